This design comes from an exercise in tuning for small area, a short achievable clock period and few clock cycles per item on the open sky130 flow, not from production work.
Where RTL was checked, it was by simulation tests only, not by an equivalence proof against the original.
Order is by start time. A run may have started before the one above it ended, and the first run may already hold edits.
Not every run is shown, and edits may drop behaviour that the tests do not exercise.
No functional check of the RTL was part of runs 2 to 4.
Power is estimated from default activity; no workload was simulated.

## design/flow/run.sh

```bash
#!/bin/bash
# synth_recipe.tcl (not shown) runs the flow's synth.tcl, then flattens the netlist and writes it again
# the make line also repeats each setting of config.mk as NAME=value (left out here)
make -C /OpenROAD-flow-scripts/flow DESIGN_CONFIG=/design/flow/config.mk WORK_HOME=/design/flow/orfs CLKGATE_MAP_FILE= SYNTH_SCRIPT=/design/flow/synth_recipe.tcl finish
```

## design/flow/config.mk

```make
export PLATFORM = sky130hd
export DESIGN_NAME = sort_paralell
export DESIGN_NICKNAME = sort_paralell
export VERILOG_FILES = /design/flow/design.v
export SDC_FILE = /design/flow/constraint.sdc
export NUM_CORES = 4
export LEC_CHECK = 0
export CAP_MARGIN = 20
export CORE_MARGIN = 2
export CORE_UTILIZATION = 40
export SLEW_MARGIN = 20
```

## design/flow/constraint.sdc

```tcl
create_clock -name core_clock -period 5.0 [get_ports {clk}]
set_input_delay 1.0000 -clock core_clock [delete_from_list [all_inputs] [get_ports {clk}]]
set_output_delay 1.0000 -clock core_clock [all_outputs]
set_load 0.01 [all_outputs]
```

## design/flow/design.v

```verilog
module sort_paralell(
				input 					clk,
				input 					rst_n,
				input						en,
				input 		[15:0] 	in0, in1, in2, in3, in4, in5, in6, in7,
				output reg				complete,
				output reg 	[15:0] 	out0, out1, out2, out3, out4, out5, out6,out7
						);
reg [15:0] out_temp[7:0];				 
reg  [6:0] a;
reg  [6:0] b;
reg  [6:0] c;
reg  [6:0] d;
reg  [6:0] e;
reg  [6:0] f;
reg  [6:0] g;
reg  [6:0] h;
reg add_start;      
reg assignm_start;  
reg out_start;      
reg [3:0] mid0, mid1, mid2, mid3, mid4, mid5, mid6, mid7;  
reg [15:0] d1_0, d1_1, d1_2, d1_3, d1_4, d1_5, d1_6, d1_7;
reg [15:0] d2_0, d2_1, d2_2, d2_3, d2_4, d2_5, d2_6, d2_7;
always@(posedge clk or negedge rst_n)
begin
	if(!rst_n)
		begin
			a <= 7'b000_0000;
			b <= 7'b000_0000;
			c <= 7'b000_0000;
			d <= 7'b000_0000;
			e <= 7'b000_0000;
			f <= 7'b000_0000;
			g <= 7'b000_0000;
			h <= 7'b000_0000;
			d1_0 <= 16'd0; d1_1 <= 16'd0; d1_2 <= 16'd0; d1_3 <= 16'd0;
			d1_4 <= 16'd0; d1_5 <= 16'd0; d1_6 <= 16'd0; d1_7 <= 16'd0;
			add_start <= 0;
		end
		else
			begin
			add_start <= en;
			if(en)
			begin
				if(in0 >= in1) a[0] <= 1'b1;
				else a[0] <= 1'b0;
				if(in0 >= in2) a[1] <= 1'b1;
				else a[1] <= 1'b0;
				if(in0 >= in3) a[2] <= 1'b1;
				else a[2] <= 1'b0;
				if(in0 >= in4) a[3] <= 1'b1;
				else a[3] <= 1'b0;
				if(in0 >= in5) a[4] <= 1'b1;
				else a[4] <= 1'b0;
				if(in0 >= in6) a[5] <= 1'b1;
				else a[5] <= 1'b0;
				if(in0 >= in7) a[6] <= 1'b1;
				else a[6] <= 1'b0;
				if(in1 > in0) b[0] <= 1'b1;
				else b[0] <= 1'b0;
				if(in1 >= in2) b[1] <= 1'b1;
				else b[1] <= 1'b0;
				if(in1 >= in3) b[2] <= 1'b1;
				else b[2] <= 1'b0;
				if(in1 >= in4) b[3] <= 1'b1;
				else b[3] <= 1'b0;
				if(in1 >= in5) b[4] <= 1'b1;
				else b[4] <= 1'b0;
				if(in1 >= in6) b[5] <= 1'b1;
				else b[5] <= 1'b0;
				if(in1 >= in7) b[6] <= 1'b1;
				else b[6] <= 1'b0;
				if(in2 > in0) c[0] <= 1'b1;
				else c[0] <= 1'b0;
				if(in2 > in1) c[1] <= 1'b1;
				else c[1] <= 1'b0;
				if(in2 >= in3) c[2] <= 1'b1;
				else c[2] <= 1'b0;
				if(in2 >= in4) c[3] <= 1'b1;
				else c[3] <= 1'b0;
				if(in2 >= in5) c[4] <= 1'b1;
				else c[4] <= 1'b0;
				if(in2 >= in6) c[5] <= 1'b1;
				else c[5] <= 1'b0;
				if(in2 >= in7) c[6] <= 1'b1;
				else c[6] <= 1'b0;
				if(in3 > in0) d[0] <= 1'b1;
				else d[0] <= 1'b0;
				if(in3 > in1) d[1] <= 1'b1;
				else d[1] <= 1'b0;
				if(in3 > in2) d[2] <= 1'b1;
				else d[2] <= 1'b0;
				if(in3 >= in4) d[3] <= 1'b1;
				else d[3] <= 1'b0;
				if(in3 >= in5) d[4] <= 1'b1;
				else d[4] <= 1'b0;
				if(in3 >= in6) d[5] <= 1'b1;
				else d[5] <= 1'b0;
				if(in3 >= in7) d[6] <= 1'b1;
				else d[6] <= 1'b0;
				if(in4 > in0) e[0] <= 1'b1;
				else e[0] <= 1'b0;
				if(in4 > in1) e[1] <= 1'b1;
				else e[1] <= 1'b0;
				if(in4 > in2) e[2] <= 1'b1;
				else e[2] <= 1'b0;
				if(in4 > in3) e[3] <= 1'b1;
				else e[3] <= 1'b0;
				if(in4 >= in5) e[4] <= 1'b1;
				else e[4] <= 1'b0;
				if(in4 >= in6) e[5] <= 1'b1;
				else e[5] <= 1'b0;
				if(in4 >= in7) e[6] <= 1'b1;
				else e[6] <= 1'b0;
				if(in5 > in0) f[0] <= 1'b1;
				else f[0] <= 1'b0;
				if(in5 > in1) f[1] <= 1'b1;
				else f[1] <= 1'b0;
				if(in5 > in2) f[2] <= 1'b1;
				else f[2] <= 1'b0;
				if(in5 > in3) f[3] <= 1'b1;
				else f[3] <= 1'b0;
				if(in5 > in4) f[4] <= 1'b1;
				else f[4] <= 1'b0;
				if(in5 >= in6) f[5] <= 1'b1;
				else f[5] <= 1'b0;
				if(in5 >= in7) f[6] <= 1'b1;
				else f[6] <= 1'b0;
				if(in6 > in0) g[0] <= 1'b1;
				else g[0] <= 1'b0;
				if(in6 > in1) g[1] <= 1'b1;
				else g[1] <= 1'b0;
				if(in6 > in2) g[2] <= 1'b1;
				else g[2] <= 1'b0;
				if(in6 > in3) g[3] <= 1'b1;
				else g[3] <= 1'b0;
				if(in6 > in4) g[4] <= 1'b1;
				else g[4] <= 1'b0;
				if(in6 > in5) g[5] <= 1'b1;
				else g[5] <= 1'b0;
				if(in6 >= in7) g[6] <= 1'b1;
				else g[6] <= 1'b0;
				if(in7 > in0) h[0] <= 1'b1;
				else h[0] <= 1'b0;
				if(in7 > in1) h[1] <= 1'b1;
				else h[1] <= 1'b0;
				if(in7 > in2) h[2] <= 1'b1;
				else h[2] <= 1'b0;
				if(in7 > in3) h[3] <= 1'b1;
				else h[3] <= 1'b0;
				if(in7 > in4) h[4] <= 1'b1;
				else h[4] <= 1'b0;
				if(in7 > in5) h[5] <= 1'b1;
				else h[5] <= 1'b0;
				if(in7 > in6) h[6] <= 1'b1;
				else h[6] <= 1'b0;
				d1_0 <= in0; d1_1 <= in1; d1_2 <= in2; d1_3 <= in3;
				d1_4 <= in4; d1_5 <= in5; d1_6 <= in6; d1_7 <= in7;
			end
			end
end
always@(posedge clk or negedge rst_n)
begin
	if(!rst_n)
		begin
			mid0 <= 4'b0000;
			mid1 <= 4'b0000;
			mid2 <= 4'b0000;
			mid3 <= 4'b0000;
			mid4 <= 4'b0000;
			mid5 <= 4'b0000;
			mid6 <= 4'b0000;
			mid7 <= 4'b0000;
			d2_0 <= 16'd0; d2_1 <= 16'd0; d2_2 <= 16'd0; d2_3 <= 16'd0;
			d2_4 <= 16'd0; d2_5 <= 16'd0; d2_6 <= 16'd0; d2_7 <= 16'd0;
			assignm_start <= 0;
		end
	else
		begin
		assignm_start <= add_start;
		if(add_start == 1)
		begin
			mid0 <= a[0] + a[1] + a[2] + a[3] + a[4] + a[5] + a[6];
			mid1 <= b[0] + b[1] + b[2] + b[3] + b[4] + b[5] + b[6];
			mid2 <= c[0] + c[1] + c[2] + c[3] + c[4] + c[5] + c[6];
			mid3 <= d[0] + d[1] + d[2] + d[3] + d[4] + d[5] + d[6];
			mid4 <= e[0] + e[1] + e[2] + e[3] + e[4] + e[5] + e[6];
			mid5 <= f[0] + f[1] + f[2] + f[3] + f[4] + f[5] + f[6];
			mid6 <= g[0] + g[1] + g[2] + g[3] + g[4] + g[5] + g[6];
			mid7 <= h[0] + h[1] + h[2] + h[3] + h[4] + h[5] + h[6];
			d2_0 <= d1_0; d2_1 <= d1_1; d2_2 <= d1_2; d2_3 <= d1_3;
			d2_4 <= d1_4; d2_5 <= d1_5; d2_6 <= d1_6; d2_7 <= d1_7;
		end
		end
end
always@(posedge clk or negedge rst_n)
begin
	if(!rst_n)
		begin
			out_temp[0]  <= 16'b00000000_00000000;
			out_temp[1]  <= 16'b00000000_00000000;
			out_temp[2]  <= 16'b00000000_00000000;
			out_temp[3]  <= 16'b00000000_00000000;
			out_temp[4]  <= 16'b00000000_00000000;
			out_temp[5]  <= 16'b00000000_00000000;
			out_temp[6]  <= 16'b00000000_00000000;
			out_temp[7]  <= 16'b00000000_00000000;
			out_start <= 0;
		end
	else
		begin
		out_start <= assignm_start;
		if(assignm_start == 1)
		begin
			out_temp[mid0[2:0]] <= d2_0;
			out_temp[mid1[2:0]] <= d2_1;
			out_temp[mid2[2:0]] <= d2_2;
			out_temp[mid3[2:0]] <= d2_3;
			out_temp[mid4[2:0]] <= d2_4;
			out_temp[mid5[2:0]] <= d2_5;
			out_temp[mid6[2:0]] <= d2_6;
			out_temp[mid7[2:0]] <= d2_7;
		end
		end
end
always@(posedge clk or negedge rst_n)
begin
	if(!rst_n)
		begin
			out0 <= 16'b00000000_00000000;
			out1 <= 16'b00000000_00000000;
			out2 <= 16'b00000000_00000000;
			out3 <= 16'b00000000_00000000;
			out4 <= 16'b00000000_00000000;
			out5 <= 16'b00000000_00000000;
			out6 <= 16'b00000000_00000000;
			out7 <= 16'b00000000_00000000;
			complete <= 0;
		end
	else
		begin
		complete <= out_start;
		if(out_start == 1)
		begin
			out0 <= out_temp[0];
			out1 <= out_temp[1];
			out2 <= out_temp[2];
			out3 <= out_temp[3];
			out4 <= out_temp[4];
			out5 <= out_temp[5];
			out6 <= out_temp[6];
			out7 <= out_temp[7];
		end
		end
end
endmodule
```

==> flow_summary.ini, run 1 <==
[cts]
clock-sinks = 596
cts_buffers = 69
insertion_delay_ps = 670
cts_htree_levels = 3
clock_tree.buffer_depth = 3
path_clk_slew_ps = 70
hold_buffers = 0
cts.repair.resized = 0
cts-root-buf = clkbuf_16
cts_tree = built
cts_setup_buffers = 0

[timing]
finalHoldViolations = 0
setup_violations = 0
fmax_ghz = 0.289
final_max_slew_viol_count = 0
period_minus_slack_ps = 3450
rsz0062_at_grt = no
fin_tns_setup_ps = 0
max_slew_margin = 0.175
finClkSkew_ps = 37.3
finalCritPeriodShare = 0.691
setup_ws_ps = 1550
worst_pin_slew_ps = 1240

[min_path]
hold_path.class = primary input to async pin

[detailed_routing]
vias = 40400
top_layer_used = met5
met3_length_um = 23900
dr.pass1.iters = 7
viasPerCell = 6.76
drt-met1-wl_um = 86400
ant_nets = 0
drtIter0Drc = 5763
wl_um = 219000
wl_met2_um = 91400
drc = 0
routedWlPerCell_um = 36.7

[yosys]
ys_ff_latch = 596
yosysTopAreaCell = dfrtp_1
avgSynthCellArea_um2 = 9.49
synthArstFlopShare = 1.00
yosysMostFrequentCell = dfrtp_1
synth_edf_count = 0
ys_seq_area_frac = 0.352
ys_top_cells_by_count = dfrtp_1 (596), ha_1 (448), mux2_2 (360), clkbuf_1 (282), nand2_1 (276)
yosysUniqueCellTypes = 65
yosysWarnings = 2
yosysTopAreaCellShare = 0.352
netlist_instances = 4467
synthesis.nets = 5078
synthTopCellsByArea = dfrtp_1 (35%), ha_1 (13%), mux2_2 (9.6%), o21ai_0 (3.2%), o211ai_1 (2.9%)
ys.flop_type = dfrtp_1
syn_area_um2 = 42400

[cells_and_area]
final_cells = 5969
utilization = 0.462
area_growth_pct = 14.5
nets = 5122
top_register = out_temp
drive_gt1_frac = 0.140
largest_register_ffs = 128

[pwr]
p_leak_nw = 20.1
irDropWorstVdd_mv = 0.431
pwr_density_cell_nw_per_um2 = 589

[floorplanning]
start_util = 0.403
fp.coreArea_um2 = 105000
die_area_um2 = 109000
rows = 119
die_h_um = 329
io_pins = 260
die_w_um = 329

[placement]
post-place-ws_ps = 1240
placed_cells = 5831
routabilityCongestion = 1.11
port_buffers = 259
hpwl_um = 157000

[global_route]
antenna_found_initial = 22
grt_pass1_wl_um = 300000
grt_overflow = 0
grt_pass1_vias = 37500
grt_max_degree = 146
gr-usage-all-layers = 0.396

[critical_path]
cp-start-kind = register
worstSetupEndpointType = register
required_ps = 5500
ff2ff_setup_slack_ps = 1550
crit_type = register to register
path_max_fanout = 33
cp.arrival_ps = 3960

[run_status]
status = timing/DRC/antenna clean

[run]
cap_viol_max_count = 0
## critical path: stages (launching register included)
cell and delay [ps]:
dfrtp_1 650, buf_4 290, or3_1 780, o21a_1 760, o211ai_1 440, o2111ai_1 230, a31oi_1 110
## worst paths after layout
check	to	cells after the start	start
worst min register to register	d2_6[2]	2	d1_6[2]
worst max register to register	out_temp[0][14]	6	mid6[1]
min in group core_clock	d2_6[2]	2	d1_6[2]
max in group asynchronous	d1_4[3]	2	rst_n
worst max-delay path	out_temp[0][14]	6	mid6[1]
worst min-delay path	out0[2]	1	rst_n
## cell usage in the layout (no fill, tap or decap), types with 33 or more instances in the layout
master and count:
nor3_1 61, inv_1 249, a31oi_1 114, a22oi_1 105, nor2_1 158, o22ai_1 61, nand3_1 96, nor2b_1 61
ha_1 448, o21a_1 35, o2111ai_1 46, a21oi_1 241, nand2b_1 33, o31ai_1 47, o21ai_0 271, nand4_1 95
o211ai_1 161, a211oi_1 56, dfrtp_1 592, nand2_1 276, buf_4 92, o32ai_1 34, nor4_1 60, mux2_2 360
clkdlybuf4s50_1 257, clkbuf_16 70, a221oi_1 116
## per-stage QoR
stage / power (mW) / cell area [um^2] / hold WS (ps)
finish: 28.6 / 48500 / 447
global placement: 22.2 / 46000 / 466
detailed placement: 22.3 / 46000 / 469
floorplan: 15.9 / 42400 / 370
CTS: 27.8 / 48500 / 467
global route: 29.6 / 48500 / 503
## power breakdown
part | leakage (nW) | total [mW] | internal (mW) | switching [mW]
Clock | 1.18 | 5.45 | 3.23 | 2.22
Combinational | 12.0 | 14.5 | 5.33 | 9.22
Sequential | 6.89 | 8.61 | 6.31 | 2.30
Total | 20.1 | 28.6 | 14.9 | 13.7
## kinds of logic (layout without fill, tap and decap cells)
| logic type | Yosys count | in the layout | synth area share |
|---|---|---|---|
| AO/OA/AOI/OAI | 1381 | 1381 | 0.219 |
| AND/OR/NAND/NOR | 986 | 986 | 0.120 |
| buffers and inverters | 634 | 732 | 0.0588 |
| flip-flops | 596 | 596 | 0.352 |
| adder cells (fa/ha/maj) | 480 | 480 | 0.147 |
| multiplexers | 390 | 390 | 0.103 |
| other | 0 | 13 | 0 |
## metal layers
metal / up-vias / track usage
met3: 777 / 0.131
li1: 17000 / -
met4: 16 / 0.254
met1: 19900 / 0.505
met2: 2671 / 0.574
met5: - / 0
## layout make-up
cell class	count	area (um^2)
Tap cell	1391	1740
Clock inverter	31	520
Timing Repair Buffer	358	3430
Inverter	249	935
Multi-Input combinational cell	3237	25000
Sequential cell	596	14900
Fill cell	10100	56600
Clock buffer	94	1930
Antenna cell	13	32.5
Testbench counts, summed over its fixed seeds: cycles 2,072, items 2,048.
==> inputs of run 2 (changes only) <==
==> design/flow/design.v (replaced) <==
module sort_paralell(
				input 					clk,
				input 					rst_n,
				input						en,
				input 		[15:0] 	in0, in1, in2, in3, in4, in5, in6, in7,
				output reg				complete,
				output reg 	[15:0] 	out0, out1, out2, out3, out4, out5, out6,out7
						);
wire [15:0] in_w [0:7];
assign in_w[0] = in0; assign in_w[1] = in1; assign in_w[2] = in2; assign in_w[3] = in3;
assign in_w[4] = in4; assign in_w[5] = in5; assign in_w[6] = in6; assign in_w[7] = in7;
reg        v1;               
reg [15:0] d1 [0:7];         
reg        ge [0:7][0:7];    
integer i, j, p;
always @(posedge clk or negedge rst_n)
	if (!rst_n) v1 <= 1'b0;
	else        v1 <= en;
always @(posedge clk) begin
	for (i = 0; i < 8; i = i + 1) begin
		d1[i] <= in_w[i];
		for (j = i + 1; j < 8; j = j + 1)
			ge[i][j] <= (in_w[i] >= in_w[j]);
	end
end
reg [2:0] rank [0:7];
always @* begin
	for (i = 0; i < 8; i = i + 1) begin
		rank[i] = 3'd0;
		for (j = 0; j < 8; j = j + 1)
			if (j < i)      rank[i] = rank[i] + {2'b00, ~ge[j][i]};
			else if (j > i) rank[i] = rank[i] + {2'b00,  ge[i][j]};
	end
end
reg [15:0] placed [0:7];
always @* begin
	for (p = 0; p < 8; p = p + 1) begin
		placed[p] = 16'd0;
		for (i = 0; i < 8; i = i + 1)
			placed[p] = placed[p] | ({16{rank[i] == p}} & d1[i]);
	end
end
always @(posedge clk or negedge rst_n)
	if (!rst_n) complete <= 1'b0;
	else        complete <= v1;
always @(posedge clk) begin
	out0 <= placed[0]; out1 <= placed[1]; out2 <= placed[2]; out3 <= placed[3];
	out4 <= placed[4]; out5 <= placed[5]; out6 <= placed[6]; out7 <= placed[7];
end
endmodule
==> run 2 against run 1 <==
  * Via count is 42% lower
  * Total power decreased by 44%
  * Worst setup slack lost 620 ps
  * Worst hold slack worse by 94 ps
  * Highest routed layer is now met4
==> flow_summary.ini, run 2 <==
[yosys]
syn_area_um2 = 22500
yosysUniqueCellTypes = 51
yosysWarnings = 5
yosysTopAreaCellShare = 0.252
ys.flop_type = dfxtp_1
synthTopCellsByArea = dfxtp_1 (25%), ha_1 (25%), a22oi_1 (7.3%), a221oi_1 (4.6%), nand3_1 (3.2%)
synth_edf_count = 0
netlist_instances = 2549
synthesis.nets = 3160
avgSynthCellArea_um2 = 8.84
synthArstFlopShare = 0.00699
ys_seq_area_frac = 0.254
ys_ff_latch = 286
ys_top_cells_by_count = ha_1 (448), dfxtp_1 (284), a22oi_1 (220), inv_1 (178), nand2_1 (174)
yosysTopAreaCell = dfxtp_1
yosysMostFrequentCell = ha_1

[critical_path]
r2r_end = out3[15]
path_cells = inv_1 -> fa_1 -> inv_1 -> fa_1 -> fa_1 -> inv_1 -> fa_1 -> nand2b_1 -> nor2_2 -> a221oi_1 -> nand3_1
path_max_fanout = 14
max_stage_delay_ps = 920
ff2ff_path_depth = 11
crit_type = register to register
r2r_start = ge[55]
required_ps = 5550
worstSetupEndpointType = register
cp_top_family = adder cells
cp-start-kind = register
critical_path_buf_inv_count = 3
ff2ff_setup_slack_ps = 920
cp_slowest_cell = nor2_2
cp.arrival_ps = 4620
timing.critical_path.mode_cell = fa_1

[cts]
cts.repair.resized = 0
path_clk_slew_ps = 70
hold_buffers = 0
cts_tree = built
cts_buffers = 31
clock-sinks = 286
cts_htree_levels = 1
clock_tree.buffer_depth = 3
insertion_delay_ps = 610
cts-root-buf = clkbuf_16
cts_setup_buffers = 0

[timing]
max_slew_margin = 0.108
finClkSkew_ps = 15.1
finalHoldViolations = 0
period_minus_slack_ps = 4080
rsz0062_at_grt = no
fmax_ghz = 0.245
finalCritPeriodShare = 0.816
setup_violations = 0
final_max_slew_viol_count = 0
worst_pin_slew_ps = 1340
fin_tns_setup_ps = 0

[min_path]
hold_depth = 0
min_to = complete
hold_path.class = register to register
min_from = v1

[detailed_routing]
wl_um = 111000
dr.pass1.iters = 11
viasPerCell = 6.76
vias = 23400
drtIter0Drc = 3592
routedWlPerCell_um = 32.1
ant_nets = 0
drc = 0

[cells_and_area]
multi_input_area_um2 = 15300
largest_register_ffs = 128
final_cells = 3468
nets = 3296
drive_gt1_frac = 0.0535
top_regs = d1 (128), ge (28)
fillers = 5288
final-seq-area_um2 = 5740
fin_area_um2 = 26800
top_register = d1
area_growth_pct = 18.8
layout_commonest_cell = ha_1
final_cell_mix = ha_1 (448), dfxtp_1 (284), clkdlybuf4s50_1 (259)

[global_route]
grt_overflow = 0
antenna_found_initial = 2
grt_pass1_wl_um = 158000
gr-usage-all-layers = 0.373
grt_max_degree = 28
grt_pass1_vias = 22800

[run]
cap_viol_max_count = 0

[placement]
place_area_um2 = 25700
port_buffers = 259
placed_cells = 3408
routabilityCongestion = 1.04
hpwl_um = 82900

[floorplanning]
die_h_um = 241
die_w_um = 241
io_pins = 260
start_util = 0.402
die_area_um2 = 58300
fp.coreArea_um2 = 56100
rows = 87

[pwr]
p_leak_nw = 12.0
finalPower_mw = 16.2
irDropWorstVdd_mv = 0.466
pwr_density_cell_nw_per_um2 = 604

[run_status]
status = timing/DRC/antenna clean
## run 2: cells by family (layout without fill, tap and decap cells)
family,count (synthesis),after routing,synth area share
adders and majority gates,480,480,0.277
buffers and inverters,385,546,0.0705
other,0,2,0
AOI/OAI and AO/OA,839,839,0.268
DFF,286,286,0.254
and+or+nand+nor,559,559,0.130
## run 2: power by group
group	total, mW	switching [mW]	leakage [nW]	internal, mW
Combinational	10.1	6.30	9.00	3.81
Clock	2.56	1.14	0.540	1.42
Sequential	3.50	0.481	2.42	3.02
Total	16.2	7.92	12.0	8.24
## run 2: metal layers
layer / global-route usage / part of all wire / wire [um]
met4: 0.221 / 0.070 / 7750
met5: 0 / 0 / 0
met2: 0.571 / 0.43 / 47700
met3: 0.0830 / 0.097 / 10900
met1: 0.480 / 0.40 / 45000
## run 2: worst register-to-register path: stages (launching register included)
cell and delay, ps:
dfxtp_1 310, inv_1 80, fa_1 510, inv_1 50, fa_1 450, fa_1 380
inv_1 80, fa_1 580, nand2b_1 310, nor2_2 920, a221oi_1 210, nand3_1 150
## run 2: worst max path at each step
stage           start       end  slack [ps]  cells past startpoint
6_report       ge[55]  out3[15]         920                     11
3_3_place_gp   ge[55]  out0[15]        1120                     11
2_1_floorplan  ge[15]  out0[12]        1670                     13
3_5_place_dp   ge[55]   out3[0]        1110                     11
5_1_grt        ge[55]   out3[0]         760                     11
4_1_cts        ge[55]   out3[0]        1080                     11
## run 2: area by class of cell
type	count	share of cell area
inverters	179	0.0251
flip-flops and latches	286	0.214
clock buffers	34	0.0305
repair buffers	309	0.111
well taps	756	0.0353
multi-input cells	1878	0.573
diodes	2	0.000187
clock inverters	24	0.0109
## run 2: stage by stage
step	hold slack, ps	worst slack [ps]	util
floorplan	331	1670	-
global placement	338	1120	0.458
detailed placement	340	1110	0.458
CTS	355	1080	0.478
global route	368	759	0.478
finish	353	922	0.478
==> inputs of run 3 (changes only) <==
==> design/flow/design.v (replaced) <==
module sort_paralell(
				input 					clk,
				input 					rst_n,
				input						en,
				input 		[15:0] 	in0, in1, in2, in3, in4, in5, in6, in7,
				output reg				complete,
				output reg 	[15:0] 	out0, out1, out2, out3, out4, out5, out6,out7
						);
function automatic ge16(input [15:0] a, input [15:0] b);
	reg [15:0] g, l;
	reg [7:0]  g1, l1;
	reg [3:0]  g2, l2;
	reg [1:0]  g3, l3;
	integer k;
	begin
		g = a & ~b;
		l = ~a & b;
		for (k = 0; k < 8; k = k + 1) begin
			g1[k] = g[2*k+1] | (~l[2*k+1] & g[2*k]);
			l1[k] = l[2*k+1] | (~g[2*k+1] & l[2*k]);
		end
		for (k = 0; k < 4; k = k + 1) begin
			g2[k] = g1[2*k+1] | (~l1[2*k+1] & g1[2*k]);
			l2[k] = l1[2*k+1] | (~g1[2*k+1] & l1[2*k]);
		end
		for (k = 0; k < 2; k = k + 1) begin
			g3[k] = g2[2*k+1] | (~l2[2*k+1] & g2[2*k]);
			l3[k] = l2[2*k+1] | (~g2[2*k+1] & l2[2*k]);
		end
		ge16 = g3[1] | (~l3[1] & ~l3[0]);
	end
endfunction
function automatic [7:0] onehot7(input [6:0] c);
	reg [3:0] x;
	reg [4:0] y;
	integer m, n;
	begin
		x[0] = ~c[0] & ~c[1] & ~c[2];
		x[1] = (c[0] & ~c[1] & ~c[2]) | (~c[0] & c[1] & ~c[2]) | (~c[0] & ~c[1] & c[2]);
		x[2] = (c[0] & c[1] & ~c[2]) | (c[0] & ~c[1] & c[2]) | (~c[0] & c[1] & c[2]);
		x[3] = c[0] & c[1] & c[2];
		y[0] = ~c[3] & ~c[4] & ~c[5] & ~c[6];
		y[1] = (c[3] & ~c[4] & ~c[5] & ~c[6]) | (~c[3] & c[4] & ~c[5] & ~c[6]) |
		       (~c[3] & ~c[4] & c[5] & ~c[6]) | (~c[3] & ~c[4] & ~c[5] & c[6]);
		y[2] = (c[3] & c[4] & ~c[5] & ~c[6]) | (c[3] & ~c[4] & c[5] & ~c[6]) |
		       (c[3] & ~c[4] & ~c[5] & c[6]) | (~c[3] & c[4] & c[5] & ~c[6]) |
		       (~c[3] & c[4] & ~c[5] & c[6]) | (~c[3] & ~c[4] & c[5] & c[6]);
		y[3] = (~c[3] & c[4] & c[5] & c[6]) | (c[3] & ~c[4] & c[5] & c[6]) |
		       (c[3] & c[4] & ~c[5] & c[6]) | (c[3] & c[4] & c[5] & ~c[6]);
		y[4] = c[3] & c[4] & c[5] & c[6];
		onehot7 = 8'd0;
		for (m = 0; m < 4; m = m + 1)
			for (n = 0; n < 5; n = n + 1)
				onehot7[m+n] = onehot7[m+n] | (x[m] & y[n]);
	end
endfunction
wire [15:0] in_w [0:7];
assign in_w[0] = in0; assign in_w[1] = in1; assign in_w[2] = in2; assign in_w[3] = in3;
assign in_w[4] = in4; assign in_w[5] = in5; assign in_w[6] = in6; assign in_w[7] = in7;
integer i, j, p;
reg ge [0:7][0:7];
always @* begin
	for (i = 0; i < 8; i = i + 1)
		for (j = 0; j < 8; j = j + 1)
			ge[i][j] = (j > i) ? ge16(in_w[i], in_w[j]) : 1'b0;
end
reg [6:0] above [0:7];
reg [7:0] sel [0:7];         
always @* begin
	for (i = 0; i < 8; i = i + 1) begin
		p = 0;
		for (j = 0; j < 8; j = j + 1)
			if (j != i) begin
				above[i][p] = (j < i) ? ~ge[j][i] : ge[i][j];
				p = p + 1;
			end
		sel[i] = onehot7(above[i]);
	end
end
reg [15:0] placed [0:7];
always @* begin
	for (p = 0; p < 8; p = p + 1) begin
		placed[p] = 16'd0;
		for (i = 0; i < 8; i = i + 1)
			placed[p] = placed[p] | ({16{sel[i][p]}} & in_w[i]);
	end
end
always @(posedge clk or negedge rst_n)
	if (!rst_n) complete <= 1'b0;
	else        complete <= en;
always @(posedge clk) begin
	out0 <= placed[0]; out1 <= placed[1]; out2 <= placed[2]; out3 <= placed[3];
	out4 <= placed[4]; out5 <= placed[5]; out6 <= placed[6]; out7 <= placed[7];
end
endmodule
--- a/design/flow/config.mk
+++ b/design/flow/config.mk
@@ -8,4 +8,5 @@
 export CAP_MARGIN = 20
 export CORE_MARGIN = 2
 export CORE_UTILIZATION = 40
+export SETUP_SLACK_MARGIN = 2.8
 export SLEW_MARGIN = 20
==> run 3 against run 2 <==
  * The run now fails in 5_1_grt
  * Synthesized area fell by 3.5%
  * Synthesized cell count rose by 26%
==> flow_summary.ini, run 3 <==
[cts]
hold_buffers = 0
cts-root-buf = clkbuf_16
clock-sinks = 129
cts_buffers = 17
cts_htree_levels = 4
clock_tree.buffer_depth = 2

[yosys]
ys.flop_type = dfxtp_1
yosysTopAreaCellShare = 0.118
ys_top_cells_by_count = nand2_1 (282), a21oi_1 (239), o21ai_0 (236), nor2_1 (193), clkbuf_1 (192)
ys_ff_latch = 129
synthTopCellsByArea = dfxtp_1 (12%), a21oi_1 (5.5%), o21ai_0 (5.4%), nand2_1 (4.9%), maj3_1 (4.5%)
yosysWarnings = 5
netlist_instances = 3210
avgSynthCellArea_um2 = 6.78
ys_seq_area_frac = 0.119
yosysMostFrequentCell = nand2_1
synthesis.nets = 3341
synthArstFlopShare = 0.00775
syn_area_um2 = 21800
yosysUniqueCellTypes = 105
synth_edf_count = 0
yosysTopAreaCell = dfxtp_1

[run_status]
stop_error = [ERROR GRT-0232] Routing congestion too high. Check the congestion heatmap in the GUI.
status = did not finish
lastStage = 5_1_grt

[floorplanning]
rows = 85
start_util = 0.404
die_h_um = 237
io_pins = 260
die_w_um = 237

[placement]
place_area_um2 = 34700
placed_cells = 4996
routabilityCongestion = 1.34
port_buffers = 259
hpwl_um = 137000

[timing]
grt-worst-endpoint = out2[10]$_DFF_P_/D
worst-ep-kind = register data pin

[global_route]
grt_max_degree = 23
grt_overflow = 8
gr-usage-all-layers = 0.780
run 3: cell count changes after synthesis, sizes merged, moves of 76 or more:
cell / delta
a21oi: +101
inv: -77
nor3: +76
dfxtp: -156
nor2: +113
a22oi: -119
maj3: +105
o21ai: +119
clkbuf: +86
buf: +92
nand2: +109
ha: -448
run 3: metal layers:
metal,GRT overflow,global-route usage
met1,0,0.793
met2,6,0.899
met3,0,0.676
met4,2,0.746
met5,0,0.409
run 3: metrics by stage:
stage	setup WS, ps	total power, mW
CTS	467	11.2
detailed placement	-924	9.01
global placement	-1030	8.90
floorplan	614	4.77
run 3: worst max-delay path by stage:
stage	from	endpoint	slack (ps)	cells after the start
after CTS	in6[3]	out2[1]	470	18
after detailed placement	in4[5]	out3[15]	-920	16
after global placement	in7[2]	out7[6]	-1030	15
after floorplan	in0[0]	out4[4]	610	14
run 3: repair_timing:
action                     4_1_cts
gates resized for setup        660
cloned                          14
pin swaps                      169
buffers inserted               156
setup endpoints to repair      257
run 3: logic make-up after synthesis:
kind of cell | share of synthesized area
AOI/OAI and AO/OA | 0.487
and+or+nand+nor | 0.229
buffers and inverters | 0.102
DFF | 0.119
adders and majority gates | 0.0487
xor gates and xnor gates | 0.0101
muxes | 0.00529
run 3: power by group through the flow:
stage                     logic (mW)  registers [mW]  clock network [mW]
after floorplan                 3.05            1.72                   0
after global placement          7.24            1.66                   0
after detailed placement        7.36            1.66                   0
after CTS                       8.17            1.64                1.36
==> inputs of run 4 (changes only) <==
--- a/design/flow/design.v
+++ b/design/flow/design.v
@@ -57,12 +57,19 @@
 wire [15:0] in_w [0:7];
 assign in_w[0] = in0; assign in_w[1] = in1; assign in_w[2] = in2; assign in_w[3] = in3;
 assign in_w[4] = in4; assign in_w[5] = in5; assign in_w[6] = in6; assign in_w[7] = in7;
+reg        v1;               
+reg [15:0] d1 [0:7];         
+reg        ge [0:7][0:7];    
 integer i, j, p;
-reg ge [0:7][0:7];
-always @* begin
-	for (i = 0; i < 8; i = i + 1)
-		for (j = 0; j < 8; j = j + 1)
-			ge[i][j] = (j > i) ? ge16(in_w[i], in_w[j]) : 1'b0;
+always @(posedge clk or negedge rst_n)
+	if (!rst_n) v1 <= 1'b0;
+	else        v1 <= en;
+always @(posedge clk) begin
+	for (i = 0; i < 8; i = i + 1) begin
+		d1[i] <= in_w[i];
+		for (j = i + 1; j < 8; j = j + 1)
+			ge[i][j] <= ge16(in_w[i], in_w[j]);
+	end
 end
 reg [6:0] above [0:7];
 reg [7:0] sel [0:7];         
@@ -82,12 +89,12 @@
 	for (p = 0; p < 8; p = p + 1) begin
 		placed[p] = 16'd0;
 		for (i = 0; i < 8; i = i + 1)
-			placed[p] = placed[p] | ({16{sel[i][p]}} & in_w[i]);
+			placed[p] = placed[p] | ({16{sel[i][p]}} & d1[i]);
 	end
 end
 always @(posedge clk or negedge rst_n)
 	if (!rst_n) complete <= 1'b0;
-	else        complete <= en;
+	else        complete <= v1;
 always @(posedge clk) begin
 	out0 <= placed[0]; out1 <= placed[1]; out2 <= placed[2]; out3 <= placed[3];
 	out4 <= placed[4]; out5 <= placed[5]; out6 <= placed[6]; out7 <= placed[7];
==> run 4 against run 3 <==
  * Now clean on timing, DRC and antenna
  * Synthesized area grew 7.7%
  * Synthesized cell count shrank 1.2%
==> flow_summary.ini, run 4 <==
[run_status]
status = timing/DRC/antenna clean

[detailed_routing]
vias = 33400
wl_um = 160000
dr.pass1.iters = 20
ant_nets = 0
drtIter0Drc = 6224
routedWlPerCell_um = 36.2
drc = 0
viasPerCell = 7.57

[min_path]
min_to = complete
hold_depth = 0
min_from = v1
hold_path.class = register to register

[timing]
finalHoldViolations = 0
setup_violations = 0
final_max_slew_viol_count = 0
finalCritPeriodShare = 0.597
finClkSkew_ps = 21.6
max_slew_margin = 0.406
rsz0062_at_grt = yes
period_minus_slack_ps = 2980
fin_tns_setup_ps = 0
worst_pin_slew_ps = 889
hold_slack_ps = 349
fmax_ghz = 0.335

[floorplanning]
rows = 88
die_w_um = 246
fp.coreArea_um2 = 57800
die_h_um = 246
start_util = 0.405
die_area_um2 = 60500
io_pins = 260

[critical_path]
r2r_end = out3[13]
required_ps = 5300
path_max_fanout = 9
cp-start-kind = register
r2r_start = ge[19]
worstSetupEndpointType = register
ff2ff_setup_slack_ps = 2020
ff2ff_path_depth = 9
cp.arrival_ps = 3280
crit_type = register to register

[cts]
clock-sinks = 286
cts-root-buf = clkbuf_16
insertion_delay_ps = 600
clock_tree.buffer_depth = 3
cts_htree_levels = 2
cts_buffers = 34
cts_tree = built
path_clk_slew_ps = 60
hold_buffers = 0

[global_route]
grt_overflow = 0
grt_pass1_vias = 31100
gr-usage-all-layers = 0.497
grt_pass1_wl_um = 220000
grt_max_degree = 30
antenna_found_initial = 12

[pwr]
pwr_density_cell_nw_per_um2 = 366
irDropWorstVdd_mv = 0.315
p_leak_nw = 14.3

[yosys]
yosysUniqueCellTypes = 84
ys.flop_type = dfxtp_1
synthesis.nets = 3303
ys_seq_area_frac = 0.245
netlist_instances = 3172
synth_edf_count = 0
syn_area_um2 = 23400
avgSynthCellArea_um2 = 7.39
yosysMostFrequentCell = clkbuf_1
yosysTopAreaCellShare = 0.243
synthArstFlopShare = 0.00699
ys_ff_latch = 286
synthTopCellsByArea = dfxtp_1 (24%), a22oi_1 (5.8%), maj3_1 (5.2%), a221oi_1 (4.7%), clkbuf_1 (4.7%)
yosysWarnings = 6
ys_top_cells_by_count = clkbuf_1 (291), dfxtp_1 (284), nand2_1 (252), o21ai_0 (201), a22oi_1 (182)
yosysTopAreaCell = dfxtp_1

[cells_and_area]
area_growth_pct = 56.8
largest_register_ffs = 128
top_register = d1
layout_commonest_cell = buf_4
nets = 3747
fillers = 4916
drive_gt1_frac = 0.407
top_regs = d1 (128), ge (28)
final_cell_mix = buf_4 (322), dfxtp_1 (251), nand2_1 (230)
final_cells = 4417

[placement]
routabilityCongestion = 1.07
hpwl_um = 97300
port_buffers = 259
placed_cells = 3902

[run]
cap_viol_max_count = 0
[run 4: worst max-delay path: stages, from the launching register on]
cell	delay, ps
dfxtp_4	410
xnor2_1	210
a221o_1	360
a222oi_1	410
buf_4	200
a22oi_2	90
buf_12	170
a22o_1	190
a2111oi_2	220
nand4_1	420
[run 4: worst max-delay path by stage]
stage,from,end,cells after the start
CTS,ge[30],out3[13],9
global placement,in4[0],ge[38],7
floorplan,in6[0],ge[46],8
finish,ge[19],out3[13],9
global route,ge[19],out3[13],9
detailed placement,in2[0],ge[22],7
[run 4: routing by layer]
layer | vias up | GRT usage | share of wire
li1 | 13200 | - | -
met1 | 15800 | 0.579 | 0.34
met2 | 3283 | 0.719 | 0.40
met3 | 1180 | 0.196 | 0.15
met4 | 8 | 0.396 | 0.11
met5 | - | 0.0131 | 0.00064
[run 4: kinds of logic (layout without fill, tap and decap cells)]
| group | Yosys count | in the layout | synth area share |
|---|---|---|---|
| adders and majority gates | 121 | 121 | 0.0517 |
| and+or+nand+nor | 895 | 896 | 0.192 |
| buffers and inverters | 561 | 1025 | 0.0942 |
| other | 0 | 11 | 0 |
| xor gates and xnor gates | 44 | 44 | 0.0171 |
| AOI/OAI and AO/OA | 1253 | 1256 | 0.395 |
| DFF | 286 | 286 | 0.245 |
| muxes | 12 | 13 | 0.00523 |
[run 4: final cells by class]
cell class                      count  area, um^2  area share
Antenna cell                       11        27.5    0.000749
Clock buffer                       40         913      0.0249
Clock inverter                     21         303     0.00824
Inverter                          157         771      0.0210
Multi-Input combinational cell   2330       19500       0.531
Sequential cell                   286        5850       0.159
Tap cell                          765         957      0.0261
Timing Repair Buffer              805        8410       0.229
Timing Repair inverter              2        12.5    0.000341
[run 4: per-stage QoR]
| step | setup WS [ps] | cell area (um^2) | power, mW | utilization |
|---|---|---|---|---|
| after floorplan | 2330 | 24700 | 5.95 | - |
| after global placement | 877 | 27100 | 8.18 | 0.468 |
| after detailed placement | 889 | 27100 | 8.23 | 0.468 |
| after CTS | 2340 | 34500 | 12.3 | 0.597 |
| after global routing | 2050 | 36700 | 13.7 | 0.635 |
| final | 2020 | 36700 | 13.5 | 0.635 |
[run 4: what timing repair did]
| item | CTS | global route |
|---|---|---|
| gates resized for setup | 1349 | 356 |
| buffers inserted | 311 | 99 |
| gates cloned | 23 | 9 |
| pin swaps | 233 | 188 |
| endpoints found under the setup margin | 285 | 194 |
[run 4: where the power goes]
part / switching (mW) / total (mW) / internal [mW]
Combinational: 4.27 / 7.52 / 3.26
Clock: 1.16 / 2.72 / 1.56
Sequential: 0.493 / 3.21 / 2.72
==> inputs of run 5 (changes only) <==
--- a/design/flow/design.v
+++ b/design/flow/design.v
@@ -7,27 +7,27 @@
 				output reg 	[15:0] 	out0, out1, out2, out3, out4, out5, out6,out7
 						);
 function automatic ge16(input [15:0] a, input [15:0] b);
-	reg [15:0] g, l;
-	reg [7:0]  g1, l1;
-	reg [3:0]  g2, l2;
-	reg [1:0]  g3, l3;
+	reg [15:0] g, q;
+	reg [7:0]  g1, q1;
+	reg [3:0]  g2, q2;
+	reg [1:0]  g3, q3;
 	integer k;
 	begin
 		g = a & ~b;
-		l = ~a & b;
+		q = a | ~b;
 		for (k = 0; k < 8; k = k + 1) begin
-			g1[k] = g[2*k+1] | (~l[2*k+1] & g[2*k]);
-			l1[k] = l[2*k+1] | (~g[2*k+1] & l[2*k]);
+			g1[k] = g[2*k+1] | (q[2*k+1] & g[2*k]);
+			q1[k] = g[2*k+1] | (q[2*k+1] & q[2*k]);
 		end
 		for (k = 0; k < 4; k = k + 1) begin
-			g2[k] = g1[2*k+1] | (~l1[2*k+1] & g1[2*k]);
-			l2[k] = l1[2*k+1] | (~g1[2*k+1] & l1[2*k]);
+			g2[k] = g1[2*k+1] | (q1[2*k+1] & g1[2*k]);
+			q2[k] = g1[2*k+1] | (q1[2*k+1] & q1[2*k]);
 		end
 		for (k = 0; k < 2; k = k + 1) begin
-			g3[k] = g2[2*k+1] | (~l2[2*k+1] & g2[2*k]);
-			l3[k] = l2[2*k+1] | (~g2[2*k+1] & l2[2*k]);
+			g3[k] = g2[2*k+1] | (q2[2*k+1] & g2[2*k]);
+			q3[k] = g2[2*k+1] | (q2[2*k+1] & q2[2*k]);
 		end
-		ge16 = g3[1] | (~l3[1] & ~l3[0]);
+		ge16 = g3[1] | (q3[1] & q3[0]);
 	end
 endfunction
 function automatic [7:0] onehot7(input [6:0] c);
@@ -57,18 +57,18 @@
 wire [15:0] in_w [0:7];
 assign in_w[0] = in0; assign in_w[1] = in1; assign in_w[2] = in2; assign in_w[3] = in3;
 assign in_w[4] = in4; assign in_w[5] = in5; assign in_w[6] = in6; assign in_w[7] = in7;
+integer i, j, p;
 reg        v1;               
-reg [15:0] d1 [0:7];         
+reg [15:0] d [0:7];          
 reg        ge [0:7][0:7];    
-integer i, j, p;
 always @(posedge clk or negedge rst_n)
 	if (!rst_n) v1 <= 1'b0;
 	else        v1 <= en;
 always @(posedge clk) begin
 	for (i = 0; i < 8; i = i + 1) begin
-		d1[i] <= in_w[i];
-		for (j = i + 1; j < 8; j = j + 1)
-			ge[i][j] <= ge16(in_w[i], in_w[j]);
+		d[i] <= in_w[i];
+		for (j = 0; j < 8; j = j + 1)
+			ge[i][j] <= (j > i) ? ge16(in_w[i], in_w[j]) : 1'b0;
 	end
 end
 reg [6:0] above [0:7];
@@ -89,7 +89,7 @@
 	for (p = 0; p < 8; p = p + 1) begin
 		placed[p] = 16'd0;
 		for (i = 0; i < 8; i = i + 1)
-			placed[p] = placed[p] | ({16{sel[i][p]}} & d1[i]);
+			placed[p] = placed[p] | ({16{sel[i][p]}} & d[i]);
 	end
 end
 always @(posedge clk or negedge rst_n)
--- a/design/flow/config.mk
+++ b/design/flow/config.mk
@@ -8,5 +8,5 @@
 export CAP_MARGIN = 20
 export CORE_MARGIN = 2
 export CORE_UTILIZATION = 40
-export SETUP_SLACK_MARGIN = 2.8
+export SETUP_SLACK_MARGIN = 2.5
 export SLEW_MARGIN = 20
==> run 5 against run 4 <==
  * Clock-buffer cell count down 1
  * Flip-flop and latch count did not move
  * Combinational power shrank 17%
  * Worst setup slack gained 230 ps
  * Maximum frequency increased by 8.2%
  * Clock skew grew 6.0 ps
  * First-iteration DRC count decreased by 2.8%
  * Critical endpoint is now out3[14]
  * Largest cell class unchanged
==> flow_summary.ini, run 5 <==
[cells_and_area]
top_register = d
fillers = 5047
top_regs = d (128), ge (28)
layout_commonest_cell = a22oi_1
area_growth_pct = 34.7
nets = 3312
largest_register_ffs = 128
utilization = 0.547
final_cell_mix = a22oi_1 (268), dfxtp_1 (258), o21ai_0 (233)
drive_gt1_frac = 0.226

[floorplanning]
start_util = 0.406
fp.coreArea_um2 = 55200
die_w_um = 241
rows = 86
die_area_um2 = 57900
die_h_um = 241
io_pins = 260

[timing]
fin_tns_setup_ps = 0
setup_violations = 0
setup_ws_ps = 2240
finalHoldViolations = 0
finClkSkew_ps = 27.5
max_slew_margin = 0.204
final_max_slew_viol_count = 0
rsz0062_at_grt = yes
fmax_ghz = 0.363
period_minus_slack_ps = 2760
worst_pin_slew_ps = 1190
finalCritPeriodShare = 0.551

[critical_path]
worstSetupEndpointType = register
critical_path_buf_inv_count = 4
cp.arrival_ps = 3160
path_max_fanout = 8
max_stage_delay_ps = 410
cp_slowest_cell = dfxtp_4
cp-start-kind = register
path_cells = buf_8 -> xor2_4 -> a222oi_1 -> buf_4 -> nor2_2 -> a211o_4 -> buf_12 -> mux2_4 -> buf_4 -> a22oi_2 -> nand4_1
crit_type = register to register
required_ps = 5410
cp_top_family = compound AO/OA/AOI/OAI gates
timing.critical_path.mode_cell = buf_4

[pwr]
irDropWorstVdd_mv = 0.240
sequentialPowerShare = 0.271
finalPower_mw = 11.7
power_switching_share = 0.429
p_leak_nw = 11.3
p_switching_mw = 5.04
pwr_density_cell_nw_per_um2 = 389
pwr-share-clk = 0.197
combPwrFrac = 0.532
p_int_mw = 6.71

[global_route]
grt_max_degree = 36
grt_overflow = 0
grt_use_met2 = 0.619
gr-usage-all-layers = 0.424
grt_pass1_wl_um = 183000
globalRouteMet1Util = 0.560
antenna_found_initial = 3
grt_busiest_layer = met2
grt_pass1_vias = 26500
met3_usage = 0.109

[yosys]
synth_adder_area_share = 0.0307
synth_top_family_by_area = compound AO/OA/AOI/OAI gates
ys.flop_type = dfxtp_1
yosysWarnings = 6
synthArstFlopShare = 0.00699
ys_ff_latch = 286
ys_seq_area_frac = 0.256
yosysTopAreaCellShare = 0.254
syn_area_um2 = 22400
yosysTopAreaCell = dfxtp_1
synth_xor_area_frac = 0.0143
yosysUniqueCellTypes = 93
synthesis.nets = 3109
yosys.area_share.simple = 0.161
yosysMostFrequentCell = dfxtp_1
synth_compound_area_frac = 0.434
avgSynthCellArea_um2 = 7.52
synth_edf_count = 0
ys_top_cells_by_count = dfxtp_1 (284), a22oi_1 (277), o21ai_0 (259), clkbuf_1 (229), nand2_1 (212)
netlist_instances = 2978
synthTopCellsByArea = dfxtp_1 (25%), a22oi_1 (9.3%), o21ai_0 (5.8%), a222oi_1 (5.5%), clkbuf_1 (3.8%)
synthMuxAreaShare = 0.00832

[placement]
post-place-ws_ps = 702
port_buffers = 259
hpwl_um = 90300
routabilityCongestion = 1.07

[detailed_routing]
ant_nets = 0
drc = 0
routedWlPerCell_um = 34.0
viasPerCell = 7.50
vias = 29700
wl_um = 135000
dr.pass1.iters = 13
drtIter0Drc = 6049

[cts]
cts-root-buf = clkbuf_16
cts_buffers = 30
clock_tree.buffer_depth = 3
cts_htree_levels = 1
path_clk_slew_ps = 70
cts_tree = built
insertion_delay_ps = 600
clock-sinks = 286

[run]
cap_viol_max_count = 0

[run_status]
status = timing/DRC/antenna clean

[min_path]
hold_path.class = register to register
[run 5: worst paths after layout]
path                        start        to  slack [ps]  cells after the start
max                        ge[23]  out3[14]        2240                     11
min                            v1  complete         350                      0
max reg2reg                ge[23]  out3[14]        2240                     11
min reg2reg                    v1  complete         350                      0
max in group asynchronous   rst_n        v1        4310                      1
min in group asynchronous   rst_n  complete         580                      1
[run 5: cell type report]
cell class	instances	area [um^2]	area share
Sequential cell	286	5830	0.193
Clock buffer	39	866	0.0287
Clock inverter	16	151	0.00502
Inverter	116	536	0.0177
Antenna cell	3	7.51	0.000249
Multi-Input combinational cell	2181	16100	0.532
Timing Repair Buffer	563	5770	0.191
Tap cell	748	936	0.0310
Timing Repair inverter	3	20.0	0.000663
[run 5: repair_timing]
item	in CTS	in global routing
gates cloned	9	15
pin swaps	89	123
hold buffers	0	0
setup endpoints to repair	168	150
resized for setup	461	260
setup buffers	121	100
[run 5: logic make-up (layout without fill, tap and decap cells)]
kind of cell,Yosys count,count (layout)
AO/OA/AOI/OAI,1338,1341
XOR/XNOR,34,34
adder cells (fa/ha/maj),68,68
buffers and inverters,518,737
flip-flops,286,286
multiplexers,17,20
other,0,3
AND/OR/NAND/NOR,717,718
[run 5: routing by layer]
metal / part of all wire / routed length [um] / vias to the layer above
met5: 0 / 0 / -
met4: 0.085 / 11500 / 0
met3: 0.14 / 18900 / 664
met2: 0.40 / 53800 / 2835
met1: 0.37 / 50400 / 14100
li1: - / - / 12100
[run 5: power groups by stage]
| stage | Combinational (mW) | Sequential [mW] | Clock [mW] |
|---|---|---|---|
| after floorplan | 2.57 | 3.05 | 0 |
| after global routing | 6.37 | 3.21 | 2.41 |
| after global placement | 4.49 | 3.20 | 0 |
| after CTS | 5.17 | 3.16 | 2.33 |
| final | 6.25 | 3.19 | 2.31 |
| after detailed placement | 4.51 | 3.22 | 0 |
[run 5: metrics by stage]
stage               hold WS, ps  cell area [um^2]  std cells
finish                      351             30200       3955
global route                366             30200       3952
CTS                         353             28100       3837
detailed placement          342             24900       3652
global placement            344             24900       3652
floorplan                   331             22400       2978
Testbench counts for the RTL of run 5, summed over its fixed seeds: cycles 2,056, items 2,048.
==> inputs of run 6 (changes only) <==
==> design/flow/flow/run.sh (new file) <==
#!/bin/bash
# Layout flow: the standard ORFS flow (standard.sh), with
#  - port buffers of type buf_2 instead of the delay cell buffer_ports picks by default,
#  - timing repair aiming at a setup slack margin of 2.5 ns through CTS and 2.5 ns after global routing.
# Each make run's full output goes to a log of its own in the work folder.
set -euo pipefail
cd "$(dirname "$0")/.."
export BUFFER_PORTS_ARGS="-buffer_cell sky130_fd_sc_hd__buf_2"
SETUP_SLACK_MARGIN=2.5 bash standard.sh cts > make_to_cts.log 2>&1
SETUP_SLACK_MARGIN=2.5 bash standard.sh finish > make_finish.log 2>&1
test -f out/final.def
==> design/flow/standard.sh (new file) <==
#!/bin/bash
# synth_recipe.tcl (not shown) runs the flow's synth.tcl, then flattens the netlist and writes it again
# the make line also repeats each setting of config.mk as NAME=value (left out here)
make -C /OpenROAD-flow-scripts/flow DESIGN_CONFIG=/design/flow/config.mk WORK_HOME=/design/flow/orfs CLKGATE_MAP_FILE= SYNTH_SCRIPT=/design/flow/synth_recipe.tcl "${@:-finish}"
--- a/design/flow/config.mk
+++ b/design/flow/config.mk
@@ -8,5 +8,4 @@
 export CAP_MARGIN = 20
 export CORE_MARGIN = 2
 export CORE_UTILIZATION = 40
-export SETUP_SLACK_MARGIN = 2.5
 export SLEW_MARGIN = 20
removed: design/flow/run.sh
==> run 6 against run 5 <==
  * Still clean
  * Synthesized cell count unchanged
  * Worst hold slack got worse by 180 ps
  * Core utilization is 5.5 points lower
  * Largest cell class unchanged
==> flow_summary.ini, run 6 <==
[cells_and_area]
area_growth_pct = 21.2
top_regs = d (128), ge (28)
final_cell_mix = a22oi_1 (258), dfxtp_1 (258), buf_2 (249)
top_register = d
nets = 3166
drive_gt1_frac = 0.235
largest_register_ffs = 128
fillers = 5446

[cts]
clock_tree.buffer_depth = 3
cts_tree = built
insertion_delay_ps = 610
cts-root-buf = clkbuf_16
cts_htree_levels = 1
hold_buffers = 0
cts_buffers = 31
path_clk_slew_ps = 70
clock-sinks = 286

[detailed_routing]
routedWlPerCell_um = 34.6
vias = 29000
drtIter0Drc = 6233
drc = 0
wl_um = 132000
viasPerCell = 7.61
ant_nets = 0
dr.pass1.iters = 12

[yosys]
synth_edf_count = 0
yosysMostFrequentCell = dfxtp_1
yosysWarnings = 6
yosysTopAreaCell = dfxtp_1
synthMuxAreaShare = 0.00832
ys.flop_type = dfxtp_1
ys_ff_latch = 286
avgSynthCellArea_um2 = 7.52
ys_top_cells_by_count = dfxtp_1 (284), a22oi_1 (277), o21ai_0 (259), clkbuf_1 (229), nand2_1 (212)
synth_compound_area_frac = 0.434
yosysUniqueCellTypes = 93
synthArstFlopShare = 0.00699
yosysTopAreaCellShare = 0.254
ys_seq_area_frac = 0.256
syn_area_um2 = 22400
yosys.area_share.simple = 0.161
synthesis.nets = 3109
synthTopCellsByArea = dfxtp_1 (25%), a22oi_1 (9.3%), o21ai_0 (5.8%), a222oi_1 (5.5%), clkbuf_1 (3.8%)
synth_top_family_by_area = compound AO/OA/AOI/OAI gates
synth_adder_area_share = 0.0307
synth_xor_area_frac = 0.0143
netlist_instances = 2978

[pwr]
pwr_density_cell_nw_per_um2 = 407
p_leak_nw = 10.2
pwr-share-clk = 0.225
sequentialPowerShare = 0.296
irDropWorstVdd_mv = 0.327
finalPower_mw = 11.1
p_int_mw = 6.17
combPwrFrac = 0.479
power_switching_share = 0.442
p_switching_mw = 4.89

[placement]
port_buffers = 259
routabilityCongestion = 1.01
hpwl_um = 88700

[global_route]
gr-usage-all-layers = 0.419
grt_pass1_wl_um = 181000
antenna_found_initial = 6
grt_overflow = 0
grt_pass1_vias = 26200
grt_max_degree = 32

[run_status]
status = timing/DRC/antenna clean

[critical_path]
cp.arrival_ps = 3150
required_ps = 5450
crit_type = register to register
path_max_fanout = 8
cp-start-kind = register
worstSetupEndpointType = register

[floorplanning]
start_util = 0.406
io_pins = 260
die_h_um = 241
rows = 86
die_w_um = 241
fp.coreArea_um2 = 55200
die_area_um2 = 57900

[timing]
max_slew_margin = 0.359
finClkSkew_ps = 27.9
period_minus_slack_ps = 2700
rsz0062_at_grt = yes
worst_pin_slew_ps = 952
setup_violations = 0
fin_tns_setup_ps = 0
final_max_slew_viol_count = 0
finalHoldViolations = 0
finalCritPeriodShare = 0.540
fmax_ghz = 0.370

[min_path]
hold_path.class = primary input to async pin

[run]
cap_viol_max_count = 0
==> run 6: power by group through the flow <==
stage	sequential, mW	combinational, mW	clock (mW)
2_1_floorplan	3.05	2.57	0
3_3_place_gp	3.29	3.98	0
3_5_place_dp	3.31	4.01	0
4_1_cts	3.21	4.50	2.49
5_1_grt	3.29	5.46	2.57
6_report	3.27	5.30	2.49
==> run 6: path summary, 6_finish.rpt <==
kind | start | end | slack [ps] | depth (start not counted)
worst max-delay path | ge[23] | out3[7] | 2300 | 10
worst min-delay path | rst_n | v1 | 170 | 1
worst max register to register | ge[23] | out3[7] | 2300 | 10
worst min register to register | v1 | complete | 360 | 0
max in group asynchronous | rst_n | complete | 4740 | 1
min in group core_clock | v1 | complete | 360 | 0
==> run 6: logic make-up after synthesis <==
group	Yosys count
and+or+nand+nor	717
muxes	17
DFF	286
xor gates and xnor gates	34
buffers and inverters	518
AOI/OAI and AO/OA	1338
adders and majority gates	68
==> run 6: metrics by stage <==
stage / setup slack [ps] / utilization / instance area (um^2) / hold slack (ps) / std cells
2_1_floorplan: 2250 / - / 22400 / 331 / 2978
3_5_place_dp: 1440 / 0.423 / 23400 / 348 / 3622
5_1_grt: 2230 / 0.492 / 27100 / 172 / 3810
3_3_place_gp: 1430 / 0.423 / 23400 / 344 / 3621
6_report: 2300 / 0.492 / 27200 / 171 / 3811
4_1_cts: 2390 / 0.466 / 25700 / 160 / 3750
==> run 6: layout make-up <==
type,count,area [um^2],area share
Sequential cell,286,5830,0.215
Clock buffer,37,838,0.0309
Timing Repair Buffer,419,3140,0.116
Antenna cell,3,7.51,0.000276
Inverter,116,465,0.0171
Tap cell,748,936,0.0345
Multi-Input combinational cell,2181,15700,0.577
Clock inverter,21,258,0.00949
==> run 6: layer usage <==
metal	GRT usage	wire, um	part of all wire
met1	0.559	49300	0.37
met2	0.599	52000	0.40
met3	0.103	18400	0.14
met4	0.275	11900	0.090
met5	0	57	0.00043
==> run 6: worst max-delay path, stage by stage, from the launching register on <==
cell	delay [ps]
dfxtp_4	360
buf_12	150
xor2_4	160
a222oi_1	420
buf_4	190
buf_6	90
buf_6	90
o221ai_4	200
mux2_4	430
a222oi_1	260
nand4_1	190
==> run 6: what timing repair did <==
item / CTS / global route
endpoints found under the setup margin: 151 / 139
resized for setup: 147 / 170
cloned: 5 / 9
buffers inserted: 65 / 49
pin swaps: 25 / 114
==> inputs of run 7 (changes only) <==
==> design/flow/flow/run.sh (replaced) <==
#!/bin/bash
# Layout flow: the standard ORFS flow (standard.sh), with
#  - port buffers of type buf_2 instead of the delay cell buffer_ports picks by default,
#  - timing repair aiming at a setup slack margin of 2.7 ns through CTS and 2.0 ns after global routing.
# Each make run's full output goes to a log of its own in the work folder.
set -euo pipefail
cd "$(dirname "$0")/.."
export BUFFER_PORTS_ARGS="-buffer_cell sky130_fd_sc_hd__buf_2"
SETUP_SLACK_MARGIN=2.7 bash standard.sh cts > make_to_cts.log 2>&1
SETUP_SLACK_MARGIN=2.0 bash standard.sh finish > make_finish.log 2>&1
test -f out/final.def
==> run 7 against run 6 <==
  * Still clean
  * Register-to-register slack is essentially flat
  * Synthesized area stayed put
  * Sequential power shrank 1%
  * Critical path depth down 2
  * First-iteration DRC count is 1.3% higher
  * Maximum frequency shrank 0.42%
  * Core utilization fell by 1.9 points
  * Critical endpoint is now out3[8]
  * Routed wire length down 1.7%
  * Non-clock buffer count decreased by 37
  * Highest routed layer unchanged
  * Die area did not move
  * Global-route usage up 1.0 points
==> flow_summary.ini, run 7 <==
[floorplanning]
io_pins = 260
rows = 86
die_h_um = 241
start_util = 0.406
fp.coreArea_um2 = 55200
die_area_um2 = 57900
die_w_um = 241

[yosys]
yosysUniqueCellTypes = 93
yosysWarnings = 6
synthesis.nets = 3109
ys_seq_area_frac = 0.256
ys.flop_type = dfxtp_1
ys_ff_latch = 286
netlist_instances = 2978
ys_top_cells_by_count = dfxtp_1 (284), a22oi_1 (277), o21ai_0 (259), clkbuf_1 (229), nand2_1 (212)
synth_edf_count = 0
yosysMostFrequentCell = dfxtp_1
syn_area_um2 = 22400
yosysTopAreaCellShare = 0.254
synthArstFlopShare = 0.00699
yosysTopAreaCell = dfxtp_1
avgSynthCellArea_um2 = 7.52
synthTopCellsByArea = dfxtp_1 (25%), a22oi_1 (9.3%), o21ai_0 (5.8%), a222oi_1 (5.5%), clkbuf_1 (3.8%)

[detailed_routing]
routedWlPerCell_um = 34.4
drt-met1-wl_um = 48300
wl_um = 130000
drc = 0
vias = 28700
dr.pass1.iters = 11
drtIter0Drc = 6312
viasPerCell = 7.62
wl_met2_um = 52600
top_layer_used = met5
met3_length_um = 17600
ant_nets = 0

[timing]
finalHoldViolations = 0
rsz0062_at_grt = no
finClkSkew_ps = 13.8
finalCritPeriodShare = 0.542
final_max_slew_viol_count = 0
max_slew_margin = 0.193
setup_violations = 0
fin_tns_setup_ps = 0
worst_pin_slew_ps = 1210
fmax_ghz = 0.369
period_minus_slack_ps = 2710

[pwr]
irDropWorstVdd_mv = 0.265
pwr_density_cell_nw_per_um2 = 401
p_leak_nw = 9.78
finalPower_mw = 10.5

[cts]
path_clk_slew_ps = 70
cts_buffers = 31
cts_tree = built
cts_htree_levels = 1
clock-sinks = 286
insertion_delay_ps = 590
cts-root-buf = clkbuf_16
clock_tree.buffer_depth = 3
hold_buffers = 0

[critical_path]
path_cells = buf_4 -> and4bb_2 -> o21a_1 -> o31a_1 -> buf_4 -> or2_4 -> a222oi_1 -> nand3_1
max_stage_delay_ps = 430
cp_top_family = compound AO/OA/AOI/OAI gates
path_max_fanout = 17
crit_type = register to register
cp.arrival_ps = 3150
critical_path_buf_inv_count = 2
worstSetupEndpointType = register
required_ps = 5440
timing.critical_path.mode_cell = buf_4
cp_slowest_cell = a222oi_1
cp-start-kind = register

[run_status]
status = timing/DRC/antenna clean

[global_route]
antenna_found_initial = 7
grt_pass1_vias = 26700
grt_overflow = 0
grt_pass1_wl_um = 185000
gr-usage-all-layers = 0.429
grt_max_degree = 32

[placement]
routabilityCongestion = 1.07
place_area_um2 = 23400
hpwl_um = 90800
port_buffers = 259

[cells_and_area]
fillers = 5389
top_regs = d (128), ge (28)
layout_commonest_cell = a22oi_1
nets = 3125
largest_register_ffs = 128
area_growth_pct = 16.5
fin_area_um2 = 26100
drive_gt1_frac = 0.212
final_cell_mix = a22oi_1 (273), dfxtp_1 (262), o21ai_0 (240)
utilization = 0.473
top_register = d

[run]
cap_viol_max_count = 0

[min_path]
hold_path.class = primary input to async pin
==> run 7: where the power goes <==
part           internal, mW  switching (mW)
sequential             2.72           0.511
combinational          1.75            3.10
clock                  1.31            1.07
total                  5.79            4.68
==> run 7: worst reg2reg max path: stages, from the launching register on <==
cell and delay [ps]:
dfxtp_4 420, buf_4 210, and4bb_2 230, o21a_1 220
o31a_1 330, buf_4 220, or2_4 310, a222oi_1 430
nand3_1 180
==> run 7: through the flow <==
| step | std cells | worst slack [ps] | hold slack [ps] |
|---|---|---|---|
| final | 3770 | 2290 | 181 |
| after CTS | 3765 | 2420 | 162 |
| after global routing | 3765 | 2190 | 172 |
| after global placement | 3625 | 1390 | 344 |
| after floorplan | 2978 | 2250 | 331 |
| after detailed placement | 3626 | 1490 | 352 |
==> run 7: cell families (layout without fill, tap and decap cells) <==
logic type / count (synthesis) / after routing / share of synthesized area
adders and majority gates: 68 / 68 / 0.0307
xor gates and xnor gates: 34 / 34 / 0.0143
AOI/OAI and AO/OA: 1338 / 1338 / 0.434
buffers and inverters: 518 / 555 / 0.0960
other: 0 / 5 / 0
muxes: 17 / 18 / 0.00832
DFF: 286 / 286 / 0.256
and+or+nand+nor: 717 / 718 / 0.161
==> run 7: timing repair <==
item                                    CTS  global route
buffers inserted                         78             0
resized for setup                       238             0
endpoints found under the setup margin  156             0
==> run 7: worst paths after layout <==
check                        from  endpoint  slack (ps)  cells after the start
min reg2reg                    v1  complete         370                      0
max in group asynchronous   rst_n  complete        4720                      1
max                        ge[13]   out3[8]        2290                      8
min                         rst_n        v1         180                      1
max reg2reg                ge[13]   out3[8]        2290                      8
min in group core_clock        v1  complete         370                      0
==> run 7: layout make-up <==
cell class | instances | area (um^2) | share of cell area
Tap cell | 748 | 936 | 0.0359
Timing Repair inverter | 1 | 5.00 | 0.000192
Timing Repair Buffer | 382 | 2580 | 0.0987
Antenna cell | 5 | 12.5 | 0.000479
Inverter | 116 | 482 | 0.0185
Clock buffer | 36 | 825 | 0.0316
Sequential cell | 286 | 5810 | 0.223
Multi-Input combinational cell | 2176 | 15200 | 0.584
Clock inverter | 20 | 213 | 0.00815
==> run 7: layer usage <==
layer,GRT usage,vias to the layer above
met2,0.629,2802
met1,0.563,13600
li1,-,11700
met3,0.105,679
met5,0.00253,-
met4,0.272,8
==> inputs of run 8 (changes only) <==
--- a/design/flow/config.mk
+++ b/design/flow/config.mk
@@ -8,4 +8,5 @@
 export CAP_MARGIN = 20
 export CORE_MARGIN = 2
 export CORE_UTILIZATION = 40
+export PLACE_DENSITY = 0.9
 export SLEW_MARGIN = 20
==> run 8 against run 7 <==
  * Global-route usage is 3.6 points lower
  * Register-to-register slack better by 110 ps
  * Synthesized cell count stayed put
  * Combinational power hardly changed
  * Clock power is 9.2% lower
  * Cell count is 0.48% lower
  * Critical path type unchanged
  * Largest cell class unchanged
==> flow_summary.ini, run 8 <==
[yosys]
synth_edf_count = 0
yosysUniqueCellTypes = 93
yosysTopAreaCell = dfxtp_1
synthArstFlopShare = 0.00699
netlist_instances = 2978
ys_ff_latch = 286
yosysMostFrequentCell = dfxtp_1
avgSynthCellArea_um2 = 7.52
ys_seq_area_frac = 0.256
synthesis.nets = 3109
syn_area_um2 = 22400
yosysTopAreaCellShare = 0.254
ys_top_cells_by_count = dfxtp_1 (284), a22oi_1 (277), o21ai_0 (259), clkbuf_1 (229), nand2_1 (212)
yosysWarnings = 6
synthTopCellsByArea = dfxtp_1 (25%), a22oi_1 (9.3%), o21ai_0 (5.8%), a222oi_1 (5.5%), clkbuf_1 (3.8%)
ys.flop_type = dfxtp_1

[timing]
finalHoldViolations = 0
finClkSkew_ps = 49.5
period_minus_slack_ps = 2600
fmax_ghz = 0.385
fin_tns_setup_ps = 0
worst_pin_slew_ps = 1020
rsz0062_at_grt = no
max_slew_margin = 0.314
finalCritPeriodShare = 0.520
final_max_slew_viol_count = 0
setup_violations = 0

[global_route]
gr-usage-all-layers = 0.394
antenna_found_initial = 13
grt_overflow = 0
grt_max_degree = 36
grt_pass1_vias = 26300
grt_pass1_wl_um = 173000

[run_status]
status = timing/DRC/antenna clean

[cells_and_area]
final_cell_mix = a22oi_1 (274), dfxtp_1 (263), o21ai_0 (246)
layout_commonest_cell = a22oi_1
area_growth_pct = 15.9
fin_area_um2 = 26000
drive_gt1_frac = 0.200
largest_register_ffs = 128
top_regs = d (128), ge (28)
top_register = d
nets = 3108

[floorplanning]
die_area_um2 = 57900
io_pins = 260
start_util = 0.406
fp.coreArea_um2 = 55200
die_w_um = 241
rows = 86
die_h_um = 241

[critical_path]
ff2ff_path_depth = 9
path_max_fanout = 28
required_ps = 5490
cp-start-kind = register
cp.arrival_ps = 3090
crit_type = register to register
worstSetupEndpointType = register

[pwr]
p_leak_nw = 9.67
irDropWorstVdd_mv = 0.280
pwr_density_cell_nw_per_um2 = 394

[placement]
port_buffers = 259
routabilityCongestion = 1.15
hpwl_um = 81600
place_area_um2 = 23300

[detailed_routing]
routedWlPerCell_um = 32.1
ant_nets = 0
viasPerCell = 7.82
drc = 0
wl_um = 121000
drtIter0Drc = 7722
dr.pass1.iters = 22
vias = 29300

[cts]
clock-sinks = 286
insertion_delay_ps = 610
cts_buffers = 28
cts_tree = built
clock_tree.buffer_depth = 3
path_clk_slew_ps = 80
cts-root-buf = clkbuf_16
hold_buffers = 0
cts_htree_levels = 1

[run]
cap_viol_max_count = 0

[min_path]
hold_path.class = primary input to async pin
==> run 8: cell types whose count changed in the layout (fill, tap and decap cells not counted), sizes merged, moves of 2 or more <==
cell and change:
buf -15, clkbuf -3, inv -3, clkinv +2
clkinvlp -2, diode +2
==> run 8: where the power goes <==
part | internal (mW) | leakage, nW | switching [mW] | total [mW]
sequential | 2.72 | 2.41 | 0.540 | 3.26
combinational | 1.79 | 6.81 | 3.03 | 4.82
clock | 1.15 | 0.444 | 1.02 | 2.16
total | 5.66 | 9.67 | 4.58 | 10.2
==> run 8: final timing paths <==
kind | start | end | slack (ps)
max | ge[15] | out3[2] | 2400
min | rst_n | v1 | 180
max reg2reg | ge[15] | out3[2] | 2400
min reg2reg | v1 | complete | 370
max in group asynchronous | rst_n | complete | 4720
min in group core_clock | v1 | complete | 370
==> run 8: metrics by stage <==
| stage | std cells | hold slack, ps | util | setup WS [ps] | power (mW) |
|---|---|---|---|---|---|
| finish | 3752 | 183 | 0.470 | 2400 | 10.2 |
| global route | 3746 | 183 | 0.470 | 2280 | 10.4 |
| CTS | 3745 | 192 | 0.470 | 2540 | 9.83 |
| detailed placement | 3619 | 345 | 0.423 | 1650 | 7.17 |
| global placement | 3619 | 339 | 0.422 | 1640 | 7.15 |
| floorplan | 2978 | 331 | - | 2250 | 5.64 |
==> run 8: logic make-up (layout without fill, tap and decap cells) <==
group,Yosys count,after routing,share of synthesized area
buf+inv,518,533,0.0960
other cells,0,7,0
fa+ha+maj,68,68,0.0307
compound gates,1338,1340,0.434
xor+xnor,34,34,0.0143
simple gates,717,718,0.161
flops,286,286,0.256
mux,17,18,0.00832
==> run 8: final cells by class <==
cell class,instances,area (um^2)
Antenna cell,7,17.5
Clock buffer,33,751
Clock inverter,17,155
Fill cell,5278,29200
Inverter,116,460
Multi-Input combinational cell,2178,15300
Sequential cell,286,5810
Tap cell,748,936
Timing Repair Buffer,367,2500
==> run 8: repair_timing <==
action	4_1_cts	5_1_grt
setup endpoints to repair	154	0
buffers inserted	69	0
gates resized for setup	227	0
==> run 8: routing by layer <==
layer	routed length, um	vias to the layer above	track usage
li1	-	11700	-
met1	40800	13300	0.490
met2	46200	3453	0.551
met3	22700	902	0.182
met4	10700	16	0.234
met5	110	-	0.00337
==> run 8: critical path: stages (launching register included) <==
cell and delay [ps]:
dfxtp_1 330, buf_12 160, xor2_2 210, a222oi_1 420, nor2_1 70, a211o_1 280, buf_4 170, mux2_4 360
a221oi_1 370, nand3_1 110
==> inputs of run 9 (changes only) <==
--- a/design/flow/config.mk
+++ b/design/flow/config.mk
@@ -8,5 +8,6 @@
 export CAP_MARGIN = 20
 export CORE_MARGIN = 2
 export CORE_UTILIZATION = 40
+export CTS_BUF_LIST = sky130_fd_sc_hd__clkbuf_8
 export PLACE_DENSITY = 0.9
 export SLEW_MARGIN = 20
==> run 9 against run 8 <==
  * Maximum frequency is 5.0% lower
  * Critical path depth rose by 1
  * Clock-buffer cell count is 20 higher
  * Combinational power increased by 2%
  * Global-route usage up 0.95 points
  * Clock power is 13% higher
  * Register-to-register slack worse by 140 ps
  * Clock skew up 39 ps
  * Worst hold slack worse by 18 ps
  * Critical endpoint is now out4[13]
  * Largest cell class unchanged
==> flow_summary.ini, run 9 <==
[detailed_routing]
routedWlPerCell_um = 32.5
dr.pass1.iters = 25
vias = 29700
drtIter0Drc = 7945
ant_nets = 0
drc = 0
wl_um = 123000
viasPerCell = 7.82

[timing]
rsz0062_at_grt = no
fmax_ghz = 0.365
finalHoldViolations = 0
setup_ws_ps = 2260
fin_tns_setup_ps = 0
worst_pin_slew_ps = 1140
period_minus_slack_ps = 2740
max_slew_margin = 0.232
setup_violations = 0
final_max_slew_viol_count = 0
finClkSkew_ps = 88.9
finalCritPeriodShare = 0.547

[cells_and_area]
nets = 3135
top_regs = d (128), ge (28)
layout_commonest_cell = a22oi_1
area_growth_pct = 17.2
fin_area_um2 = 26300
largest_register_ffs = 128
drive_gt1_frac = 0.210
final_cell_mix = a22oi_1 (275), dfxtp_1 (261), buf_2 (247)
top_register = d
fillers = 5224

[yosys]
ys_seq_area_frac = 0.256
ys_top_cells_by_count = dfxtp_1 (284), a22oi_1 (277), o21ai_0 (259), clkbuf_1 (229), nand2_1 (212)
syn_area_um2 = 22400
synthesis.nets = 3109
synthTopCellsByArea = dfxtp_1 (25%), a22oi_1 (9.3%), o21ai_0 (5.8%), a222oi_1 (5.5%), clkbuf_1 (3.8%)
netlist_instances = 2978
synth_edf_count = 0
synthArstFlopShare = 0.00699
yosysUniqueCellTypes = 93
avgSynthCellArea_um2 = 7.52
ys_ff_latch = 286
ys.flop_type = dfxtp_1
yosysMostFrequentCell = dfxtp_1
yosysWarnings = 6
yosysTopAreaCell = dfxtp_1
yosysTopAreaCellShare = 0.254

[global_route]
gr-usage-all-layers = 0.403
grt_overflow = 0
grt_pass1_vias = 26800
antenna_found_initial = 20
grt_pass1_wl_um = 176000
grt_max_degree = 36

[floorplanning]
die_w_um = 241
die_h_um = 241
io_pins = 260
fp.coreArea_um2 = 55200
start_util = 0.406
die_area_um2 = 57900
rows = 86

[placement]
port_buffers = 259
hpwl_um = 81600
place_area_um2 = 23300
post-place-ws_ps = 1650
routabilityCongestion = 1.15

[run]
cap_viol_max_count = 0

[cts]
insertion_delay_ps = 660
cts-root-buf = clkbuf_8
cts_buffers = 48
hold_buffers = 0
cts_htree_levels = 2
path_clk_slew_ps = 60
clock_tree.buffer_depth = 3
cts_tree = built
clock-sinks = 286

[critical_path]
r2r_start = ge[10]
required_ps = 5530
cp.arrival_ps = 3270
crit_type = register to register
ff2ff_path_depth = 10
ff2ff_setup_slack_ps = 2260
r2r_end = out4[13]
cp-start-kind = register
worstSetupEndpointType = register
path_max_fanout = 11

[run_status]
status = timing/DRC/antenna clean

[min_path]
hold_path.class = primary input to async pin

[pwr]
irDropWorstVdd_mv = 0.220
p_leak_nw = 9.87
pwr_density_cell_nw_per_um2 = 405
finalPower_mw = 10.6
run 9: cell counts after synthesis:
No cell type changed its count.
run 9: per-layer routing:
metal	wire, um	vias up	global-route usage
met5	174	-	0
met2	46800	3496	0.555
met1	41300	13400	0.489
met4	11400	16	0.260
met3	23600	1012	0.206
li1	-	11700	-
run 9: per-stage QoR:
| stage | instances | hold slack, ps | utilization |
|---|---|---|---|
| 2_1_floorplan | 2978 | 331 | - |
| 3_3_place_gp | 3619 | 339 | 0.422 |
| 3_5_place_dp | 3619 | 345 | 0.423 |
| 4_1_cts | 3784 | 160 | 0.475 |
| 5_1_grt | 3787 | 166 | 0.475 |
| 6_report | 3795 | 165 | 0.476 |
run 9: cell type report:
| cell class | count | area, um^2 | share of cell area |
|---|---|---|---|
| multi-input cells | 2179 | 15400 | 0.586 |
| flip-flops and latches | 286 | 5820 | 0.222 |
| repair buffers | 373 | 2550 | 0.0971 |
| well taps | 748 | 936 | 0.0356 |
| clock buffers | 53 | 729 | 0.0278 |
| inverters | 116 | 460 | 0.0175 |
| clock inverters | 29 | 343 | 0.0131 |
| diodes | 11 | 27.5 | 0.00105 |
run 9: timing repair:
action,CTS,global route
setup endpoints to repair,153,0
hold endpoints to repair,0,0
setup buffers,72,0
resized for setup,239,0
run 9: worst max-delay path, cell delays in order (launching register included):
cell and delay (ps):
dfxtp_4 360, buf_12 110, buf_4 130, clkinv_2 260, a2111oi_0 630, a41oi_2 190
a31oi_4 360, buf_6 240, a22o_1 170, a221oi_2 40, nand3_1 180
run 9: report_power, final:
group / total [mW] / switching [mW] / internal (mW)
registers: 3.27 / 0.546 / 2.72
logic: 4.91 / 3.10 / 1.81
clock network: 2.45 / 1.06 / 1.39
total: 10.6 / 4.71 / 5.92
run 9: kinds of logic after synthesis:
kind of cell               synth area share
AOI/OAI and AO/OA                     0.434
and+or+nand+nor                       0.161
buffers and inverters                0.0960
DFF                                   0.256
adders and majority gates            0.0307
xor gates and xnor gates             0.0143
muxes                               0.00832
run 9: worst max path at each step:
stage / cells after the start / endpoint / slack, ps / from
floorplan: 7 / ge[1] / 2250 / in1[0]
global placement: 7 / out3[8] / 1640 / ge[14]
detailed placement: 7 / out3[4] / 1650 / ge[14]
CTS: 9 / out3[14] / 2540 / ge[7]
global route: 7 / out5[14] / 2230 / ge[22]
finish: 10 / out4[13] / 2260 / ge[10]

[separate check: timing with driven ports]
How much do the figures lean on ideal ports? The routed layouts below were timed once more, with nothing changed but the port constraints.
Step 1: set_driving_cell puts a clkbuf_16 on clk and a buf_2 on each other input, an assumption about the parent block.
Step 2 moves the port delays by t, midway between the first and last clock arrival at a register: inputs arrive t later, outputs are due t later. That takes back most of the time a late clock gives input paths.
Three values: ideal, step 1, step 2; two values: the first two.
run | t, ns | setup WS [ns] | latest minus earliest clock arrival (ns) | pins driven straight from the clock port
run 1 | 0.724 | 1.545 / 1.545 / 1.199 | 0.047 / 0.047 | 1
run 2 | 0.661 | 0.922 / 0.922 / 0.922 | 0.017 / 0.017 | 1
run 4 | 0.655 | 2.017 / 2.017 / 2.017 | 0.021 / 0.021 | 1
run 5 | 0.649 | 2.244 / 2.244 / 1.840 | 0.028 / 0.028 | 1
run 6 | 0.650 | 2.300 / 2.300 / 1.855 | 0.030 / 0.030 | 1
run 7 | 0.651 | 2.288 / 2.288 / 1.858 | 0.014 / 0.014 | 1
run 8 | 0.643 | 2.400 / 2.400 / 1.859 | 0.050 / 0.050 | 1
run 9 | 0.663 | 2.263 / 2.263 / 1.745 | 0.089 / 0.089 | 1
After both steps every run listed still meets setup and hold. For run 8, which loses most, drivers alone change the setup slack by 0.000 ns; drivers and shift together by -0.541 ns.
